Context: an optimization exercise on an open-source flow, tuned for small area. The choices shown serve that exercise and are no tape-out recipe.
Function was checked by simulation only, so behaviour that the tests miss may differ from the original.
Runs are listed by start time; runs that overlapped did not see each other's results, and the first one shown may already differ from the original design.
The series may have gaps, and a smaller design here may also do less where the tests do not look.
No driver is modelled on the clock port, so clock power and skew are understated where the tree is cut down; a real chip needs a root buffer or a tree.

### flow/run.sh
#!/bin/bash
# synth_recipe.tcl (not shown) runs the flow's synth.tcl, then flattens the netlist and writes it again
# the make line also repeats each setting of config.mk as NAME=value (left out here)
make -C /OpenROAD-flow-scripts/flow DESIGN_CONFIG=/design/flow/config.mk WORK_HOME=/design/flow/orfs CLKGATE_MAP_FILE= SYNTH_SCRIPT=/design/flow/synth_recipe.tcl finish
### flow/config.mk
export PLATFORM = sky130hd
export DESIGN_NAME = Version_2_FINAL
export DESIGN_NICKNAME = Version_2_FINAL
export VERILOG_FILES = /design/flow/design.v
export SDC_FILE = /design/flow/constraint.sdc
export NUM_CORES = 4
export LEC_CHECK = 0
export ABC_AREA = 1
export CAP_MARGIN = 20
export CORE_MARGIN = 2
export CORE_UTILIZATION = 40
export SLEW_MARGIN = 20
### flow/constraint.sdc
create_clock -name core_clock -period 10.0 [get_ports {clock}]
set_input_delay 2.0000 -clock core_clock [delete_from_list [all_inputs] [get_ports {clock}]]
set_output_delay 2.0000 -clock core_clock [all_outputs]
set_load 0.01 [all_outputs]
### flow/design.v
module Version_2_FINAL (clock, reset_active_low, rotate, lcd_data, lcd_rw, lcd_en, lcd_rs, lcd_on, unused_pins);
input logic clock, reset_active_low, rotate;
output logic lcd_rw, lcd_en, lcd_rs, lcd_on; output logic [3:0] lcd_data; output logic [3:0] unused_pins;
logic started;
logic [1:0] scr;
logic ini, c;
logic [4:0] k;
logic [1:0] ph;
logic [16:0] cnt;
logic [3:0] dat;
assign lcd_rw = 1'b0;
assign lcd_on = 1'b1;
assign unused_pins = 4'b1111;
assign lcd_data = dat;
logic [7:0] ch;
logic [4:0] rc;
wire [6:0] sk = {scr, k};
assign ch[0] = (sk == 7'd0) | (sk == 7'd3) | (sk == 7'd5) | (sk == 7'd8) | (sk == 7'd12) | (sk == 7'd13) | (sk == 7'd17) | (sk == 7'd18) | (sk == 7'd19) | (sk == 7'd22) | (sk == 7'd24) | (sk == 7'd25) | (sk == 7'd26) | (sk == 7'd28) | (sk == 7'd29) | (sk == 7'd30) | (sk == 7'd31) | (sk == 7'd33) | (sk == 7'd34) | (sk == 7'd64) | (sk == 7'd65) | (sk == 7'd66) | (sk == 7'd67) | (sk == 7'd98);
assign ch[1] = (sk == 7'd4) | (sk == 7'd9) | (sk == 7'd11) | (sk == 7'd12) | (sk == 7'd14) | (sk == 7'd16) | (sk == 7'd18) | (sk == 7'd22) | (sk == 7'd24) | (sk == 7'd29) | (sk == 7'd32) | (sk == 7'd36) | (sk == 7'd38) | (sk == 7'd39) | (sk == 7'd67) | (sk == 7'd68) | (sk == 7'd69) | (sk == 7'd98) | (sk == 7'd99) | (sk == 7'd100) | (sk == 7'd101);
assign ch[2] = (sk == 7'd1) | (sk == 7'd2) | (sk == 7'd3) | (sk == 7'd7) | (sk == 7'd8) | (sk == 7'd12) | (sk == 7'd15) | (sk == 7'd16) | (sk == 7'd19) | (sk == 7'd21) | (sk == 7'd22) | (sk == 7'd25) | (sk == 7'd26) | (sk == 7'd29) | (sk == 7'd30) | (sk == 7'd33) | (sk == 7'd35) | (sk == 7'd64) | (sk == 7'd65) | (sk == 7'd66) | (sk == 7'd68) | (sk == 7'd97) | (sk == 7'd98) | (sk == 7'd100) | (sk == 7'd101);
assign ch[3] = (sk == 7'd1) | (sk == 7'd12) | (sk == 7'd16) | (sk == 7'd17) | (sk == 7'd22) | (sk == 7'd28) | (sk == 7'd29) | (sk == 7'd33) | (sk == 7'd34) | (sk == 7'd65) | (sk == 7'd66) | (sk == 7'd68) | (sk == 7'd96) | (sk == 7'd98) | (sk == 7'd100) | (sk == 7'd101);
assign ch[4] = (sk == 7'd2) | (sk == 7'd4) | (sk == 7'd9) | (sk == 7'd14) | (sk == 7'd21) | (sk == 7'd24) | (sk == 7'd28) | (sk == 7'd30) | (sk == 7'd32) | (sk == 7'd35) | (sk == 7'd36) | (sk == 7'd37) | (sk == 7'd38) | (sk == 7'd39) | (sk == 7'd65) | (sk == 7'd68) | (sk == 7'd69) | (sk == 7'd99);
assign ch[5] = (sk == 7'd1) | (sk == 7'd2) | (sk == 7'd3) | (sk == 7'd4) | (sk == 7'd5) | (sk == 7'd6) | (sk == 7'd9) | (sk == 7'd10) | (sk == 7'd12) | (sk == 7'd13) | (sk == 7'd14) | (sk == 7'd15) | (sk == 7'd17) | (sk == 7'd18) | (sk == 7'd19) | (sk == 7'd20) | (sk == 7'd22) | (sk == 7'd23) | (sk == 7'd25) | (sk == 7'd26) | (sk == 7'd27) | (sk == 7'd29) | (sk == 7'd30) | (sk == 7'd31) | (sk == 7'd36) | (sk == 7'd37) | (sk == 7'd38) | (sk == 7'd39) | (sk == 7'd65) | (sk == 7'd66) | (sk == 7'd67) | (sk == 7'd69) | (sk == 7'd98) | (sk == 7'd99);
assign ch[6] = (sk == 7'd0) | (sk == 7'd1) | (sk == 7'd2) | (sk == 7'd3) | (sk == 7'd4) | (sk == 7'd5) | (sk == 7'd7) | (sk == 7'd8) | (sk == 7'd11) | (sk == 7'd12) | (sk == 7'd13) | (sk == 7'd14) | (sk == 7'd15) | (sk == 7'd16) | (sk == 7'd17) | (sk == 7'd18) | (sk == 7'd19) | (sk == 7'd21) | (sk == 7'd22) | (sk == 7'd24) | (sk == 7'd25) | (sk == 7'd26) | (sk == 7'd28) | (sk == 7'd29) | (sk == 7'd30) | (sk == 7'd32) | (sk == 7'd33) | (sk == 7'd34) | (sk == 7'd35) | (sk == 7'd64) | (sk == 7'd66) | (sk == 7'd67) | (sk == 7'd68) | (sk == 7'd96) | (sk == 7'd97) | (sk == 7'd98) | (sk == 7'd99) | (sk == 7'd100) | (sk == 7'd101);
assign ch[7] = 1'b0;
assign rc[0] = (sk == 7'd1) | (sk == 7'd3) | (sk == 7'd5) | (sk == 7'd7) | (sk == 7'd9) | (sk == 7'd11) | (sk == 7'd13) | (sk == 7'd15) | (sk == 7'd17) | (sk == 7'd19) | (sk == 7'd21) | (sk == 7'd23) | (sk == 7'd25) | (sk == 7'd27) | (sk == 7'd29) | (sk == 7'd31) | (sk == 7'd33) | (sk == 7'd35) | (sk == 7'd37) | (sk == 7'd39) | (sk == 7'd67) | (sk == 7'd69) | (sk == 7'd97) | (sk == 7'd98) | (sk == 7'd101);
assign rc[1] = (sk == 7'd2) | (sk == 7'd3) | (sk == 7'd6) | (sk == 7'd7) | (sk == 7'd10) | (sk == 7'd11) | (sk == 7'd14) | (sk == 7'd15) | (sk == 7'd18) | (sk == 7'd19) | (sk == 7'd22) | (sk == 7'd23) | (sk == 7'd26) | (sk == 7'd27) | (sk == 7'd30) | (sk == 7'd31) | (sk == 7'd32) | (sk == 7'd33) | (sk == 7'd36) | (sk == 7'd37) | (sk == 7'd65) | (sk == 7'd68) | (sk == 7'd69) | (sk == 7'd98) | (sk == 7'd100) | (sk == 7'd101);
assign rc[2] = (sk == 7'd4) | (sk == 7'd5) | (sk == 7'd6) | (sk == 7'd7) | (sk == 7'd12) | (sk == 7'd13) | (sk == 7'd14) | (sk == 7'd15) | (sk == 7'd20) | (sk == 7'd21) | (sk == 7'd22) | (sk == 7'd23) | (sk == 7'd28) | (sk == 7'd29) | (sk == 7'd30) | (sk == 7'd31) | (sk == 7'd32) | (sk == 7'd33) | (sk == 7'd36) | (sk == 7'd37) | (sk == 7'd64) | (sk == 7'd65) | (sk == 7'd96) | (sk == 7'd97) | (sk == 7'd98);
assign rc[3] = (sk == 7'd8) | (sk == 7'd9) | (sk == 7'd10) | (sk == 7'd11) | (sk == 7'd12) | (sk == 7'd13) | (sk == 7'd14) | (sk == 7'd15) | (sk == 7'd24) | (sk == 7'd25) | (sk == 7'd26) | (sk == 7'd27) | (sk == 7'd28) | (sk == 7'd29) | (sk == 7'd30) | (sk == 7'd31) | (sk == 7'd34) | (sk == 7'd35) | (sk == 7'd38) | (sk == 7'd39) | (sk == 7'd66) | (sk == 7'd67) | (sk == 7'd68) | (sk == 7'd69) | (sk == 7'd99) | (sk == 7'd100) | (sk == 7'd101);
assign rc[4] = (sk == 7'd16) | (sk == 7'd17) | (sk == 7'd18) | (sk == 7'd19) | (sk == 7'd20) | (sk == 7'd21) | (sk == 7'd22) | (sk == 7'd23) | (sk == 7'd24) | (sk == 7'd25) | (sk == 7'd26) | (sk == 7'd27) | (sk == 7'd28) | (sk == 7'd29) | (sk == 7'd30) | (sk == 7'd31) | (sk == 7'd36) | (sk == 7'd37) | (sk == 7'd38) | (sk == 7'd39);
wire last = (sk == 7'd31) | (sk == 7'd39) | (sk == 7'd69) | (sk == 7'd101);
logic [3:0] ihi, ilo;
wire [3:0] k4 = k[3:0];
assign ihi[0] = (k4 == 4'd1) | (k4 == 4'd2) | (k4 == 4'd3);
assign ihi[1] = (k4 == 4'd1) | (k4 == 4'd2) | (k4 == 4'd3) | (k4 == 4'd4) | (k4 == 4'd5);
assign ihi[2] = 1'b0;
assign ihi[3] = 1'b0;
assign ilo[0] = (k4 == 4'd6) | (k4 == 4'd7);
assign ilo[1] = (k4 == 4'd6) | (k4 == 4'd8);
assign ilo[2] = (k4 == 4'd5) | (k4 == 4'd6) | (k4 == 4'd8);
assign ilo[3] = (k4 == 4'd5) | (k4 == 4'd6);
wire [3:0] hi = ini ? ihi : c ? ch[7:4] : {1'b1, rc[4], 2'b00};
wire [3:0] lo = ini ? ilo : c ? ch[3:0] : rc[3:0];
wire [16:0] lim =
  (ph == 2'd0 || ph == 2'd2) ? 17'd22 :
  (ph == 2'd1) ? 17'd60 :
  (ini && k4 == 4'd0) ? 17'd85000 :
  (ini && k4 == 4'd1) ? 17'd30500 :
  (ini && k4 == 4'd2) ? 17'd600 :
  (ini && k4 == 4'd7) ? 17'd9200 :
  (!ini && c && last) ? 17'd5000 : 17'd300;
wire run = ~started | ~rotate;
wire done = &(cnt | ~lim);
always_ff @(posedge clock)
  cnt <= (cnt + {16'd0, run}) & {17{reset_active_low & ~(run & done)}};
always_ff @(posedge clock) begin
  if (!reset_active_low) begin
    started <= 1'b0; scr <= 2'd0; ini <= 1'b1; k <= 5'd0; c <= 1'b0; ph <= 2'd3;
    lcd_en <= 1'b0; lcd_rs <= 1'b0; dat <= 4'd0;
  end else if (run) begin
    if (ph == 2'd0) begin
      lcd_en <= 1'b1; dat <= hi; lcd_rs <= ~ini & c;
      if (done) ph <= (ini & (k4 < 4'd5)) ? 2'd3 : 2'd1;
    end else if (ph == 2'd1) begin
      lcd_en <= 1'b0;
      if (done) begin lcd_en <= 1'b1; dat <= lo; ph <= 2'd2; end
    end else if (ph == 2'd2) begin
      if (done) begin lcd_en <= 1'b0; ph <= 2'd3; end
    end else begin
      lcd_en <= 1'b0;
      if (ini & (k4 == 4'd0)) lcd_rs <= 1'b0;
      if (done) begin
        ph <= 2'd0;
        if (ini) begin
          if (k4 == 4'd8) begin ini <= 1'b0; k <= 5'd0; c <= 1'b0; end
          else k <= k + 5'd1;
        end else if (!c) c <= 1'b1;
        else if (last) begin
          ini <= 1'b1; k <= 5'd0; c <= 1'b0; ph <= 2'd3; started <= 1'b1; scr <= scr + 2'd1;
        end else begin
          k <= k + 5'd1; c <= 1'b0;
        end
      end
    end
  end
end
endmodule
==> results of run 1 <==
[layer usage]
| metal | track usage | wire length (um) | up-vias | share of wire |
|---|---|---|---|---|
| li1 | - | - | 1914 | - |
| met1 | 0.307 | 4560 | 1718 | 0.39 |
| met2 | 0.485 | 5640 | 162 | 0.49 |
| met3 | 0.0221 | 624 | 49 | 0.054 |
| met4 | 0.188 | 786 | 0 | 0.068 |
| met5 | 0 | 0 | - | 0 |
[registers in the layout (all words and copies together), names as in the netlist]
name     cells
k            5
started      1
c            1
lcd_rs       1
cnt         17
scr          2
lcd_en       1
ini          1
ph           2
dat          4
[worst max path at each step]
| stage | start | endpoint | slack [ns] |
|---|---|---|---|
| 2_1_floorplan | rotate | cnt[16] | 5.99 |
| 3_3_place_gp | rotate | cnt[16] | 5.35 |
| 3_5_place_dp | rotate | cnt[16] | 5.28 |
| 4_1_cts | rotate | cnt[16] | 5.59 |
| 5_1_grt | rotate | cnt[16] | 5.25 |
| 6_report | rotate | cnt[16] | 5.57 |
[area by class of cell]
| cell class | instances | area, um^2 |
|---|---|---|
| fillers | 904 | 4560 |
| multi-input cells | 472 | 2300 |
| flip-flops and latches | 35 | 701 |
| inverters | 66 | 248 |
| well taps | 105 | 131 |
| clock buffers | 6 | 82.6 |
| repair buffers | 8 | 80.1 |
| clock inverters | 2 | 35.0 |
[synthesized netlist by cell type (3+ instances only)]
master | number | area [um^2]
nand2_1 | 141 | 529
nor2_1 | 115 | 432
inv_1 | 59 | 221
nand3_1 | 43 | 215
a21oi_1 | 38 | 190
dfxtp_1 | 35 | 701
nor3_1 | 23 | 115
o21ai_0 | 23 | 115
nand4_1 | 15 | 93.8
ha_1 | 11 | 138
xor2_1 | 8 | 70.1
buf_4 | 7 | 52.6
nand2_2 | 6 | 37.5
clkbuf_1 | 5 | 18.8
inv_2 | 5 | 18.8
nor4_1 | 5 | 31.3
nand3b_1 | 4 | 30.0
nor2_2 | 4 | 25.0
nor3b_1 | 4 | 30.0
o2111ai_1 | 4 | 35.0
nor2_4 | 3 | 33.8
o211ai_1 | 3 | 22.5
[kinds of logic after synthesis]
logic type	Yosys count
DFF	35
AOI/OAI and AO/OA	78
other	2
adders and majority gates	11
and+or+nand+nor	369
xor gates and xnor gates	8
buffers and inverters	81
[through the flow]
step / worst slack (ns) / instances / utilization
2_1_floorplan: 5.99 / 588 / -
3_3_place_gp: 5.35 / 686 / 0.425
3_5_place_dp: 5.28 / 686 / 0.425
4_1_cts: 5.59 / 694 / 0.440
5_1_grt: 5.25 / 694 / 0.440
6_report: 5.57 / 694 / 0.440
[worst max-delay path: cells and delay by family]
family	cells	cell delay, ns
xor gates and xnor gates	1	0.13
adders and majority gates	2	0.38
buffers and inverters	2	0.47
and+or+nand+nor	11	1.63
==> flow_metrics.py, run 1 <==
metrics = {
    "cts": {
        "cts_root_buf": "clkbuf_8",
        "cts_setup_buffers": 0,
        "cts_tree": "done",
        "hold_buffers": 0,
        "cts.repair.resized": 0,
        "clock_latency_ns": 0.29,
        "clk_pin_slew_ns": 0.07,
        "cts_num_sinks": 35,
        "cts_buffer_depth": 2,
        "numCtsBuffers": 5,
        "cts.htree.levels": 2,
    },
    "sta": {
        "max_freq_mhz": 226,
        "tns_ns": 0,
        "skew_ns": 0.00630,
        "setup_viol": 0,
        "tightestPinTransition_ns": 0.662,
        "rsz0062_at_grt": "no",
        "period_share": 0.443,
        "holdWs_ns": 0.463,
        "relSlewSlack": 0.557,
        "drv_slew": 0,
        "post-route-min-period_ns": 4.43,
        "hold_viol_final": 0,
    },
    "cells_and_area": {
        "drive_gt1_frac": 0.0526,
        "antennaDiodeCount": 0,
        "fin_nets": 602,
        "synthToLayoutAreaGrowth_pct": 7.56,
        "postLayoutCellArea_um2": 3580,
        "final_cell_mix": "nand2_1, nor2_1, inv_1, nand3_1, a21oi_1",
        "final_common_cell": "nand2_1",
    },
    "placement": {
        "dp_hpwl_mm": 9.28,
        "gp_congestion": 0.979,
        "portBuffers": 8,
        "placed_area_um2": 3460,
    },
    "flow_run": {
        "max_cap_violations": 0,
    },
    "floorplanning": {
        "die_height_um": 95.2,
        "die_w_um": 95.2,
        "fp-row-count": 33,
        "boundaryPins": 15,
        "dieArea_um2": 9060,
        "initial_core_util": 0.409,
        "fp.coreArea_um2": 8130,
    },
    "global_route": {
        "grt_pass1_vias": 3712,
        "overflow": 0,
        "grt_pass1_wl_mm": 18.8,
        "antenna_found_initial": 0,
        "track_usage": 0.273,
        "grt_max_degree": 19,
    },
    "detailed_routing": {
        "num_vias": 3843,
        "wl_per_cell_um": 16.7,
        "vias_per_cell": 5.54,
        "drc": 0,
        "drt-total-wl_mm": 11.6,
        "initialDrtViolationCount": 232,
        "drtAntennaViolNets": 0,
        "dr.pass1.iters": 5,
    },
    "yosys": {
        "muxShareOfSynthArea": 0,
        "synth_area_per_cell_um2": 5.69,
        "synth_cell_types": 37,
        "synthAdderAreaFrac": 0.0414,
        "async_flop_share": 0,
        "synth-main-ff-cell": "dfxtp_1",
        "synth-edff-count": 0,
        "ys_seq_area_frac": 0.211,
        "syn_inst": 584,
        "synth_top_family_by_area": "simple AND/OR/NAND/NOR gates",
        "syn_area_um2": 3320,
        "synth_compound_area_frac": 0.134,
        "yosysWarnings": 1,
        "synth_xor_area_frac": 0.0211,
        "ys_ff_latch": 35,
        "synth_simple_gate_area_frac": 0.488,
    },
    "run_status": {
        "status": "finished clean",
    },
    "critical_path": {
        "r2r-start": "k[4]",
        "critPathMostFrequentCell": "nand2_1",
        "worst-setup-path-type": "input pin to flop",
        "worstReg2RegEnd": "dat[2]",
        "r2r_slack_ns": 7.08,
        "cp_slowest_stage_delay_ns": 0.40,
        "crit_path_max_fanout": 7,
        "critPathSlowestCell": "clkdlybuf4s50_1",
        "crit_chain": "clkdlybuf4s50_1 > nand2_1 > ha_1 > ha_1 > nand2_1 > inv_1 > nand2_1 > nor3_1 > nand2_1 > nor3b_1 > nand3_1 > nor2_1 > and3_1 > nand2_1 > xor2_1 > nor2_1",
        "endpoint_kind": "flop",
        "worstRegToRegCells": 15,
        "crit_arrival_ns": 4.61,
        "required_ns": 10.18,
        "start_kind": "input pin",
    },
    "worst_hold_path": {
        "min_path_type": "flop to flop",
        "holdPathStages": 2,
        "hold_end": "lcd_rs",
        "hold_start": "lcd_rs",
    },
}
Power of run 1 is not shown: the default activity estimate is doubtful for this run.
==> inputs of run 2 (changes only) <==
==> flow/design.v (replaced) <==
module Version_2_FINAL (clock, reset_active_low, rotate, lcd_data, lcd_rw, lcd_en, lcd_rs, lcd_on, unused_pins);
input logic clock, reset_active_low, rotate;
output logic lcd_rw, lcd_en, lcd_rs, lcd_on; output logic [3:0] lcd_data; output logic [3:0] unused_pins;
logic started;           
logic [1:0] scr;         
logic ini, c;
logic [4:0] k;
logic [1:0] ph;
logic [16:0] cnt;
assign lcd_rw = 1'b0;
assign lcd_on = 1'b1;
assign unused_pins = 4'b1111;
wire [3:0] k4 = k[3:0];
wire [6:0] sk = {scr, k};
wire last = (sk == 7'd31) | (sk == 7'd57) | (sk == 7'd75) | (sk == 7'd107);
wire [4:0] knext = (sk == 7'd41) ? 5'd22 : (sk == 7'd68) ? 5'd6 : (sk == 7'd70) ? 5'd8 : (sk == 7'd101) ? 5'd7 : (sk == 7'd104) ? 5'd10 :  k + 5'd1;
wire [4:0] kstart = (scr == 2'd1) ? 5'd6 : (scr == 2'd2) ? 5'd4 : (scr == 2'd3) ? 5'd4 :  5'd0;
wire [16:0] lim =
  (ph == 2'd0) ? 17'd22 :
  (ph == 2'd2) ? ((ini && k4 == 4'd0) ? 17'd0 : 17'd22) :
  (ph == 2'd1) ? 17'd60 :
  (ini && k4 == 4'd0) ? 17'd85000 :
  (ini && k4 == 4'd1) ? 17'd30500 :
  (ini && k4 == 4'd2) ? 17'd600 :
  (ini && k4 == 4'd7) ? 17'd9200 :
  (!ini && c && last) ? 17'd5000 : 17'd300;
wire run = ~(started | (ph == 2'd3 && !ini && c && last && done)) | ~rotate;
wire done = &(cnt | ~lim);
wire h = (ph == 2'd0) | ((ph == 2'd1) & ~done);    
assign lcd_en = (ph == 2'd0) | ((ph == 2'd1) & done) | ((ph == 2'd2) & ~done);
assign lcd_rs = ~ini & c;
logic [7:0] ch;
logic [3:0] inib;
assign ch[0] = (~scr[0] & k[3] & ~k[1] & ~k[0]) | (~scr[0] & k[4] & k[1] & ~k[0]) | (scr[1] & ~scr[0] & ~k[3]) | (~k[3] & ~k[2] & k[1] & k[0]) | (scr[0] & ~k[4] & k[2] & k[1] & k[0]) | (~scr[0] & k[4] & ~k[2] & ~k[1] & k[0]) | (~scr[1] & ~k[4] & ~k[2] & ~k[1] & ~k[0]) | (scr[1] & ~scr[0] & ~k[1]) | (k[4] & k[3] & k[2]) | (~scr[1] & ~k[4] & k[2] & ~k[1] & k[0]);
assign ch[1] = (scr[1] & ~k[2] & k[1]) | (k[4] & ~k[2] & ~k[1] & ~k[0]) | (k[4] & ~k[3] & k[1] & ~k[0]) | (~scr[0] & ~k[4] & k[3] & ~k[2] & k[0]) | (~k[4] & k[3] & k[2] & ~k[0]) | (scr[1] & scr[0] & k[3]) | (scr[0] & k[4] & k[3]) | (scr[0] & k[1] & ~k[0]) | (scr[1] & scr[0] & k[1]) | (k[4] & k[3] & k[2] & ~k[1] & k[0]) | (~scr[1] & ~k[4] & k[2] & ~k[1] & ~k[0]);
assign ch[2] = (scr[0] & ~k[4] & k[0]) | (scr[1] & ~scr[0] & ~k[0]) | (~k[4] & ~k[3] & ~k[2] & k[1]) | (k[4] & k[3] & k[1] & ~k[0]) | (k[4] & k[2] & ~k[1] & k[0]) | (~k[4] & k[2] & k[1] & k[0]) | (~scr[0] & ~k[4] & k[3] & ~k[1] & ~k[0]) | (scr[1] & scr[0] & k[1]) | (~k[4] & ~k[3] & ~k[2] & k[0]) | (~k[3] & ~k[2] & k[1] & k[0]) | (~scr[0] & k[4] & k[2] & k[1] & ~k[0]) | (k[4] & ~k[3] & ~k[2] & ~k[1] & ~k[0]) | (~scr[0] & k[4] & k[3] & ~k[1] & k[0]);
assign ch[3] = (scr[1] & k[1] & ~k[0]) | (k[3] & k[2] & ~k[1] & ~k[0]) | (k[4] & ~k[3] & ~k[2] & ~k[1]) | (scr[0] & k[2] & ~k[1] & ~k[0]) | (scr[1] & ~scr[0] & ~k[2] & ~k[0]) | (k[4] & k[3] & k[2] & ~k[1]) | (scr[0] & ~k[4] & k[1] & k[0]) | (~k[3] & ~k[2] & ~k[1] & k[0]) | (~scr[1] & scr[0] & ~k[4] & k[3] & ~k[0]) | (~scr[0] & k[4] & ~k[3] & k[2] & k[1] & ~k[0]);
assign ch[4] = (scr[0] & k[4]) | (scr[1] & ~scr[0] & k[1]) | (k[4] & k[3] & ~k[1] & ~k[0]) | (k[3] & k[2] & k[1] & ~k[0]) | (~scr[1] & ~k[4] & k[3] & ~k[2] & ~k[1] & k[0]) | (~scr[1] & scr[0] & k[1] & ~k[0]) | (scr[1] & scr[0] & k[3] & ~k[1]) | (k[4] & ~k[3] & k[2] & ~k[1] & k[0]) | (~k[4] & ~k[3] & ~k[2] & k[1] & ~k[0]) | (~scr[1] & ~k[4] & ~k[3] & k[2] & ~k[1] & ~k[0]);
assign ch[5] = (k[4] & k[1]) | (~scr[0] & k[3] & ~k[1] & k[0]) | (~scr[1] & ~scr[0] & k[1] & ~k[0]) | (~k[3] & ~k[2] & k[0]) | (~scr[1] & ~k[4] & k[2] & ~k[1]) | (scr[0] & k[4]) | (scr[1] & k[3] & ~k[1]) | (scr[1] & k[2] & k[1]) | (scr[1] & ~scr[0] & k[0]) | (k[3] & k[2] & k[1]) | (k[4] & ~k[3] & k[2] & ~k[0]);
assign ch[6] = (scr[0] & ~k[4]) | (~k[3] & ~k[2]) | (~k[4] & k[2] & ~k[1]) | (~scr[0] & k[3] & ~k[1] & ~k[0]) | (~scr[0] & k[4] & ~k[1] & k[0]) | (~scr[0] & k[4] & k[1] & ~k[0]) | (~scr[1] & ~k[4] & k[1] & k[0]) | (scr[1] & ~k[1]) | (scr[1] & ~k[2] & ~k[0]) | (k[3] & k[2] & ~k[0]);
assign ch[7] = 1'b0;
assign inib[0] = (~k[2] & k[0]) | (~h & k[1]) | (~k[2] & k[1]) | (~scr[1] & scr[0] & ~k[3] & ~k[2]);
assign inib[1] = (~k[2] & k[0]) | (~k[2] & k[1]) | (k[2] & ~k[1] & ~k[0]) | (h & ~k[1] & k[0]) | (~h & k[3]) | (~h & k[2] & ~k[0]) | (started & ~scr[0] & ~k[3] & ~k[2]) | (scr[1] & ~k[3] & ~k[2]);
assign inib[2] = (~h & k[3]) | (~h & k[2] & ~k[1] & k[0]) | (~h & k[2] & k[1] & ~k[0]) | (started & ~scr[1] & ~scr[0] & ~k[3] & ~k[2] & ~k[1] & ~k[0]);
assign inib[3] = (~h & k[2] & ~k[1] & k[0]) | (~h & k[2] & k[1] & ~k[0]) | (started & ~scr[1] & ~scr[0] & ~k[3] & ~k[2] & ~k[1] & ~k[0]);
assign lcd_data = ini ? inib : c ? (h ? ch[7:4] : ch[3:0]) : (h ? {1'b1, k[4], 2'b00} : k[3:0]);
always_ff @(posedge clock)
  cnt <= (cnt + {16'd0, run}) & {17{reset_active_low & ~(run & done)}};
always_ff @(posedge clock) begin
  if (!reset_active_low) begin
    started <= 1'b0; scr <= 2'd0; ini <= 1'b1; k <= 5'd0; c <= 1'b0; ph <= 2'd2;
  end else if (run & done) begin
    case (ph)
      2'd0: ph <= (ini & (k4 < 4'd5)) ? 2'd3 : 2'd1;
      2'd1: ph <= 2'd2;
      2'd2: ph <= 2'd3;
      default: begin
        ph <= 2'd0;
        if (ini) begin
          if (k4 == 4'd8) begin ini <= 1'b0; k <= kstart; end
          else k <= k + 5'd1;
        end else if (!c) c <= 1'b1;
        else if (last) begin
          ini <= 1'b1; k <= 5'd0; c <= 1'b0; ph <= 2'd3; started <= 1'b1; scr <= scr + 2'd1;
        end else begin
          k <= knext; c <= 1'b0;
        end
      end
    endcase
  end
end
endmodule
==> flow/flow/run.sh (new file) <==
#!/bin/bash
# Layout flow: the standard ORFS flow, with an area-oriented synthesis.
#  - ABC maps the logic with flow/abc_area.script (area recovery, no buffering/upsizing)
#  - no half/full adder extraction before ABC
# Everything else (floorplan, power grid, placement, CTS, routing) is the standard flow.
set -euo pipefail
HERE=$(pwd)
rm -rf "$HERE/scripts_area"
cp -r "$FLOW_HOME/scripts" "$HERE/scripts_area"
cp "$HERE/flow/abc_area.script" "$HERE/scripts_area/abc_area.script"
export SCRIPTS_DIR="$HERE/scripts_area"
export ABC_AREA=1
export ADDER_MAP_FILE=
bash standard.sh > "$HERE/flow_make.log" 2>&1
==> flow/flow/abc_area.script (new file) <==
strash; &get -n; &fraig -x; &put; scorr; dc2; balance -l; resub -K 6 -l; rewrite -l; resub -K 6 -N 2 -l; refactor -l; resub -K 8 -l; balance -l; resub -K 8 -N 2 -l; rewrite -l; resub -K 10 -l; rewrite -z -l; resub -K 10 -N 2 -l; balance -l; resub -K 12 -l; refactor -z -l; resub -K 12 -N 2 -l; rewrite -z -l; balance -l; balance -l; resub -K 6 -l; rewrite -l; resub -K 6 -N 2 -l; refactor -l; resub -K 8 -l; balance -l; resub -K 8 -N 2 -l; rewrite -l; resub -K 10 -l; rewrite -z -l; resub -K 10 -N 2 -l; balance -l; resub -K 12 -l; refactor -z -l; resub -K 12 -N 2 -l; rewrite -z -l; balance -l; dch -f; amap; topo
==> flow/standard.sh (new file) <==
#!/bin/bash
# synth_recipe.tcl (not shown) runs the flow's synth.tcl, then flattens the netlist and writes it again
# the make line also repeats each setting of config.mk as NAME=value (left out here)
make -C /OpenROAD-flow-scripts/flow DESIGN_CONFIG=/design/flow/config.mk WORK_HOME=/design/flow/orfs CLKGATE_MAP_FILE= SYNTH_SCRIPT=/design/flow/synth_recipe.tcl "${@:-finish}"
--- a/flow/config.mk
+++ b/flow/config.mk
@@ -7,3 +7,2 @@
 export LEC_CHECK = 0
-export ABC_AREA = 1
 export CAP_MARGIN = 20
removed: flow/run.sh
==> flow_metrics.py, run 2 <==
metrics = {
    "run_status": {
        "status": "finished clean",
    },
    "critical_path": {
        "endpoint_kind": "output port",
        "r2r_slack_ns": 3.68,
        "worstRegToRegCells": 31,
        "crit_chain": "clkinv_1 > nor2_1 > clkinv_1 > nor2_1 > clkinv_1 > nor2_1 > nand2_1 > o22ai_1 > nand2_1 > clkinv_1 > nor2_1 > nor2_1 > nor3_1 > o22ai_1 > o211ai_1 > o21ai_0 > clkinv_1 > nor2_1 > clkinv_1 > o22a_1 > o221ai_1 > clkdlybuf4s50_1",
        "cp_slowest_stage_delay_ns": 0.67,
        "start_kind": "flop",
        "critPathSlowestCell": "dfxtp_1",
        "required_ns": 8.00,
        "crit_arrival_ns": 5.92,
        "worstReg2RegEnd": "cnt[15]",
        "r2r-start": "k[0]",
        "crit_path_max_fanout": 14,
        "path_buf_inv": 7,
        "worst-setup-path-type": "flop to output port",
        "path_delay_family": "buffers and inverters",
    },
    "sta": {
        "hold_viol_final": 0,
        "rsz0062_at_grt": "no",
        "post-route-min-period_ns": 7.92,
        "setup_ws_ns": 2.08,
        "max_freq_mhz": 126,
        "relSlewSlack": 0.497,
        "setup_viol": 0,
        "period_share": 0.792,
        "tightestPinTransition_ns": 0.747,
        "skew_ns": 0.00198,
        "drv_slew": 0,
        "tns_ns": 0,
    },
    "cts": {
        "cts.htree.levels": 2,
        "cts_root_buf": "clkbuf_8",
        "cts_buffer_depth": 2,
        "clock_latency_ns": 0.28,
        "cts_tree": "done",
        "clk_pin_slew_ns": 0.06,
        "cts.repair.resized": 0,
        "cts_setup_buffers": 0,
        "numCtsBuffers": 5,
        "hold_buffers": 0,
        "cts_num_sinks": 29,
    },
    "flow_run": {
        "max_cap_violations": 0,
    },
    "detailed_routing": {
        "initialDrtViolationCount": 300,
        "wl_per_cell_um": 16.5,
        "num_vias": 2538,
        "drc": 0,
        "dr.pass1.iters": 5,
        "drtAntennaViolNets": 0,
        "vias_per_cell": 6.01,
        "drt-total-wl_mm": 6.95,
    },
    "cells_and_area": {
        "synthToLayoutAreaGrowth_pct": 10.3,
        "postLayoutCellArea_um2": 2340,
        "top_register": "cnt",
        "fin_nets": 354,
        "final_cell_mix": "nor2_1, clkinv_1, nand2_1, dfxtp_1, nor3_1",
        "final_cells": 422,
        "multi_input_area_um2": 1370,
        "final_common_cell": "nor2_1",
        "nFillCells": 561,
        "largest_reg_flops": 17,
        "drive_gt1_frac": 0.0142,
        "largestRegisters": "cnt x17, k x5",
        "antennaDiodeCount": 0,
        "seq_area_um2": 581,
    },
    "yosys": {
        "synth_area_per_cell_um2": 6.28,
        "syn_area_um2": 2120,
        "async_flop_share": 0,
        "ys_ff_latch": 29,
        "synth-main-ff-cell": "dfxtp_1",
        "ys_seq_area_frac": 0.274,
        "yosys.area.top_type": "dfxtp_1",
        "synth_common_cells": "nor2_1, clkinv_1, dfxtp_1, nand2_1, nor3_1",
        "syn_inst": 338,
        "synth_most_common_cell": "nor2_1",
        "synth-edff-count": 0,
        "yosysTopAreaCellShare": 0.274,
        "yosysWarnings": 1,
        "synth_area_leaders": "dfxtp_1, nor2_1, clkinv_1, nor3_1, nand2_1",
        "synth_cell_types": 34,
    },
    "floorplanning": {
        "fp-row-count": 26,
        "boundaryPins": 15,
        "die_w_um": 76.8,
        "fp.coreArea_um2": 5110,
        "die_height_um": 76.8,
        "dieArea_um2": 5900,
        "initial_core_util": 0.415,
    },
    "global_route": {
        "overflow": 0,
        "antenna_found_initial": 0,
        "grt_max_degree": 18,
        "track_usage": 0.246,
        "grt_pass1_wl_mm": 11.6,
        "grt_pass1_vias": 2403,
    },
    "worst_hold_path": {
        "min_path_type": "flop to flop",
        "hold_start": "cnt[1]",
        "hold_end": "cnt[1]",
        "holdPathStages": 2,
    },
    "placement": {
        "gp_congestion": 1.01,
        "dp_hpwl_mm": 5.38,
        "placed_area_um2": 2260,
        "portBuffers": 8,
        "dp.cells": 414,
        "place_ws_ns": 2.55,
    },
}
-- run 2: worst register-to-register path: cells and delay by family (launching register included) --
family / cells / cell delay [ns]
and+or+nand+nor: 23 / 3.60
AOI/OAI and AO/OA: 4 / 1.00
buffers and inverters: 4 / 0.96
DFF: 1 / 0.67
-- run 2: kinds of logic (layout without fill, tap and decap cells) --
family	after synthesis	after routing	synth area share
AOI/OAI and AO/OA	95	95	0.293
buffers and inverters	45	55	0.0902
DFF	29	29	0.274
other	2	6	0.00354
and+or+nand+nor	167	167	0.340
-- run 2: how the worst max path moves through the flow --
stage,from,endpoint,slack (ns),cells after the start
after floorplan,k[0],lcd_data[3],3.99,21
after global placement,k[0],lcd_data[2],2.73,22
after detailed placement,k[0],lcd_data[2],2.55,22
after CTS,k[0],lcd_data[2],2.25,22
after global routing,k[0],lcd_data[2],1.57,22
final,k[0],lcd_data[2],2.08,22
-- run 2: per-stage QoR --
step                      utilization  hold slack [ns]
after global placement          0.442            0.460
after detailed placement        0.442            0.461
after global routing            0.458            0.496
after CTS                       0.458            0.470
final                           0.458            0.467
after floorplan                     -            0.438
-- run 2: final cells by class --
type,count,share of cell area
multi-input combinational,268,0.583
sequential,29,0.248
inverter,39,0.0626
tap,70,0.0374
clock buffer,8,0.0342
timing repair buffer,8,0.0342
-- run 2: per-layer routing --
metal  GRT usage  wire (um)  part of all wire
met1       0.292       3000              0.43
met2       0.414       3240              0.47
met3      0.0412        388             0.056
met4       0.147        320             0.046
met5           0          0                 0
Power of run 2 is not shown: the default activity estimate is doubtful for this run.
==> inputs of run 3 (changes only) <==
--- a/flow/flow/run.sh
+++ b/flow/flow/run.sh
@@ -4,2 +4,3 @@
 #  - no half/full adder extraction before ABC
+#  - port buffers are buf_1 cells; the clock tree has no dummy loads
 # Everything else (floorplan, power grid, placement, CTS, routing) is the standard flow.
@@ -13,2 +14,6 @@
 export ADDER_MAP_FILE=
+# port buffers: the smallest buffer (the standard flow picks a delay cell)
+export BUFFER_PORTS_ARGS="-buffer_cell sky130_fd_sc_hd__buf_1"
+# clock tree: one cluster for this small design, no dummy loads
+export CTS_ARGS="-sink_clustering_enable -repair_clock_nets -buf_list sky130_fd_sc_hd__clkbuf_8 -root_buf sky130_fd_sc_hd__clkbuf_8 -sink_clustering_size 40 -sink_clustering_max_diameter 300 -dont_use_dummy_load"
 bash standard.sh > "$HERE/flow_make.log" 2>&1
==> flow_metrics.py, run 3 <==
metrics = {
    "global_route": {
        "grt_pass1_wl_mm": 11.1,
        "antenna_found_initial": 0,
        "track_usage": 0.234,
        "overflow": 0,
        "grt_max_degree": 18,
        "grt_pass1_vias": 2351,
    },
    "sta": {
        "rsz0062_at_grt": "no",
        "relSlewSlack": 0.439,
        "hold_viol_final": 0,
        "drv_slew": 0,
        "tns_ns": 0,
        "skew_ns": 0.00999,
        "period_share": 0.756,
        "tightestPinTransition_ns": 0.832,
        "post-route-min-period_ns": 7.56,
        "setup_viol": 0,
        "max_freq_mhz": 132,
    },
    "worst_hold_path": {
        "min_path_type": "flop to flop",
        "holdPathStages": 2,
        "hold_start": "cnt[1]",
        "hold_end": "cnt[1]",
    },
    "critical_path": {
        "endpoint_kind": "output port",
        "worstReg2RegEnd": "cnt[15]",
        "worstRegToRegCells": 31,
        "crit_path_max_fanout": 14,
        "r2r_slack_ns": 3.85,
        "r2r-start": "k[0]",
        "crit_arrival_ns": 5.56,
        "required_ns": 8.00,
        "worst-setup-path-type": "flop to output port",
        "startpoint": "k[0]",
        "start_kind": "flop",
    },
    "cts": {
        "cts.htree.levels": 2,
        "numCtsBuffers": 5,
        "cts_num_sinks": 29,
        "cts_buffer_depth": 2,
        "clock_latency_ns": 0.28,
        "hold_buffers": 0,
        "cts_tree": "done",
        "cts.repair.resized": 0,
        "clk_pin_slew_ns": 0.06,
        "cts_root_buf": "clkbuf_8",
        "cts_setup_buffers": 0,
    },
    "detailed_routing": {
        "initialDrtViolationCount": 446,
        "dr.pass1.iters": 5,
        "drt-total-wl_mm": 6.79,
        "drtAntennaViolNets": 0,
        "num_vias": 2564,
        "vias_per_cell": 6.12,
        "drc": 0,
        "wl_per_cell_um": 16.2,
    },
    "placement": {
        "gp_congestion": 0.945,
        "dp_hpwl_mm": 5.19,
        "placed_area_um2": 2210,
        "portBuffers": 8,
    },
    "floorplanning": {
        "die_w_um": 76.8,
        "dieArea_um2": 5900,
        "initial_core_util": 0.415,
        "boundaryPins": 15,
        "fp.coreArea_um2": 5110,
        "fp-row-count": 26,
        "die_height_um": 76.8,
    },
    "cells_and_area": {
        "seq_area_um2": 581,
        "synthToLayoutAreaGrowth_pct": 7.37,
        "antennaDiodeCount": 0,
        "fin_nets": 354,
        "largest_reg_flops": 17,
        "drive_gt1_frac": 0.0143,
        "largestRegisters": "cnt x17, k x5",
        "final_common_cell": "nor2_1",
        "final_cell_mix": "nor2_1, clkinv_1, nand2_1, dfxtp_1, nor3_1",
        "postLayoutCellArea_um2": 2280,
        "nFillCells": 549,
        "multi_input_area_um2": 1370,
        "final_util": 0.446,
        "top_register": "cnt",
    },
    "yosys": {
        "synth-main-ff-cell": "dfxtp_1",
        "synth_area_per_cell_um2": 6.28,
        "syn_inst": 338,
        "ys_seq_area_frac": 0.274,
        "yosysTopAreaCellShare": 0.274,
        "ys_ff_latch": 29,
        "synth_area_leaders": "dfxtp_1, nor2_1, clkinv_1, nor3_1, nand2_1",
        "yosysWarnings": 1,
        "async_flop_share": 0,
        "synth-edff-count": 0,
        "synth_common_cells": "nor2_1, clkinv_1, dfxtp_1, nand2_1, nor3_1",
        "synth_most_common_cell": "nor2_1",
        "synth_cell_types": 34,
        "syn_area_um2": 2120,
        "yosys.area.top_type": "dfxtp_1",
    },
    "flow_run": {
        "max_cap_violations": 0,
    },
    "run_status": {
        "status": "finished clean",
    },
}
[run 3: cell counts after synthesis]
No cell type changed its count.
[run 3: cell type report]
type,count,area share
Sequential cell,29,0.255
Inverter,39,0.0643
Clock buffer,5,0.0302
Timing Repair Buffer,8,0.0132
Multi-Input combinational cell,268,0.599
Tap cell,70,0.0384
[run 3: kinds of logic (layout without fill, tap and decap cells)]
| group | after synthesis | count (layout) | share of synthesized area |
|---|---|---|---|
| AND/OR/NAND/NOR | 167 | 167 | 0.340 |
| AO/OA/AOI/OAI | 95 | 95 | 0.293 |
| buffers and inverters | 45 | 52 | 0.0902 |
| flip-flops | 29 | 29 | 0.274 |
| other | 2 | 6 | 0.00354 |
[run 3: through the flow]
stage | setup WS, ns | hold slack [ns] | instances
2_1_floorplan | 3.99 | 0.438 | 342
3_3_place_gp | 3.09 | 0.458 | 414
3_5_place_dp | 2.92 | 0.460 | 414
4_1_cts | 2.59 | 0.470 | 419
5_1_grt | 1.76 | 0.489 | 419
6_report | 2.44 | 0.467 | 419
[run 3: routing by layer]
layer	vias to the layer above	global-route usage	wire length, um
li1	1228	-	-
met1	1143	0.276	2810
met2	157	0.396	3080
met3	36	0.0565	576
met4	0	0.116	319
met5	-	0	0
[run 3: how the worst max path moves through the flow]
stage / endpoint / slack, ns / cells after the start
6_report: lcd_data[2] / 2.44 / 22
2_1_floorplan: lcd_data[3] / 3.99 / 21
3_3_place_gp: lcd_data[2] / 3.09 / 22
4_1_cts: lcd_data[2] / 2.59 / 22
5_1_grt: lcd_data[3] / 1.76 / 22
3_5_place_dp: lcd_data[3] / 2.92 / 22
[run 3: worst max-delay path: stages, from the launching register on]
cell	delay [ns]
dfxtp_1	0.63
clkinv_1	0.46
nor2_1	0.33
clkinv_1	0.18
nor2_1	0.21
clkinv_1	0.17
nor2_1	0.19
nand2_1	0.12
o22ai_1	0.27
nand2_1	0.16
clkinv_1	0.12
nor2_1	0.06
nor2_1	0.10
nor3_1	0.05
o22ai_1	0.11
o211ai_1	0.13
o21ai_0	0.68
clkinv_1	0.40
nor2_1	0.23
clkinv_1	0.10
o22a_1	0.24
o221ai_1	0.15
buf_1	0.18
Power of run 3 is not shown: the default activity estimate is doubtful for this run.
==> inputs of run 4 (changes only) <==
--- a/flow/flow/run.sh
+++ b/flow/flow/run.sh
@@ -16,4 +16,5 @@
 export BUFFER_PORTS_ARGS="-buffer_cell sky130_fd_sc_hd__buf_1"
-# clock tree: one cluster for this small design, no dummy loads
-export CTS_ARGS="-sink_clustering_enable -repair_clock_nets -buf_list sky130_fd_sc_hd__clkbuf_8 -root_buf sky130_fd_sc_hd__clkbuf_8 -sink_clustering_size 40 -sink_clustering_max_diameter 300 -dont_use_dummy_load"
+# clock tree: no dummy loads; flow/post_cts.tcl then merges the tree into its root buffer
+export CTS_ARGS="-sink_clustering_enable -repair_clock_nets -buf_list sky130_fd_sc_hd__clkbuf_8 -root_buf sky130_fd_sc_hd__clkbuf_16 -sink_clustering_size 40 -sink_clustering_max_diameter 300 -dont_use_dummy_load"
+export POST_CTS_TCL="$HERE/flow/post_cts.tcl"
 bash standard.sh > "$HERE/flow_make.log" 2>&1
==> flow/flow/post_cts.tcl (new file) <==
# Collapse the clock tree into its root buffer: for this small design one
# buffer drives every register's clock pin (all registers see the same
# arrival). Runs at the end of the standard CTS step.
set block [ord::get_db_block]
set root ""
foreach it [[$block findNet clock] getITerms] { set root [$it getInst] }
set rootnet [[$root findITerm X] getNet]
set leaves {}
foreach it [$rootnet getITerms] {
  set inst [$it getInst]
  if { $inst != $root && [string match "sky130_fd_sc_hd__clkbuf_*" [[$inst getMaster] getName]] } {
    lappend leaves $inst
  }
}
foreach inst $leaves {
  set onet [[$inst findITerm X] getNet]
  set sinks {}
  foreach s [$onet getITerms] {
    if { [$s getInst] != $inst } { lappend sinks $s }
  }
  foreach s $sinks {
    $s disconnect
    $s connect $rootnet
  }
  [$inst findITerm A] disconnect
  [$inst findITerm X] disconnect
  odb::dbInst_destroy $inst
  odb::dbNet_destroy $onet
}
puts "post_cts: root [$root getName] ([[$root getMaster] getName]) now drives [llength [$rootnet getITerms]] pins; removed [llength $leaves] buffers"
estimate_parasitics -placement
report_clock_min_period
==> flow_metrics.py, run 4 <==
metrics = {
    "cells_and_area": {
        "largest_reg_flops": 17,
        "drive_gt1_frac": 0.00290,
        "final_util": 0.438,
        "postLayoutCellArea_um2": 2230,
        "largestRegisters": "cnt x17, k x5",
        "final_common_cell": "nor2_1",
        "synthToLayoutAreaGrowth_pct": 5.31,
        "antennaDiodeCount": 0,
        "final_cell_mix": "nor2_1, clkinv_1, nand2_1, dfxtp_1, nor3_1",
        "fin_nets": 350,
        "top_register": "cnt",
    },
    "yosys": {
        "ys_seq_area_frac": 0.274,
        "yosys.area.top_type": "dfxtp_1",
        "synth_common_cells": "nor2_1, clkinv_1, dfxtp_1, nand2_1, nor3_1",
        "synth_most_common_cell": "nor2_1",
        "synth-main-ff-cell": "dfxtp_1",
        "synth_cell_types": 34,
        "async_flop_share": 0,
        "synth_area_per_cell_um2": 6.28,
        "synth-edff-count": 0,
        "synth_area_leaders": "dfxtp_1, nor2_1, clkinv_1, nor3_1, nand2_1",
        "syn_area_um2": 2120,
        "syn_inst": 338,
        "ys_ff_latch": 29,
        "yosysWarnings": 1,
        "yosysTopAreaCellShare": 0.274,
    },
    "global_route": {
        "met1_usage": 0.308,
        "grt_busiest_layer": "met2",
        "grt_pass1_wl_mm": 11.1,
        "grt_use_met3": 0.0306,
        "grt_pass1_vias": 2328,
        "overflow": 0,
        "use_met2": 0.430,
        "grt_max_degree": 30,
        "antenna_found_initial": 0,
        "track_usage": 0.245,
    },
    "detailed_routing": {
        "dr.pass1.iters": 5,
        "vias_per_cell": 6.14,
        "initialDrtViolationCount": 496,
        "drtAntennaViolNets": 0,
        "drc": 0,
        "num_vias": 2548,
        "drt-total-wl_mm": 6.73,
        "wl_per_cell_um": 16.2,
    },
    "critical_path": {
        "crit_arrival_ns": 5.42,
        "worst-setup-path-type": "flop to output port",
        "start_kind": "flop",
        "crit_path_max_fanout": 14,
        "r2r_slack_ns": 3.83,
        "endpoint_kind": "output port",
        "required_ns": 8.00,
    },
    "floorplanning": {
        "fp-row-count": 26,
        "initial_core_util": 0.415,
        "boundaryPins": 15,
        "fp.coreArea_um2": 5110,
        "die_w_um": 76.8,
        "dieArea_um2": 5900,
        "die_height_um": 76.8,
    },
    "placement": {
        "placed_area_um2": 2210,
        "gp_congestion": 0.945,
        "dp_hpwl_mm": 5.19,
        "portBuffers": 8,
    },
    "run_status": {
        "status": "finished clean",
    },
    "sta": {
        "max_freq_mhz": 135,
        "post-route-min-period_ns": 7.42,
        "tns_ns": 0,
        "period_share": 0.742,
        "skew_ns": 0.00691,
        "relSlewSlack": 0.460,
        "holdWs_ns": 0.474,
        "tightestPinTransition_ns": 0.801,
        "rsz0062_at_grt": "no",
        "setup_viol": 0,
        "drv_slew": 0,
        "hold_viol_final": 0,
    },
    "worst_hold_path": {
        "min_path_type": "flop to flop",
    },
    "cts": {
        "clk_pin_slew_ns": 0.11,
        "cts_num_sinks": 29,
        "clock_latency_ns": 0.17,
    },
    "flow_run": {
        "max_cap_violations": 0,
    },
}
run 4: cell counts after synthesis:
Identical to the previous run, type by type.
run 4: layer usage:
metal / vias to the layer above / wire length [um]
met1: 1140 / 2720
met4: 0 / 278
li1: 1218 / -
met3: 30 / 568
met5: - / 0
met2: 160 / 3160
run 4: path summary, 6_finish.rpt:
kind,start,to,depth (start not counted)
max,k[0],lcd_data[2],22
min,cnt[1],cnt[1],2
max reg2reg,k[0],cnt[15],31
min reg2reg,cnt[1],cnt[1],2
run 4: final cells by class:
| type | count | area (um^2) |
|---|---|---|
| fill | 554 | 2870 |
| tap | 70 | 87.6 |
| multi-input combinational | 268 | 1370 |
| sequential | 29 | 581 |
| clock buffer | 1 | 25.0 |
| timing repair buffer | 8 | 30.0 |
| inverter | 39 | 146 |
run 4: cell families after synthesis:
logic type | Yosys count | synth area share
compound gates | 95 | 0.293
buf+inv | 45 | 0.0902
flops | 29 | 0.274
other cells | 2 | 0.00354
simple gates | 167 | 0.340
run 4: critical path: stages, from the launching register on:
cell      delay (ns)
dfxtp_1         0.64
clkinv_1        0.46
nor2_1          0.33
clkinv_1        0.18
nor2_1          0.21
clkinv_1        0.19
nor2_1          0.19
nand2_1         0.10
o22ai_1         0.26
nand2_1         0.16
clkinv_1        0.12
nor2_1          0.06
nor2_1          0.10
nor3_1          0.05
o22ai_1         0.11
o211ai_1        0.13
o21ai_0         0.66
clkinv_1        0.39
nor2_1          0.22
clkinv_1        0.10
o22a_1          0.24
o221ai_1        0.16
buf_1           0.18
run 4: stage by stage:
| stage | worst slack (ns) | instances |
|---|---|---|
| after floorplan | 3.99 | 342 |
| after global placement | 3.09 | 414 |
| after detailed placement | 2.92 | 414 |
| after global routing | 1.84 | 415 |
| final | 2.58 | 415 |
Power of run 4 is not shown: the default activity estimate is doubtful for this run.
==> inputs of run 5 (changes only) <==
--- a/flow/design.v
+++ b/flow/design.v
@@ -8,3 +8,3 @@
 logic [1:0] ph;
-logic [16:0] cnt;
+logic [14:0] cnt;
 assign lcd_rw = 1'b0;
@@ -17,11 +17,12 @@
 wire [4:0] kstart = (scr == 2'd1) ? 5'd6 : (scr == 2'd2) ? 5'd4 : (scr == 2'd3) ? 5'd4 :  5'd0;
-wire [16:0] lim =
-  (ph == 2'd0) ? 17'd22 :
-  (ph == 2'd2) ? ((ini && k4 == 4'd0) ? 17'd0 : 17'd22) :
-  (ph == 2'd1) ? 17'd60 :
-  (ini && k4 == 4'd0) ? 17'd85000 :
-  (ini && k4 == 4'd1) ? 17'd30500 :
-  (ini && k4 == 4'd2) ? 17'd600 :
-  (ini && k4 == 4'd7) ? 17'd9200 :
-  (!ini && c && last) ? 17'd5000 : 17'd300;
+wire [1:0] nscr = (scr == 2'd0) ? 2'd1 : (scr == 2'd1) ? 2'd2 : (scr == 2'd2) ? 2'd3 :  2'd0;
+wire [14:0] lim =
+  (ph == 2'd0) ? 15'd22 :
+  (ph == 2'd2) ? ((ini && k4 == 4'd0) ? 15'd0 : 15'd22) :
+  (ph == 2'd1) ? 15'd60 :
+  (ini && (k4 == 4'd0 || k4 == 4'd1 || k4 == 4'd3)) ? 15'd30500 :
+  (ini && (k4 == 4'd2)) ? 15'd23998 :
+  (ini && (k4 == 4'd9)) ? 15'd9200 :
+  (ini && (k4 == 4'd4)) ? 15'd600 :
+  (!ini && c && last) ? 15'd5000 : 15'd300;
 wire run = ~(started | (ph == 2'd3 && !ini && c && last && done)) | ~rotate;
@@ -41,9 +42,9 @@
 assign ch[7] = 1'b0;
-assign inib[0] = (~k[2] & k[0]) | (~h & k[1]) | (~k[2] & k[1]) | (~scr[1] & scr[0] & ~k[3] & ~k[2]);
-assign inib[1] = (~k[2] & k[0]) | (~k[2] & k[1]) | (k[2] & ~k[1] & ~k[0]) | (h & ~k[1] & k[0]) | (~h & k[3]) | (~h & k[2] & ~k[0]) | (started & ~scr[0] & ~k[3] & ~k[2]) | (scr[1] & ~k[3] & ~k[2]);
-assign inib[2] = (~h & k[3]) | (~h & k[2] & ~k[1] & k[0]) | (~h & k[2] & k[1] & ~k[0]) | (started & ~scr[1] & ~scr[0] & ~k[3] & ~k[2] & ~k[1] & ~k[0]);
-assign inib[3] = (~h & k[2] & ~k[1] & k[0]) | (~h & k[2] & k[1] & ~k[0]) | (started & ~scr[1] & ~scr[0] & ~k[3] & ~k[2] & ~k[1] & ~k[0]);
+assign inib[0] = (k[2] & ~k[1]) | (~h & k[3] & ~k[1]) | (~k[2] & k[1] & k[0]) | (~scr[1] & scr[0] & ~k[3] & ~k[2]);
+assign inib[1] = (k[2] & ~k[0]) | (scr[1] & ~k[3] & ~k[2]) | (h & k[2]) | (~h & k[3] & ~k[0]) | (started & ~scr[0] & ~k[3] & ~k[2]) | (k[2] & ~k[1]) | (~k[2] & k[1] & k[0]);
+assign inib[2] = (~h & k[3] & ~k[0]) | (~h & k[2] & k[1] & k[0]) | (started & ~scr[1] & ~scr[0] & ~k[3] & ~k[2] & ~k[1]) | (started & ~scr[1] & ~scr[0] & ~k[3] & ~k[2] & ~k[0]);
+assign inib[3] = (~h & k[2] & k[1] & k[0]) | (~h & k[3] & ~k[1] & ~k[0]) | (started & ~scr[1] & ~scr[0] & ~k[3] & ~k[2] & ~k[1]) | (started & ~scr[1] & ~scr[0] & ~k[3] & ~k[2] & ~k[0]);
 assign lcd_data = ini ? inib : c ? (h ? ch[7:4] : ch[3:0]) : (h ? {1'b1, k[4], 2'b00} : k[3:0]);
 always_ff @(posedge clock)
-  cnt <= (cnt + {16'd0, run}) & {17{reset_active_low & ~(run & done)}};
+  cnt <= (cnt + {14'd0, run}) & {15{reset_active_low & ~(run & done)}};
 always_ff @(posedge clock) begin
@@ -53,3 +54,3 @@
     case (ph)
-      2'd0: ph <= (ini & (k4 < 4'd5)) ? 2'd3 : 2'd1;
+      2'd0: ph <= (ini & (k4 < 4'd7)) ? 2'd3 : 2'd1;
       2'd1: ph <= 2'd2;
@@ -57,5 +58,5 @@
       default: begin
-        ph <= 2'd0;
+        ph <= (ini & (k4 < 4'd2)) ? 2'd3 : 2'd0;
         if (ini) begin
-          if (k4 == 4'd8) begin ini <= 1'b0; k <= kstart; end
+          if (k4 == 4'd10) begin ini <= 1'b0; k <= kstart; end
           else k <= k + 5'd1;
@@ -63,3 +64,3 @@
         else if (last) begin
-          ini <= 1'b1; k <= 5'd0; c <= 1'b0; ph <= 2'd3; started <= 1'b1; scr <= scr + 2'd1;
+          ini <= 1'b1; k <= 5'd0; c <= 1'b0; ph <= 2'd3; started <= 1'b1; scr <= nscr;
         end else begin
--- a/flow/flow/run.sh
+++ b/flow/flow/run.sh
@@ -2,3 +2,3 @@
 # Layout flow: the standard ORFS flow, with an area-oriented synthesis.
-#  - ABC maps the logic with flow/abc_area.script (area recovery, no buffering/upsizing)
+#  - ABC maps the logic with flow/abc_area.script (deep AIG optimisation, area mapping, no buffering/upsizing)
 #  - no half/full adder extraction before ABC
==> flow/flow/abc_area.script (replaced) <==
strash; &get -n; &fraig -x; &put; scorr; dc2; balance -l; resub -K 6 -l; rewrite -l; resub -K 6 -N 2 -l; refactor -l; resub -K 8 -l; balance -l; resub -K 8 -N 2 -l; rewrite -l; resub -K 10 -l; rewrite -z -l; resub -K 10 -N 2 -l; balance -l; resub -K 12 -l; refactor -z -l; resub -K 12 -N 2 -l; rewrite -z -l; balance -l; balance -l; resub -K 6 -l; rewrite -l; resub -K 6 -N 2 -l; refactor -l; resub -K 8 -l; balance -l; resub -K 8 -N 2 -l; rewrite -l; resub -K 10 -l; rewrite -z -l; resub -K 10 -N 2 -l; balance -l; resub -K 12 -l; refactor -z -l; resub -K 12 -N 2 -l; rewrite -z -l; balance -l; &get -n; &deepsyn -I 4 -T 60; &put; dch -f; amap; topo
==> flow_metrics.py, run 5 <==
metrics = {
    "detailed_routing": {
        "wl_per_cell_um": 16.0,
        "drt-total-wl_mm": 5.89,
        "dr.pass1.iters": 6,
        "initialDrtViolationCount": 299,
        "drc": 0,
        "drtAntennaViolNets": 0,
        "num_vias": 2278,
        "vias_per_cell": 6.21,
    },
    "yosys": {
        "synthAdderAreaFrac": 0,
        "async_flop_share": 0,
        "synth_most_common_cell": "nor2_1",
        "syn_area_um2": 1930,
        "muxShareOfSynthArea": 0,
        "synth_common_cells": "nor2_1, clkinv_1, dfxtp_1",
        "synth-edff-count": 0,
        "synth_compound_area_frac": 0.312,
        "ys_seq_area_frac": 0.280,
        "yosysTopAreaCellShare": 0.280,
        "synth_xor_area_frac": 0,
        "synth_simple_gate_area_frac": 0.306,
        "synth-main-ff-cell": "dfxtp_1",
        "synth_top_family_by_area": "compound AO/OA/AOI/OAI gates",
        "yosysWarnings": 1,
        "ys_ff_latch": 27,
        "yosys.area.top_type": "dfxtp_1",
        "synth_area_leaders": "dfxtp_1, nor2_1, clkinv_1, o21ai_0, a21oi_1",
        "synth_area_per_cell_um2": 6.30,
        "synth_cell_types": 33,
        "syn_inst": 306,
    },
    "sta": {
        "tns_ns": 0,
        "drv_slew": 0,
        "hold_viol_final": 0,
        "setup_viol": 0,
        "tightestPinTransition_ns": 0.678,
        "period_share": 0.590,
        "post-route-min-period_ns": 5.90,
        "relSlewSlack": 0.536,
        "rsz0062_at_grt": "no",
        "max_freq_mhz": 169,
        "skew_ns": 0.00454,
    },
    "global_route": {
        "grt_max_degree": 28,
        "overflow": 0,
        "track_usage": 0.246,
        "antenna_found_initial": 0,
        "grt_pass1_vias": 2025,
        "grt_pass1_wl_mm": 9.70,
    },
    "run_status": {
        "status": "finished clean",
    },
    "cells_and_area": {
        "largest_reg_flops": 15,
        "synthToLayoutAreaGrowth_pct": 4.80,
        "final_cell_mix": "nor2_1, clkinv_1, dfxtp_1, nand2_1, o21ai_0",
        "drive_gt1_frac": 0.00319,
        "top_register": "cnt",
        "largestRegisters": "cnt x15, k x5",
        "antennaDiodeCount": 0,
        "fin_nets": 318,
        "final_common_cell": "nor2_1",
    },
    "floorplanning": {
        "initial_core_util": 0.411,
        "fp-row-count": 25,
        "die_height_um": 73.4,
        "dieArea_um2": 5390,
        "fp.coreArea_um2": 4690,
        "boundaryPins": 15,
        "die_w_um": 73.4,
    },
    "placement": {
        "gp_congestion": 1.01,
        "portBuffers": 8,
        "dp_hpwl_mm": 4.40,
    },
    "critical_path": {
        "required_ns": 8.00,
        "crit_arrival_ns": 3.90,
        "start_kind": "flop",
        "crit_path_max_fanout": 18,
        "endpoint_kind": "output port",
        "worst-setup-path-type": "flop to output port",
    },
    "flow_run": {
        "max_cap_violations": 0,
    },
    "cts": {
        "clock_latency_ns": 0.17,
        "clk_pin_slew_ns": 0.10,
        "cts_num_sinks": 27,
    },
    "worst_hold_path": {
        "min_path_type": "flop to flop",
    },
}
## run 5: final cells by class
type	instances	area (um^2)
clock buffers	1	25.0
repair buffers	8	30.0
well taps	54	67.6
inverters	38	143
flip-flops and latches	27	541
fillers	517	2670
multi-input cells	239	1210
## run 5: path summary, 6_finish.rpt
kind / depth (start not counted) / from / slack [ns] / end
max: 12 / k[0] / 4.10 / lcd_data[1]
min: 2 / cnt[11] / 0.48 / cnt[11]
max reg2reg: 30 / scr[0] / 4.59 / cnt[14]
min reg2reg: 2 / cnt[11] / 0.48 / cnt[11]
## run 5: critical path, stage by stage (launching register included)
cell and delay (ns):
dfxtp_1 0.78, nor2_1 0.15, or3_1 0.36, nor3_1 0.34, nand2_1 0.17, o21ai_0 0.17
o311ai_0 0.18, nor4_1 0.30, nor2_1 0.19, a2111oi_0 0.56, o31ai_1 0.13, nor4_1 0.20
buf_1 0.18
## run 5: kinds of logic (layout without fill, tap and decap cells)
kind of cell	count (synthesis)	after routing
flops	27	27
simple gates	140	140
buf+inv	44	47
compound gates	93	93
other cells	2	6
## run 5: layer usage
layer	part of all wire	track usage	vias up
li1	-	-	1084
met2	0.41	0.367	165
met3	0.11	0.0274	24
met5	0	0	-
met4	0.032	0.0687	0
met1	0.45	0.373	1005
## run 5: per-stage QoR
step	setup slack [ns]	hold slack, ns	instances	cell area [um^2]	util
finish	4.10	0.484	367	2020	0.431
global route	3.70	0.514	367	2020	0.431
global placement	4.25	0.460	366	2000	0.425
floorplan	5.11	0.436	310	1940	-
detailed placement	4.40	0.465	366	2000	0.425
Power of run 5 is not shown: the default activity estimate is doubtful for this run.
==> inputs of run 6 (changes only) <==
==> flow/design.v (replaced) <==
module Version_2_FINAL (clock, reset_active_low, rotate, lcd_data, lcd_rw, lcd_en, lcd_rs, lcd_on, unused_pins);
input logic clock, reset_active_low, rotate;
output logic lcd_rw, lcd_en, lcd_rs, lcd_on; output logic [3:0] lcd_data; output logic [3:0] unused_pins;
logic started;           
logic [1:0] scr;         
logic ini, c;
logic [4:0] k;
logic [1:0] ph;
logic [14:0] cnt;
assign lcd_rw = 1'b0;
assign lcd_on = 1'b1;
assign unused_pins = 4'b1111;
wire [3:0] k4 = k[3:0];
wire [6:0] sk = {scr, k};
wire last = (sk == 7'd31) | (sk == 7'd39) | (sk == 7'd69) | (sk == 7'd101);
logic [4:0] rct;
assign rct[0] = (~scr[1] & k[0]) | (k[2] & k[0]) | (scr[0] & ~k[1] & k[0]) | (~scr[0] & k[1] & k[0]) | (scr[1] & scr[0] & k[1] & ~k[0]);
assign rct[1] = (k[2] & ~k[1]) | (~scr[1] & ~k[1]) | (~scr[0] & ~k[1] & k[0]) | (scr[1] & scr[0] & k[1] & ~k[0]);
assign rct[2] = (~k[2] & ~k[1]) | (~scr[1] & ~k[1]) | (scr[1] & scr[0] & ~k[2] & ~k[0]);
assign rct[3] = (scr[1] & k[2]) | (~scr[1] & k[1]) | (~scr[0] & k[1]) | (k[1] & k[0]);
assign rct[4] = (~scr[1] & k[2]);
wire [4:0] rc = (scr == 2'd0) ? k : rct;
wire [1:0] nscr = (scr == 2'd0) ? 2'd1 : (scr == 2'd1) ? 2'd2 : (scr == 2'd2) ? 2'd3 :  2'd0;
wire [14:0] lim =
  (ph == 2'd0) ? 15'd22 :
  (ph == 2'd2) ? ((ini && k == 5'd21) ? 15'd0 : 15'd22) :
  (ph == 2'd1) ? 15'd60 :
  (ini && (k == 5'd21 || k == 5'd22 || k == 5'd24)) ? 15'd30500 :
  (ini && (k == 5'd23)) ? 15'd23998 :
  (ini && (k == 5'd30)) ? 15'd9200 :
  (ini && (k == 5'd25)) ? 15'd600 :
  (!ini && c && last) ? 15'd5000 : 15'd300;
wire run = ~(started | (ph == 2'd3 && !ini && c && last && done)) | ~rotate;
wire done = &(cnt | ~lim);
wire h = (ph == 2'd0) | ((ph == 2'd1) & ~done);    
assign lcd_en = (ph == 2'd0) | ((ph == 2'd1) & done) | ((ph == 2'd2) & ~done);
assign lcd_rs = ~ini & c;
logic [7:0] ch;
logic [3:0] inib;
assign ch[0] = (k[3] & ~k[1] & ~k[0]) | (k[4] & k[1] & ~k[0]) | (scr[1] & ~scr[0] & ~k[2]) | (k[4] & k[3] & k[2]) | (scr[0] & ~k[2] & k[1] & ~k[0]) | (k[4] & ~k[3] & ~k[2] & k[0]) | (~scr[1] & ~scr[0] & ~k[4] & k[2] & ~k[1] & k[0]) | (k[4] & k[3] & ~k[1]) | (~scr[0] & ~k[3] & ~k[2] & k[1] & k[0]) | (~scr[0] & ~k[4] & ~k[2] & ~k[1] & ~k[0]) | (~scr[1] & scr[0] & ~k[2] & ~k[1] & k[0]);
assign ch[1] = (~k[4] & k[2] & ~k[1] & ~k[0]) | (scr[1] & k[2]) | (scr[1] & scr[0] & k[1]) | (scr[0] & k[2] & k[1]) | (k[4] & ~k[3] & k[1] & ~k[0]) | (~k[4] & k[3] & ~k[2] & k[0]) | (k[4] & ~k[2] & ~k[1] & ~k[0]) | (scr[1] & k[1] & k[0]) | (~scr[1] & scr[0] & ~k[1] & ~k[0]) | (~k[4] & k[3] & k[2] & ~k[0]) | (k[4] & k[3] & k[2] & ~k[1] & k[0]);
assign ch[2] = (~scr[1] & ~k[4] & ~k[3] & ~k[2] & k[0]) | (scr[1] & ~scr[0] & ~k[0]) | (scr[1] & scr[0] & k[2]) | (k[4] & k[2] & k[1] & ~k[0]) | (k[4] & k[2] & ~k[1] & k[0]) | (scr[1] & ~k[2] & ~k[1] & k[0]) | (~k[4] & k[3] & ~k[1] & ~k[0]) | (~scr[0] & ~k[4] & k[2] & k[1] & k[0]) | (scr[1] & k[1] & ~k[0]) | (k[4] & k[3] & k[1] & ~k[0]) | (k[4] & k[3] & ~k[1] & k[0]) | (k[4] & ~k[3] & ~k[2] & ~k[1] & ~k[0]) | (k[4] & ~k[3] & ~k[2] & k[1] & k[0]) | (~scr[1] & ~scr[0] & ~k[4] & ~k[3] & ~k[2] & k[1]);
assign ch[3] = (scr[1] & scr[0] & ~k[0]) | (~scr[0] & ~k[3] & ~k[2] & ~k[1] & k[0]) | (k[4] & k[3] & k[2] & ~k[1]) | (scr[1] & scr[0] & k[2]) | (scr[1] & k[2] & ~k[0]) | (scr[1] & k[1] & ~k[0]) | (k[4] & ~k[3] & ~k[2] & ~k[1]) | (scr[0] & ~k[2] & k[1] & ~k[0]) | (k[3] & k[2] & ~k[1] & ~k[0]) | (k[4] & ~k[3] & k[2] & k[1] & ~k[0]) | (~scr[1] & scr[0] & ~k[2] & ~k[1] & k[0]);
assign ch[4] = (~scr[1] & scr[0] & k[2]) | (scr[0] & k[1] & k[0]) | (k[4] & k[3] & ~k[1] & ~k[0]) | (k[3] & k[2] & k[1] & ~k[0]) | (scr[1] & ~scr[0] & ~k[1] & k[0]) | (~scr[1] & scr[0] & ~k[1] & ~k[0]) | (~k[4] & k[3] & ~k[2] & ~k[1] & k[0]) | (k[4] & ~k[3] & k[2] & ~k[1] & k[0]) | (~scr[0] & ~k[4] & ~k[3] & k[2] & ~k[1] & ~k[0]) | (~scr[1] & ~scr[0] & ~k[4] & ~k[3] & ~k[2] & k[1] & ~k[0]);
assign ch[5] = (~scr[0] & k[1] & ~k[0]) | (~scr[1] & ~k[4] & k[2] & ~k[1]) | (~scr[0] & ~k[3] & ~k[2] & k[0]) | (k[4] & k[3] & k[0]) | (scr[1] & k[1]) | (~scr[1] & scr[0] & k[2]) | (~scr[0] & ~k[4] & ~k[1] & k[0]) | (k[4] & k[1]) | (k[3] & k[2] & k[1]) | (k[4] & ~k[3] & k[2] & ~k[0]);
assign ch[6] = (~scr[1] & ~k[3] & ~k[2]) | (scr[1] & ~k[0]) | (k[3] & ~k[1] & ~k[0]) | (~scr[0] & ~k[4] & k[1] & k[0]) | (~scr[1] & ~scr[0] & k[2] & ~k[1] & k[0]) | (scr[1] & scr[0]) | (k[4] & k[1] & ~k[0]) | (k[4] & ~k[2] & ~k[1]) | (~k[4] & k[3] & k[2]) | (~scr[0] & ~k[4] & ~k[1] & ~k[0]);
assign ch[7] = 1'b0;
assign inib[0] = (~k[2] & ~k[1]) | (~k[2] & ~k[0]) | (~scr[1] & scr[0] & ~k[3]) | (~h & k[3] & k[1] & ~k[0]) | (~h & k[3] & ~k[1] & k[0]);
assign inib[1] = (~k[2]) | (scr[1] & ~k[3]) | (~h & k[3] & k[0]) | (started & ~scr[0] & ~k[3]) | (h & ~k[1] & ~k[0]);
assign inib[2] = (~h & k[3] & k[2] & k[0]) | (started & ~scr[1] & ~scr[0] & ~k[3]) | (~h & k[2] & ~k[1] & ~k[0]);
assign inib[3] = (~h & k[3] & k[2] & ~k[1]) | (started & ~scr[1] & ~scr[0] & ~k[3]);
assign lcd_data = ini ? inib : c ? (h ? ch[7:4] : ch[3:0]) : (h ? {1'b1, rc[4], 2'b00} : rc[3:0]);
always_ff @(posedge clock)
  cnt <= (cnt + {14'd0, run}) & {15{reset_active_low & ~(run & done)}};
always_ff @(posedge clock) begin
  if (!reset_active_low) begin
    started <= 1'b0; scr <= 2'd0; ini <= 1'b1; k <= 5'd21; c <= 1'b0; ph <= 2'd2;
  end else if (run & done) begin
    case (ph)
      2'd0: ph <= (ini & (k < 5'd28)) ? 2'd3 : 2'd1;
      2'd1: ph <= 2'd2;
      2'd2: ph <= 2'd3;
      default: begin
        ph <= (ini & (k < 5'd23)) ? 2'd3 : 2'd0;
        if (ini) begin
          if (k == 5'd31) ini <= 1'b0;
          k <= k + 5'd1;
        end else if (!c) c <= 1'b1;
        else if (last) begin
          ini <= 1'b1; k <= 5'd21; c <= 1'b0; ph <= 2'd3; started <= 1'b1; scr <= nscr;
        end else begin
          k <= k + 5'd1; c <= 1'b0;
        end
      end
    endcase
  end
end
endmodule
==> flow/flow/abc_area.script (replaced) <==
strash; &get -n; &fraig -x; &put; scorr; dc2; balance -l; resub -K 6 -l; rewrite -l; resub -K 6 -N 2 -l; refactor -l; resub -K 8 -l; balance -l; resub -K 8 -N 2 -l; rewrite -l; resub -K 10 -l; rewrite -z -l; resub -K 10 -N 2 -l; balance -l; resub -K 12 -l; refactor -z -l; resub -K 12 -N 2 -l; rewrite -z -l; balance -l; balance -l; resub -K 6 -l; rewrite -l; resub -K 6 -N 2 -l; refactor -l; resub -K 8 -l; balance -l; resub -K 8 -N 2 -l; rewrite -l; resub -K 10 -l; rewrite -z -l; resub -K 10 -N 2 -l; balance -l; resub -K 12 -l; refactor -z -l; resub -K 12 -N 2 -l; rewrite -z -l; balance -l; &get -n; &deepsyn -J 500; &put; dch -f; amap; strash; &get -n; &deepsyn -J 500; &put; dch -f; amap; topo
==> flow_metrics.py, run 6 <==
metrics = {
    "run_status": {
        "status": "finished clean",
    },
    "detailed_routing": {
        "drc": 0,
        "vias_per_cell": 6.21,
        "num_vias": 2199,
        "drt-total-wl_mm": 5.98,
        "dr.pass1.iters": 8,
        "drtAntennaViolNets": 0,
        "wl_per_cell_um": 16.9,
        "initialDrtViolationCount": 425,
    },
    "floorplanning": {
        "fp-row-count": 24,
        "dieArea_um2": 5270,
        "fp.coreArea_um2": 4440,
        "die_w_um": 72.6,
        "boundaryPins": 15,
        "die_height_um": 72.6,
        "initial_core_util": 0.424,
    },
    "sta": {
        "relSlewSlack": 0.501,
        "skew_ns": 0.00698,
        "tightestPinTransition_ns": 0.730,
        "setup_viol": 0,
        "post-route-min-period_ns": 6.71,
        "drv_slew": 0,
        "max_freq_mhz": 149,
        "rsz0062_at_grt": "no",
        "tns_ns": 0,
        "period_share": 0.671,
        "hold_viol_final": 0,
    },
    "global_route": {
        "track_usage": 0.260,
        "grt_max_degree": 28,
        "overflow": 0,
        "grt_pass1_wl_mm": 10.0,
        "grt_pass1_vias": 2020,
        "antenna_found_initial": 0,
    },
    "cts": {
        "clock_latency_ns": 0.17,
        "clk_pin_slew_ns": 0.11,
        "cts_num_sinks": 27,
    },
    "critical_path": {
        "endpoint_kind": "output port",
        "critPathSlowestCell": "a2111oi_0",
        "critPathMostFrequentCell": "nor2_1",
        "path_buf_inv": 3,
        "crit_path_max_fanout": 10,
        "required_ns": 8.00,
        "cp_slowest_stage_delay_ns": 0.58,
        "crit_chain": "clkinv_1 > nor2_1 > clkinv_1 > nor3_1 > a311oi_1 > a32o_1 > o311ai_0 > nor2_1 > a2111oi_0 > nor2_1 > nor2_1 > a21oi_1 > nor4_1 > a21oi_1 > a31oi_1 > a31oi_1 > o22a_1 > a31oi_1 > buf_1",
        "crit_arrival_ns": 4.71,
        "path_delay_family": "compound AO/OA/AOI/OAI gates",
        "start_kind": "flop",
        "worst-setup-path-type": "flop to output port",
    },
    "placement": {
        "gp_congestion": 1.08,
        "dp_hpwl_mm": 4.64,
        "portBuffers": 8,
    },
    "yosys": {
        "yosysTopAreaCellShare": 0.287,
        "ys_seq_area_frac": 0.287,
        "synth_area_per_cell_um2": 6.38,
        "syn_area_um2": 1880,
        "yosysWarnings": 1,
        "synth_cell_types": 36,
        "synth-main-ff-cell": "dfxtp_1",
        "ys_ff_latch": 27,
        "synth_area_leaders": "dfxtp_1, nor2_1, clkinv_1, o21ai_0, nor3_1",
        "synth_common_cells": "nor2_1, clkinv_1, dfxtp_1",
        "synth-edff-count": 0,
        "yosys.area.top_type": "dfxtp_1",
        "synth_most_common_cell": "nor2_1",
        "async_flop_share": 0,
        "syn_inst": 295,
    },
    "cells_and_area": {
        "largest_reg_flops": 15,
        "final_cell_mix": "nor2_1, clkinv_1, dfxtp_1, o21ai_0, nor3_1",
        "top_register": "cnt",
        "antennaDiodeCount": 0,
        "fin_nets": 307,
        "largestRegisters": "cnt x15, k x5",
        "drive_gt1_frac": 0.00331,
        "final_common_cell": "nor2_1",
        "synthToLayoutAreaGrowth_pct": 4.78,
    },
    "flow_run": {
        "max_cap_violations": 0,
    },
    "worst_hold_path": {
        "min_path_type": "flop to flop",
    },
}
==> run 6: area by class of cell <==
| cell class | count | area [um^2] |
|---|---|---|
| fillers | 490 | 2470 |
| multi-input cells | 227 | 1170 |
| flip-flops and latches | 27 | 541 |
| inverters | 39 | 146 |
| well taps | 52 | 65.1 |
| repair buffers | 8 | 30.0 |
| clock buffers | 1 | 25.0 |
==> run 6: final timing paths <==
kind | slack [ns] | start | endpoint | cells past startpoint
hold reg to reg | 0.48 | cnt[13] | cnt[13] | 2
hold / removal | 0.48 | cnt[13] | cnt[13] | 2
setup reg to reg | 3.76 | k[3] | cnt[14] | 28
setup / recovery | 3.29 | k[3] | lcd_data[0] | 19
==> run 6: layer usage <==
layer | global-route usage | up-vias | part of all wire | routed length (um)
met5 | 0 | - | 0 | 0
met4 | 0.107 | 0 | 0.043 | 257
met3 | 0.0304 | 34 | 0.072 | 433
met2 | 0.427 | 125 | 0.46 | 2780
met1 | 0.346 | 984 | 0.42 | 2520
li1 | - | 1056 | - | -
==> run 6: worst min-delay path, cell delays in order, from the launching register on <==
cell and delay (ns):
dfxtp_1 0.33, clkinv_1 0.05, a211oi_1 0.05
==> run 6: cell families (layout without fill, tap and decap cells) <==
family          count (synthesis)  in the layout  synth area share
compound gates                 87             87             0.305
flops                          27             27             0.287
simple gates                  134            134             0.302
other cells                     2              6           0.00399
buf+inv                        45             48             0.102
==> run 6: through the flow <==
stage                     setup slack [ns]  cell area [um^2]   util  instances  hold WS (ns)
after floorplan                       4.54              1900      -        299         0.432
after global placement                3.59              1950  0.438        353         0.455
after detailed placement              3.60              1950  0.438        353         0.463
after global routing                  2.75              1970  0.444        354         0.491
final                                 3.29              1970  0.444        354         0.477
Power of run 6 is not shown: the default activity estimate is doubtful for this run.
==> inputs of run 7 (changes only) <==
--- a/flow/design.v
+++ b/flow/design.v
@@ -7,4 +7,3 @@
 logic [4:0] k;
-logic [1:0] ph;
-logic [14:0] cnt;
+logic [14:0] t;
 assign lcd_rw = 1'b0;
@@ -12,3 +11,2 @@
 assign unused_pins = 4'b1111;
-wire [3:0] k4 = k[3:0];
 wire [6:0] sk = {scr, k};
@@ -23,15 +21,20 @@
 wire [1:0] nscr = (scr == 2'd0) ? 2'd1 : (scr == 2'd1) ? 2'd2 : (scr == 2'd2) ? 2'd3 :  2'd0;
-wire [14:0] lim =
-  (ph == 2'd0) ? 15'd22 :
-  (ph == 2'd2) ? ((ini && k == 5'd21) ? 15'd0 : 15'd22) :
-  (ph == 2'd1) ? 15'd60 :
-  (ini && (k == 5'd21 || k == 5'd22 || k == 5'd24)) ? 15'd30500 :
-  (ini && (k == 5'd23)) ? 15'd23998 :
-  (ini && (k == 5'd30)) ? 15'd9200 :
-  (ini && (k == 5'd25)) ? 15'd600 :
-  (!ini && c && last) ? 15'd5000 : 15'd300;
-wire run = ~(started | (ph == 2'd3 && !ini && c && last && done)) | ~rotate;
-wire done = &(cnt | ~lim);
-wire h = (ph == 2'd0) | ((ph == 2'd1) & ~done);    
-assign lcd_en = (ph == 2'd0) | ((ph == 2'd1) & done) | ((ph == 2'd2) & ~done);
+wire [14:0] tend =
+  (ini && (k == 5'd24)) ? 15'd30523 :
+  (ini && (k == 5'd22 || k == 5'd23)) ? 15'd30500 :
+  (ini && (k == 5'd21)) ? 15'd23999 :
+  (ini && (k == 5'd30)) ? 15'd9307 :
+  (ini && (k == 5'd25)) ? 15'd623 :
+  (ini && (k == 5'd26 || k == 5'd27)) ? 15'd323 :
+  (!ini && c && last) ? 15'd5107 : 15'd407;
+wire done = &(t | ~tend);
+wire eos = !ini && c && last && done;        
+wire run = ~(started | eos) | ~rotate;
+wire hi7 = ~|t[14:7];
+wire strobe1 = hi7 && t[6:0] <= 7'd22;
+wire strobe2 = hi7 && t[6:0] >= 7'd83 && t[6:0] <= 7'd105;
+wire nib = ini && k >= 5'd24 && k < 5'd28;
+wire wt = ini && k < 5'd24;
+wire h = hi7 && t[6:0] <= 7'd82;                  
+assign lcd_en = ~wt & (strobe1 | (~nib & strobe2));
 assign lcd_rs = ~ini & c;
@@ -53,24 +56,18 @@
 always_ff @(posedge clock)
-  cnt <= (cnt + {14'd0, run}) & {15{reset_active_low & ~(run & done)}};
+  if (!reset_active_low) t <= 15'd0;
+  else if (run & done) t <= {14'd0, eos};
+  else t <= t + {14'd0, run};
 always_ff @(posedge clock) begin
   if (!reset_active_low) begin
-    started <= 1'b0; scr <= 2'd0; ini <= 1'b1; k <= 5'd21; c <= 1'b0; ph <= 2'd2;
+    started <= 1'b0; scr <= 2'd0; ini <= 1'b1; k <= 5'd21; c <= 1'b0;
   end else if (run & done) begin
-    case (ph)
-      2'd0: ph <= (ini & (k < 5'd28)) ? 2'd3 : 2'd1;
-      2'd1: ph <= 2'd2;
-      2'd2: ph <= 2'd3;
-      default: begin
-        ph <= (ini & (k < 5'd23)) ? 2'd3 : 2'd0;
-        if (ini) begin
-          if (k == 5'd31) ini <= 1'b0;
-          k <= k + 5'd1;
-        end else if (!c) c <= 1'b1;
-        else if (last) begin
-          ini <= 1'b1; k <= 5'd21; c <= 1'b0; ph <= 2'd3; started <= 1'b1; scr <= nscr;
-        end else begin
-          k <= k + 5'd1; c <= 1'b0;
-        end
-      end
-    endcase
+    if (ini) begin
+      if (k == 5'd31) ini <= 1'b0;
+      k <= k + 5'd1;
+    end else if (!c) c <= 1'b1;
+    else if (last) begin
+      ini <= 1'b1; k <= 5'd21; c <= 1'b0; started <= 1'b1; scr <= nscr;
+    end else begin
+      k <= k + 5'd1; c <= 1'b0;
+    end
   end
==> flow_metrics.py, run 7 <==
metrics = {
    "run_status": {
        "status": "finished clean",
    },
    "placement": {
        "dp_hpwl_mm": 4.59,
        "gp_congestion": 1.03,
        "dp.cells": 358,
        "portBuffers": 8,
    },
    "cells_and_area": {
        "antennaDiodeCount": 0,
        "top_register": "t",
        "final_util": 0.440,
        "drive_gt1_frac": 0.00326,
        "synthToLayoutAreaGrowth_pct": 4.90,
        "largestRegisters": "t x15, k x5, scr x2",
        "final_cells": 359,
        "largest_reg_flops": 15,
        "nFillCells": 482,
        "fin_nets": 312,
        "final_cell_mix": "nor2_1, clkinv_1, o21ai_0, dfxtp_1, nand2_1",
        "final_common_cell": "nor2_1",
    },
    "detailed_routing": {
        "drtAntennaViolNets": 0,
        "drc": 0,
        "num_vias": 2219,
        "vias_per_cell": 6.18,
        "initialDrtViolationCount": 353,
        "drt-total-wl_mm": 5.99,
        "drt-met1-wl_mm": 2.37,
        "wl_met2_mm": 2.59,
        "dr.pass1.iters": 7,
        "met3_length_um": 752,
        "top_layer": "met4",
        "wl_per_cell_um": 16.7,
    },
    "floorplanning": {
        "die_height_um": 71.8,
        "fp.coreArea_um2": 4380,
        "initial_core_util": 0.419,
        "dieArea_um2": 5150,
        "fp-row-count": 24,
        "die_w_um": 71.8,
        "boundaryPins": 15,
    },
    "worst_hold_path": {
        "min_path_type": "flop to flop",
        "holdPathStages": 2,
    },
    "yosys": {
        "synth_area_per_cell_um2": 6.13,
        "synth-edff-count": 0,
        "synth_cell_types": 33,
        "synth_area_leaders": "dfxtp_1, nor2_1, clkinv_1, o21ai_0, nor3_1",
        "syn_inst": 300,
        "synthAdderAreaFrac": 0,
        "async_flop_share": 0,
        "synth_most_common_cell": "nor2_1",
        "syn_area_um2": 1840,
        "ys_seq_area_frac": 0.272,
        "yosysTopAreaCellShare": 0.272,
        "ys_ff_latch": 25,
        "synth_common_cells": "nor2_1, clkinv_1, o21ai_0",
        "synth-main-ff-cell": "dfxtp_1",
        "yosys.area.top_type": "dfxtp_1",
        "synth_simple_gate_area_frac": 0.317,
        "synth_top_family_by_area": "simple AND/OR/NAND/NOR gates",
        "synth_xor_area_frac": 0,
        "muxShareOfSynthArea": 0,
        "synth_compound_area_frac": 0.300,
        "yosysWarnings": 1,
    },
    "sta": {
        "holdWs_ns": 0.496,
        "drv_slew": 0,
        "relSlewSlack": 0.606,
        "tightestPinTransition_ns": 0.575,
        "tns_ns": 0,
        "post-route-min-period_ns": 5.40,
        "hold_viol_final": 0,
        "period_share": 0.540,
        "setup_viol": 0,
        "skew_ns": 0.00316,
        "rsz0062_at_grt": "no",
        "max_freq_mhz": 185,
    },
    "critical_path": {
        "crit_arrival_ns": 3.40,
        "required_ns": 8.00,
        "start_kind": "flop",
        "crit_path_max_fanout": 14,
        "endpoint_kind": "output port",
        "worst-setup-path-type": "flop to output port",
        "worstRegToRegCells": 24,
    },
    "global_route": {
        "grt_max_degree": 26,
        "overflow": 0,
        "grt_pass1_wl_mm": 9.78,
        "grt_pass1_vias": 2052,
        "antenna_found_initial": 0,
        "track_usage": 0.260,
    },
    "cts": {
        "clk_pin_slew_ns": 0.10,
        "clock_latency_ns": 0.16,
        "cts_num_sinks": 25,
    },
    "flow_run": {
        "max_cap_violations": 0,
    },
}
==> run 7: worst max-delay path: stages, from the launching register on <==
cell and delay [ns]:
dfxtp_1 0.70, clkinv_1 0.47, nor2_1 0.34, nand2_1 0.16
a21oi_1 0.15, nor2_1 0.07, clkinv_1 0.08, a211oi_1 0.06
or4_1 0.47, o221a_1 0.23, nor2_1 0.16, o311ai_0 0.18
buf_1 0.16
==> run 7: logic make-up (layout without fill, tap and decap cells) <==
group	Yosys count	count (layout)
and+or+nand+nor	142	142
AOI/OAI and AO/OA	85	85
buffers and inverters	46	49
DFF	25	25
other	2	6
==> run 7: layer usage <==
layer  vias to the layer above  track usage
li1                       1063            -
met1                       937        0.358
met2                       180        0.395
met3                        39       0.0422
met4                         0        0.128
met5                         -            0
==> run 7: final timing paths <==
kind	start	end	slack [ns]
worst max register to register	k[2]	t[14]	4.74
worst min-delay path	started	started	0.50
worst min register to register	started	started	0.50
worst max-delay path	k[2]	lcd_data[1]	4.60
==> run 7: cell type report <==
class	instances	area, um^2	area share
flip-flops and latches	25	500	0.260
well taps	52	65.1	0.0337
multi-input cells	233	1160	0.600
clock buffers	1	25.0	0.0130
inverters	40	150	0.0779
repair buffers	8	30.0	0.0156
==> run 7: stage by stage <==
step	area [um^2]	setup WS [ns]
6_report	1930	4.60
5_1_grt	1930	4.09
3_5_place_dp	1900	4.85
3_3_place_gp	1900	4.67
2_1_floorplan	1850	5.74
Power of run 7 is not shown: the default activity estimate is doubtful for this run.
==> inputs of run 8 (changes only) <==
--- a/flow/flow/run.sh
+++ b/flow/flow/run.sh
@@ -14,2 +14,3 @@
 export ADDER_MAP_FILE=
+export SKIP_REPAIR_TIE_FANOUT=1
 # port buffers: the smallest buffer (the standard flow picks a delay cell)
==> flow/flow/abc_area.script (replaced) <==
strash; &get -n; &fraig -x; &put; scorr; dc2; balance -l; resub -K 6 -l; rewrite -l; resub -K 6 -N 2 -l; refactor -l; resub -K 8 -l; balance -l; resub -K 8 -N 2 -l; rewrite -l; resub -K 10 -l; rewrite -z -l; resub -K 10 -N 2 -l; balance -l; resub -K 12 -l; refactor -z -l; resub -K 12 -N 2 -l; rewrite -z -l; balance -l; balance -l; resub -K 6 -l; rewrite -l; resub -K 6 -N 2 -l; refactor -l; resub -K 8 -l; balance -l; resub -K 8 -N 2 -l; rewrite -l; resub -K 10 -l; rewrite -z -l; resub -K 10 -N 2 -l; balance -l; resub -K 12 -l; refactor -z -l; resub -K 12 -N 2 -l; rewrite -z -l; balance -l; dch -f; amap; topo
==> flow_metrics.py, run 8 <==
metrics = {
    "cells_and_area": {
        "drive_gt1_frac": 0.00324,
        "seq_area_um2": 500,
        "final_common_cell": "nor2_1",
        "nFillCells": 491,
        "largest_reg_flops": 15,
        "largestRegisters": "t x15, k x5, scr x2",
        "fin_nets": 314,
        "antennaDiodeCount": 0,
        "synthToLayoutAreaGrowth_pct": 4.06,
        "multi_input_area_um2": 1230,
        "final_cell_mix": "nor2_1, clkinv_1, o21ai_0, dfxtp_1, nor3_1",
        "postLayoutCellArea_um2": 1990,
        "top_register": "t",
    },
    "yosys": {
        "yosysTopAreaCellShare": 0.262,
        "synth_area_leaders": "dfxtp_1, nor2_1, clkinv_1, o21ai_0, nor3_1",
        "synth_most_common_cell": "nor2_1",
        "yosysWarnings": 1,
        "yosys.area.top_type": "dfxtp_1",
        "async_flop_share": 0,
        "synth_cell_types": 35,
        "syn_area_um2": 1910,
        "synth_area_per_cell_um2": 6.24,
        "ys_ff_latch": 25,
        "synth-edff-count": 0,
        "ys_seq_area_frac": 0.262,
        "synth-main-ff-cell": "dfxtp_1",
        "syn_inst": 306,
        "synth_common_cells": "nor2_1, clkinv_1, dfxtp_1, o21ai_0, nor3_1",
    },
    "placement": {
        "placed_area_um2": 1960,
        "dp_hpwl_mm": 4.63,
        "portBuffers": 8,
        "gp_congestion": 1.01,
    },
    "global_route": {
        "track_usage": 0.249,
        "grt_use_met3": 0.0359,
        "grt_busiest_layer": "met2",
        "use_met2": 0.398,
        "met1_usage": 0.334,
        "antenna_found_initial": 0,
        "overflow": 0,
        "grt_pass1_wl_mm": 9.76,
        "grt_pass1_vias": 2044,
        "grt_max_degree": 26,
    },
    "critical_path": {
        "endpoint_kind": "flop",
        "crit_arrival_ns": 5.50,
        "required_ns": 10.08,
        "startpoint": "k[1]",
        "worst-setup-path-type": "flop to flop",
        "start_kind": "flop",
        "crit_path_max_fanout": 16,
        "r2r-start": "k[1]",
    },
    "sta": {
        "skew_ns": 0.00601,
        "drv_slew": 0,
        "tightestPinTransition_ns": 0.602,
        "post-route-min-period_ns": 5.42,
        "rsz0062_at_grt": "no",
        "tns_ns": 0,
        "period_share": 0.542,
        "max_freq_mhz": 185,
        "holdWs_ns": 0.484,
        "setup_viol": 0,
        "hold_viol_final": 0,
        "relSlewSlack": 0.597,
    },
    "detailed_routing": {
        "drt-total-wl_mm": 6.06,
        "drtAntennaViolNets": 0,
        "dr.pass1.iters": 7,
        "vias_per_cell": 6.35,
        "wl_per_cell_um": 16.7,
        "initialDrtViolationCount": 357,
        "num_vias": 2306,
        "drc": 0,
    },
    "cts": {
        "cts_num_sinks": 25,
        "clk_pin_slew_ns": 0.10,
        "clock_latency_ns": 0.16,
    },
    "floorplanning": {
        "fp.coreArea_um2": 4660,
        "boundaryPins": 15,
        "die_w_um": 73.1,
        "initial_core_util": 0.410,
        "die_height_um": 73.1,
        "dieArea_um2": 5350,
        "fp-row-count": 25,
    },
    "run_status": {
        "status": "finished clean",
    },
    "worst_hold_path": {
        "hold_start": "t[1]",
        "min_path_type": "flop to flop",
    },
    "flow_run": {
        "max_cap_violations": 0,
    },
}
[run 8: cell types whose count changed in the layout (fill, tap and decap cells not counted), sizes merged, moves of 4 or more]
cell and delta:
o221ai +6, nor3 +5, o21ai -4, nor2 -8, conb -4, clkinv -5
[run 8: cell type report]
cell class / instances / share of cell area
Multi-Input combinational cell: 240 / 0.621
Clock buffer: 1 / 0.0126
Sequential cell: 25 / 0.252
Tap cell: 54 / 0.0340
Timing Repair Buffer: 8 / 0.0151
Inverter: 35 / 0.0661
[run 8: worst paths after layout]
| path | endpoint | slack (ns) | cells past startpoint |
|---|---|---|---|
| worst min register to register | t[1] | 0.48 | 2 |
| worst max-delay path | t[13] | 4.58 | 26 |
| worst max register to register | t[13] | 4.58 | 26 |
| worst min-delay path | t[1] | 0.48 | 2 |
[run 8: logic make-up (layout without fill, tap and decap cells)]
kind of cell	count (synthesis)	count (layout)	share of synthesized area
simple gates	146	146	0.324
compound gates	92	92	0.318
buf+inv	41	44	0.0923
flops	25	25	0.262
other cells	2	2	0.00393
[run 8: worst max-delay path: stages (launching register included)]
cell and delay, ns:
dfxtp_1 0.59, clkinv_1 0.51, nor2_1 0.43, nand2_1 0.18, nor2_1 0.28, a32oi_1 0.12
nor2_1 0.26, clkinv_1 0.16, o21ai_0 0.14, nor2_1 0.08, nor2_1 0.09, nor4_1 0.06
o221ai_1 0.11, nor2_1 0.06, o21ai_0 0.26, clkinv_1 0.13, nor2_1 0.20, nand2_1 0.10
nor2_1 0.20, nand2_1 0.10, nor2_1 0.18, and3_1 0.24, and3_1 0.22, nand2_1 0.08
nor2_1 0.19, nand2_1 0.10, a211oi_1 0.24
[run 8: routing by layer]
layer  share of wire  up-vias
li1                -     1118
met3           0.094       33
met2            0.44      153
met1            0.42     1002
met4           0.044        0
met5               0        -
[run 8: through the flow]
stage / worst slack (ns) / std cells / util
2_1_floorplan: 5.69 / 306 / -
3_3_place_gp: 4.78 / 362 / 0.421
3_5_place_dp: 4.73 / 362 / 0.421
5_1_grt: 3.88 / 363 / 0.427
6_report: 4.58 / 363 / 0.427
Power of run 8 is not shown: the default activity estimate is doubtful for this run.
==> inputs of run 9 (changes only) <==
--- a/flow/flow/run.sh
+++ b/flow/flow/run.sh
@@ -4,3 +4,4 @@
 #  - no half/full adder extraction before ABC
-#  - port buffers are buf_1 cells; the clock tree has no dummy loads
+#  - port buffers are buf_1 cells; the clock tree is one buffer
+#  - the constant outputs share one tie cell per value
 # Everything else (floorplan, power grid, placement, CTS, routing) is the standard flow.
@@ -14,2 +15,3 @@
 export ADDER_MAP_FILE=
+# constant outputs: one tie cell per value (no tie fanout repair)
 export SKIP_REPAIR_TIE_FANOUT=1
==> flow/flow/abc_area.script (replaced) <==
strash; &get -n; &fraig -x; &put; scorr; dc2; balance -l; resub -K 6 -l; rewrite -l; resub -K 6 -N 2 -l; refactor -l; resub -K 8 -l; balance -l; resub -K 8 -N 2 -l; rewrite -l; resub -K 10 -l; rewrite -z -l; resub -K 10 -N 2 -l; balance -l; resub -K 12 -l; refactor -z -l; resub -K 12 -N 2 -l; rewrite -z -l; balance -l; balance -l; resub -K 6 -l; rewrite -l; resub -K 6 -N 2 -l; refactor -l; resub -K 8 -l; balance -l; resub -K 8 -N 2 -l; rewrite -l; resub -K 10 -l; rewrite -z -l; resub -K 10 -N 2 -l; balance -l; resub -K 12 -l; refactor -z -l; resub -K 12 -N 2 -l; rewrite -z -l; balance -l; &get -n; &deepsyn -J 500; &put; dch -f; amap; strash; &get -n; &deepsyn -J 500; &put; dch -f; amap; strash; &get -n; &deepsyn -J 500; &put; dch -f; amap; topo
==> flow_metrics.py, run 9 <==
metrics = {
    "sta": {
        "setup_viol": 0,
        "rsz0062_at_grt": "no",
        "tns_ns": 0,
        "skew_ns": 0.0101,
        "relSlewSlack": 0.563,
        "hold_viol_final": 0,
        "tightestPinTransition_ns": 0.648,
        "max_freq_mhz": 191,
        "holdWs_ns": 0.497,
        "post-route-min-period_ns": 5.24,
        "drv_slew": 0,
        "setup_ws_ns": 4.76,
        "period_share": 0.524,
    },
    "yosys": {
        "muxShareOfSynthArea": 0,
        "synth-edff-count": 0,
        "synth_common_cells": "nor2_1, clkinv_1, o21ai_0",
        "synth_most_common_cell": "nor2_1",
        "synth_top_family_by_area": "compound AO/OA/AOI/OAI gates",
        "syn_inst": 290,
        "synth-main-ff-cell": "dfxtp_1",
        "synth_area_leaders": "dfxtp_1, nor2_1, clkinv_1, o21ai_0, a21oi_1",
        "synth_cell_types": 31,
        "ys_ff_latch": 25,
        "ys_seq_area_frac": 0.277,
        "yosysTopAreaCellShare": 0.277,
        "synth_simple_gate_area_frac": 0.268,
        "yosys.area.top_type": "dfxtp_1",
        "synthAdderAreaFrac": 0,
        "syn_area_um2": 1810,
        "synth_xor_area_frac": 0,
        "async_flop_share": 0,
        "yosysWarnings": 1,
        "synth_area_per_cell_um2": 6.24,
        "synth_compound_area_frac": 0.339,
    },
    "cells_and_area": {
        "largestRegisters": "t x15, k x5, scr x2",
        "postLayoutCellArea_um2": 1880,
        "nFillCells": 463,
        "final_cell_mix": "nor2_1, clkinv_1, o21ai_0, dfxtp_1, nand2_1",
        "synthToLayoutAreaGrowth_pct": 4.15,
        "antennaDiodeCount": 0,
        "final_common_cell": "nor2_1",
        "largest_reg_flops": 15,
        "top_register": "t",
        "drive_gt1_frac": 0.00341,
        "fin_nets": 298,
    },
    "cts": {
        "cts_num_sinks": 25,
        "clk_pin_slew_ns": 0.10,
        "clock_latency_ns": 0.16,
    },
    "worst_hold_path": {
        "holdPathStages": 2,
        "min_path_type": "flop to flop",
    },
    "detailed_routing": {
        "initialDrtViolationCount": 489,
        "drt-total-wl_mm": 5.64,
        "num_vias": 2145,
        "wl_per_cell_um": 16.4,
        "vias_per_cell": 6.22,
        "drt-met1-wl_mm": 2.23,
        "drc": 0,
        "dr.pass1.iters": 8,
        "met3_length_um": 485,
        "wl_met2_mm": 2.51,
        "top_layer": "met4",
        "drtAntennaViolNets": 0,
    },
    "placement": {
        "dp_hpwl_mm": 4.39,
        "gp_congestion": 0.943,
        "placed_area_um2": 1860,
        "portBuffers": 8,
        "place_ws_ns": 5.11,
    },
    "floorplanning": {
        "dieArea_um2": 5080,
        "boundaryPins": 15,
        "die_height_um": 71.3,
        "die_w_um": 71.3,
        "fp.coreArea_um2": 4350,
        "initial_core_util": 0.416,
        "fp-row-count": 24,
    },
    "global_route": {
        "overflow": 0,
        "grt_pass1_wl_mm": 9.18,
        "grt_pass1_vias": 1991,
        "antenna_found_initial": 0,
        "grt_max_degree": 26,
        "track_usage": 0.244,
    },
    "critical_path": {
        "crit_arrival_ns": 3.24,
        "endpoint_kind": "output port",
        "worst-setup-path-type": "flop to output port",
        "required_ns": 8.00,
        "crit_path_max_fanout": 14,
        "worstRegToRegCells": 26,
        "start_kind": "flop",
    },
    "run_status": {
        "status": "finished clean",
    },
    "flow_run": {
        "max_cap_violations": 0,
    },
}
[run 9: worst max-delay path: stages, from the launching register on]
cell and delay (ns):
dfxtp_1 0.49, clkinv_1 0.45, nor2_1 0.41, clkinv_1 0.17
a221oi_1 0.46, a211oi_1 0.18, o21a_1 0.20, nor3_1 0.18
a31oi_1 0.06, o211ai_1 0.20, o2111ai_1 0.15, buf_1 0.15
[run 9: metrics by stage]
step                      cells   util
after floorplan             290      -
after global placement      344  0.427
after detailed placement    344  0.427
after global routing        345  0.433
final                       345  0.433
[run 9: path summary, 6_finish.rpt]
check / from / to / slack [ns]
max: k[1] / lcd_data[1] / 4.76
min: started / started / 0.50
max reg2reg: k[3] / t[14] / 5.20
min reg2reg: started / started / 0.50
[run 9: logic make-up after synthesis]
family | Yosys count
AOI/OAI and AO/OA | 96
buffers and inverters | 48
DFF | 25
other | 2
and+or+nand+nor | 119
[run 9: routing by layer]
metal,vias to the layer above,GRT usage
met3,40,0.0366
met4,0,0.170
li1,1025,-
met1,938,0.309
met2,142,0.382
met5,-,0
[run 9: cell type report]
cell class,instances,area (um^2),area share
multi-input combinational,217,1110,0.587
sequential,25,500,0.266
inverter,42,158,0.0837
tap,52,65.1,0.0345
timing repair buffer,8,30.0,0.0159
clock buffer,1,25.0,0.0133
Power of run 9 is not shown: the default activity estimate is doubtful for this run.
==> inputs of run 10 (changes only) <==
--- a/flow/flow/run.sh
+++ b/flow/flow/run.sh
@@ -4,4 +4,3 @@
 #  - no half/full adder extraction before ABC
-#  - port buffers are buf_1 cells; the clock tree is one buffer
-#  - the constant outputs share one tie cell per value
+#  - port buffers are buf_1 cells; the clock tree has no dummy loads
 # Everything else (floorplan, power grid, placement, CTS, routing) is the standard flow.
@@ -15,4 +14,2 @@
 export ADDER_MAP_FILE=
-# constant outputs: one tie cell per value (no tie fanout repair)
-export SKIP_REPAIR_TIE_FANOUT=1
 # port buffers: the smallest buffer (the standard flow picks a delay cell)
==> flow_metrics.py, run 10 <==
metrics = {
    "yosys": {
        "synth_common_cells": "nor2_1, clkinv_1, o21ai_0",
        "syn_area_um2": 1810,
        "async_flop_share": 0,
        "synth_xor_area_frac": 0,
        "ys_ff_latch": 25,
        "muxShareOfSynthArea": 0,
        "synth-main-ff-cell": "dfxtp_1",
        "synth_simple_gate_area_frac": 0.268,
        "synthAdderAreaFrac": 0,
        "yosysTopAreaCellShare": 0.277,
        "synth_compound_area_frac": 0.339,
        "synth_cell_types": 31,
        "ys_seq_area_frac": 0.277,
        "synth_most_common_cell": "nor2_1",
        "synth_top_family_by_area": "compound AO/OA/AOI/OAI gates",
        "synth_area_leaders": "dfxtp_1, nor2_1, clkinv_1, o21ai_0, a21oi_1",
        "yosys.area.top_type": "dfxtp_1",
        "synth_area_per_cell_um2": 6.24,
        "synth-edff-count": 0,
        "yosysWarnings": 1,
        "syn_inst": 290,
    },
    "run_status": {
        "status": "finished clean",
    },
    "detailed_routing": {
        "num_vias": 2176,
        "drt-total-wl_mm": 5.60,
        "top_layer": "met4",
        "initialDrtViolationCount": 396,
        "vias_per_cell": 6.23,
        "wl_per_cell_um": 16.1,
        "dr.pass1.iters": 6,
        "met3_length_um": 480,
        "drc": 0,
        "wl_met2_mm": 2.53,
        "drtAntennaViolNets": 0,
        "drt-met1-wl_mm": 2.26,
    },
    "cells_and_area": {
        "largest_reg_flops": 15,
        "antennaDiodeCount": 0,
        "synthToLayoutAreaGrowth_pct": 4.98,
        "largestRegisters": "t x15, k x5, scr x2",
        "postLayoutCellArea_um2": 1900,
        "final_common_cell": "nor2_1",
        "fin_nets": 302,
        "top_register": "t",
        "final_cell_mix": "nor2_1, clkinv_1, o21ai_0, dfxtp_1, nand2_1",
        "drive_gt1_frac": 0.00337,
    },
    "sta": {
        "post-route-min-period_ns": 5.31,
        "setup_viol": 0,
        "tns_ns": 0,
        "tightestPinTransition_ns": 0.676,
        "period_share": 0.531,
        "drv_slew": 0,
        "rsz0062_at_grt": "no",
        "relSlewSlack": 0.544,
        "hold_viol_final": 0,
        "max_freq_mhz": 188,
        "skew_ns": 0.00783,
    },
    "cts": {
        "clock_latency_ns": 0.16,
        "cts_num_sinks": 25,
        "clk_pin_slew_ns": 0.10,
    },
    "critical_path": {
        "crit_path_max_fanout": 14,
        "required_ns": 8.00,
        "r2r_slack_ns": 5.08,
        "start_kind": "flop",
        "worstReg2RegEnd": "t[14]",
        "r2r-start": "k[0]",
        "worst-setup-path-type": "flop to output port",
        "crit_arrival_ns": 3.31,
        "endpoint_kind": "output port",
        "worstRegToRegCells": 26,
    },
    "floorplanning": {
        "die_w_um": 71.3,
        "fp-row-count": 24,
        "dieArea_um2": 5080,
        "fp.coreArea_um2": 4350,
        "boundaryPins": 15,
        "die_height_um": 71.3,
        "initial_core_util": 0.416,
    },
    "global_route": {
        "track_usage": 0.243,
        "grt_pass1_wl_mm": 9.16,
        "grt_pass1_vias": 1935,
        "overflow": 0,
        "grt_max_degree": 26,
        "antenna_found_initial": 0,
    },
    "worst_hold_path": {
        "hold_start": "started",
        "holdPathStages": 2,
        "min_path_type": "flop to flop",
        "hold_end": "started",
    },
    "placement": {
        "gp_congestion": 1.01,
        "portBuffers": 8,
        "placed_area_um2": 1870,
        "dp_hpwl_mm": 4.39,
    },
    "flow_run": {
        "max_cap_violations": 0,
    },
}
-- run 10: worst max-delay path, cell delays in order (launching register included) --
cell and delay (ns):
dfxtp_1 0.54, clkinv_1 0.47, nor2_1 0.41, clkinv_1 0.16
a221oi_1 0.44, a211oi_1 0.18, o21a_1 0.20, nor3_1 0.17
a31oi_1 0.06, o211ai_1 0.21, o2111ai_1 0.15, buf_1 0.15
-- run 10: kinds of logic after synthesis --
kind of cell / count (synthesis)
DFF: 25
AOI/OAI and AO/OA: 96
other: 2
and+or+nand+nor: 119
buffers and inverters: 48
-- run 10: per-stage QoR --
| stage | worst slack, ns | hold WS (ns) | utilization | cells |
|---|---|---|---|---|
| 2_1_floorplan | 5.79 | 0.432 | - | 294 |
| 3_3_place_gp | 4.87 | 0.467 | 0.430 | 348 |
| 3_5_place_dp | 5.03 | 0.472 | 0.430 | 348 |
| 5_1_grt | 4.33 | 0.521 | 0.436 | 349 |
| 6_report | 4.69 | 0.489 | 0.436 | 349 |
-- run 10: worst max path at each step --
| stage | startpoint | to | slack [ns] | cells past startpoint |
|---|---|---|---|---|
| floorplan | k[1] | lcd_data[1] | 5.79 | 10 |
| global placement | k[1] | lcd_data[1] | 4.87 | 11 |
| finish | k[1] | lcd_data[1] | 4.69 | 11 |
| detailed placement | k[1] | lcd_data[1] | 5.03 | 11 |
| global route | k[0] | t[14] | 4.33 | 26 |
-- run 10: layer usage --
layer  global-route usage  up-vias
met5                    0        -
met4                0.130        0
met3               0.0239       38
met2                0.390      146
met1                0.322      952
li1                     -     1040
-- run 10: cell type report --
class                           instances  area [um^2]
Inverter                               42          158
Sequential cell                        25          500
Clock buffer                            1         25.0
Timing Repair Buffer                    8         30.0
Multi-Input combinational cell        221         1120
Tap cell                               52         65.1
Fill cell                             473         2450
Power of run 10 is not shown: the default activity estimate is doubtful for this run.

[re-timing with driven ports]
In the flow no input, the clock included, has a driving cell. The finished layouts below were timed again as built, in two steps. Step 1 sets driving cells, clkbuf_16 on the clock port and buf_2 on the other inputs (assumed; they add their load-dependent delay and slew). Step 2 moves the port delays by t, midway between the first and last clock arrival at a register: inputs arrive t later, outputs are due t later. That takes back most of the time a late clock gives input paths. Slacks: ideal ports / drivers / drivers and shift; pairs: ideal ports / drivers.
| run | shift t [ns] | setup WS [ns] | worst setup path at the end | slew at the worst register clock pin (ns) | worst data-port slew with drivers (ns) |
|---|---|---|---|---|---|
| run 1 | 0.312 | 5.570 / 5.575 / 5.263 | input to register | 0.07 / 0.07 | 0.03 |
| run 2 | 0.301 | 2.077 / 2.050 / 2.351 | register to output | 0.06 / 0.06 | 0.03 |
| run 3 | 0.298 | 2.441 / 2.415 / 2.713 | register to output | 0.06 / 0.06 | 0.03 |
| run 4 | 0.197 | 2.577 / 2.547 / 2.744 | register to output | 0.11 / 0.11 | 0.03 |
| run 5 | 0.196 | 4.096 / 4.065 / 4.260 | register to output | 0.11 / 0.11 | 0.03 |
| run 6 | 0.198 | 3.290 / 3.258 / 3.456 | register to output | 0.11 / 0.11 | 0.03 |
| run 7 | 0.186 | 4.597 / 4.568 / 4.742 | register to register | 0.10 / 0.10 | 0.03 |
| run 8 | 0.188 | 4.583 / 4.583 / 4.583 | register to register | 0.10 / 0.10 | 0.03 |
| run 9 | 0.189 | 4.756 / 4.725 / 4.914 | register to output | 0.10 / 0.10 | 0.03 |
| run 10 | 0.187 | 4.687 / 4.658 / 4.845 | register to output | 0.10 / 0.10 | 0.03 |
After both steps setup and hold are still met in every run listed. For run 1, which loses most, drivers alone change the setup slack by +0.005 ns; drivers and shift together by -0.307 ns.
